This is an optimization exercise on Yosys and OpenROAD, whose aim is small area, not a production implementation. Function was checked by simulation only, so behaviour that the tests miss may differ from the original. The runs stand in the order in which they began. Some may have run side by side, so a run need not build on the results above it, and the first need not be the original design. Not every run is shown, and edits may drop behaviour that the tests do not exercise. Power and IR drop assume default switching activity.

## flow/design.v

```verilog
module CM_ARB_REQ_PRI
   #(
   parameter REQ_NUM                 = 2,
   parameter PRI_WIDTH               = 1,
   parameter PRI_NUM                 = 1 << PRI_WIDTH
   )
   (
   input                           [REQ_NUM-1:0] req,
   input                 [PRI_WIDTH*REQ_NUM-1:0] pri,
   output                          [REQ_NUM-1:0] req_tmp,
   output reg                    [PRI_WIDTH-1:0] pri_max
   );
reg                                              find_one;
reg                      [PRI_WIDTH*REQ_NUM-1:0] pri_tmp;
reg                                [REQ_NUM-1:0] req_pri[PRI_WIDTH:0];
always@*
begin : REQ_PRI_PROC
  integer ix,iy;
  req_pri[PRI_WIDTH]    = req;
  pri_tmp               = pri;
  pri_max               = {PRI_WIDTH{1'b0}};
  for(ix = PRI_WIDTH-1;ix >= 0;ix = ix-1)
  begin
    find_one = 1'b0;
    for(iy = REQ_NUM-1;iy >= 0;iy = iy-1)
    begin
      find_one          = (pri_tmp[iy*PRI_WIDTH+ix] & req_pri[ix+1][iy]) | find_one;
	    if (find_one == 1'b1)
      begin
        req_pri[ix][iy] = (pri_tmp[iy*PRI_WIDTH+ix] & req_pri[ix+1][iy]);
	      pri_max[ix]     = 1'b1;
      end
	    else
	    begin
	      req_pri[ix]     = req_pri[ix+1];  
      end
	  end
  end
end
assign req_tmp          = req_pri[0];
endmodule
module CM_ARB_DP
  #(
   parameter REQ_NUM                   = 2,
   parameter PRI_WIDTH                 = 1
   )
   (
   input                                         clk,
   input                                         rst_n,
   input                           [REQ_NUM-1:0] req,
   input                 [PRI_WIDTH*REQ_NUM-1:0] pri,
   input                                         ready,
   output                          [REQ_NUM-1:0] gnt,
   output reg                      [REQ_NUM-1:0] last_gnt
   );
reg                                [REQ_NUM-1:0] req_tmp;
reg                                [REQ_NUM-1:0] gnt_c;
CM_ARB_REQ_PRI
   #(
    .REQ_NUM                           (REQ_NUM                                ),
    .PRI_WIDTH                         (PRI_WIDTH                              )
    )
U_CM_ARB_REQ_PRI_0(
    .req                               (req                                    ),
    .pri                               (pri                                    ),
    .req_tmp                           (req_tmp                                ),
    .pri_max                           (                                       )
    );
always@*
begin : GRANT_C_PROC
    integer ix;
    gnt_c               = {REQ_NUM{1'b0}};
  if(rst_n == 1'b0)
    gnt_c               = {REQ_NUM{1'b0}};
  else
  begin
    for(ix = REQ_NUM-1; ix >= 0; ix=ix-1)
    begin
        if(req_tmp[ix] == 1'b1)
          gnt_c         = {{(REQ_NUM-1){1'b0}},1'b1} << ix;
    end
  end
end
always@(posedge clk or negedge rst_n)
begin : LAST_GRANT_PROC
    if(rst_n == 1'b0)
      last_gnt          <= {REQ_NUM{1'b0}};
    else if ((last_gnt != gnt) && (ready == 1'b1))
      last_gnt          <= gnt;
end
assign gnt              = (ready == 1'b0) ? {REQ_NUM{1'b0}} : gnt_c;
endmodule
module decoder(
    input [31:0] HADDR,
    output reg s0_HSEL,
    output reg s1_HSEL,
    output reg s2_HSEL,
    output reg s3_HSEL,
    output reg s4_HSEL,
    output reg s5_HSEL,
    output reg s6_HSEL
);
always @* begin
    s0_HSEL = 1'b0;
    s1_HSEL = 1'b0;
    s2_HSEL = 1'b0;
    s3_HSEL = 1'b0;
    s4_HSEL = 1'b0;
    s5_HSEL = 1'b0;
    s6_HSEL = 1'b0;
    case(HADDR[31:28])
        4'h0: s0_HSEL = 1'b1;
        4'h1: s1_HSEL = 1'b1;
        4'h2: s2_HSEL = 1'b1;
        4'h3: s3_HSEL = 1'b1;
        4'h4: s4_HSEL = 1'b1;
        4'h5: s5_HSEL = 1'b1;
        4'h6: s6_HSEL = 1'b1;
    endcase
end
endmodule
module m2s_mux(    
    input [1:0]       Master_Sel_A,
    input [1:0]       Master_Sel_D,
    input [31:0]      M0_HADDR,
    input [2:0]       M0_HBURST,
    input             M0_HMASTLOCK,
    input [3:0]       M0_HPROT,
    input [2:0]       M0_HSIZE,
    input [1:0]       M0_HTRANS,
    input [31:0]      M0_HWDATA,
    input             M0_HWRITE,
    input [31:0]      M1_HADDR,
    input [2:0]       M1_HBURST,
    input             M1_HMASTLOCK,
    input [3:0]       M1_HPROT,
    input [2:0]       M1_HSIZE,
    input [1:0]       M1_HTRANS,
    input [31:0]      M1_HWDATA,
    input             M1_HWRITE,
    input [31:0]      M2_HADDR,
    input [2:0]       M2_HBURST,
    input             M2_HMASTLOCK,
    input [3:0]       M2_HPROT,
    input [2:0]       M2_HSIZE,
    input [1:0]       M2_HTRANS,
    input [31:0]      M2_HWDATA,
    input             M2_HWRITE,
    input [31:0]      M3_HADDR,
    input [2:0]       M3_HBURST,
    input             M3_HMASTLOCK,
    input [3:0]       M3_HPROT,
    input [2:0]       M3_HSIZE,
    input [1:0]       M3_HTRANS,
    input [31:0]      M3_HWDATA,
    input             M3_HWRITE,
    output reg [31:0] HADDR,
    output reg [2:0]  HBURST,
    output reg        HMASTLOCK,
    output reg [3:0]  HPROT,
    output reg [2:0]  HSIZE,
    output reg [1:0]  HTRANS,
    output reg [31:0] HWDATA,
    output reg        HWRITE
);
always @* begin
    case(Master_Sel_A)
        2'b00:begin
            HADDR     = M0_HADDR;
            HBURST    = M0_HBURST;
            HMASTLOCK = M0_HMASTLOCK;
            HPROT     = M0_HPROT;
            HSIZE     = M0_HSIZE;
            HTRANS    = M0_HTRANS;
            HWRITE    = M0_HWRITE;
        end
        2'b01:begin
            HADDR     = M1_HADDR;
            HBURST    = M1_HBURST;
            HMASTLOCK = M1_HMASTLOCK;
            HPROT     = M1_HPROT;
            HSIZE     = M1_HSIZE;
            HTRANS    = M1_HTRANS;
            HWRITE    = M1_HWRITE;
        end
        2'b10:begin
            HADDR     = M2_HADDR;
            HBURST    = M2_HBURST;
            HMASTLOCK = M2_HMASTLOCK;
            HPROT     = M2_HPROT;
            HSIZE     = M2_HSIZE;
            HTRANS    = M2_HTRANS;
            HWRITE    = M2_HWRITE;
        end
        2'b11:begin
            HADDR     = M3_HADDR;
            HBURST    = M3_HBURST;
            HMASTLOCK = M3_HMASTLOCK;
            HPROT     = M3_HPROT;
            HSIZE     = M3_HSIZE;
            HTRANS    = M3_HTRANS;
            HWRITE    = M3_HWRITE;
        end
        default:begin
            HADDR     = M0_HADDR;
            HBURST    = M0_HBURST;
            HMASTLOCK = M0_HMASTLOCK;
            HPROT     = M0_HPROT;
            HSIZE     = M0_HSIZE;
            HTRANS    = M0_HTRANS;
            HWRITE    = M0_HWRITE;
        end
    endcase
end
always @* begin
    case(Master_Sel_D)
        2'b00:begin
            HWDATA = M0_HWDATA;
        end
        2'b01:begin
            HWDATA = M1_HWDATA;
        end
        2'b10:begin
            HWDATA = M2_HWDATA;
        end
        2'b11:begin
            HWDATA = M3_HWDATA;
        end
        default:begin
            HWDATA = M0_HWDATA;
        end
    endcase
end
endmodule
module s2m_mux(
    input            HCLK,
    input            HRESETn,
    input            s0_HSEL,
    input            s1_HSEL,
    input            s2_HSEL,
    input            s3_HSEL,
    input            s4_HSEL,
    input            s5_HSEL,
    input            s6_HSEL,
    input [31:0]     s0_HRDATA,
    input            s0_HREADYOUT,
    input            s0_HRESP,
    output           s0_HREADY,
    input [31:0]     s1_HRDATA,
    input            s1_HREADYOUT,
    input            s1_HRESP,
    output           s1_HREADY,
    input [31:0]     s2_HRDATA,
    input            s2_HREADYOUT,
    input            s2_HRESP,
    output           s2_HREADY,
    input [31:0]     s3_HRDATA,
    input            s3_HREADYOUT,
    input            s3_HRESP,
    output           s3_HREADY,
    input [31:0]     s4_HRDATA,
    input            s4_HREADYOUT,
    input            s4_HRESP,
    output           s4_HREADY,
    input [31:0]     s5_HRDATA,
    input            s5_HREADYOUT,
    input            s5_HRESP,
    output           s5_HREADY,
    input [31:0]     s6_HRDATA,
    input            s6_HREADYOUT,
    input            s6_HRESP,
    output           s6_HREADY,
    output reg [31:0] HRDATA,
    output reg        HREADY,
    output reg        HRESP
);
reg [2:0] sel;
reg [2:0] nxt_sel;
always @(posedge HCLK or negedge HRESETn) begin
    if(HRESETn == 1'b0)begin
        sel <= 3'b0;
    end
    else if(HREADY == 1'b1)begin
        sel <= nxt_sel;
    end
end
always @* begin
    case({s6_HSEL,s5_HSEL,s4_HSEL,s3_HSEL,s2_HSEL,s1_HSEL,s0_HSEL})
        7'b000_0001: nxt_sel = 3'b001;
        7'b000_0010: nxt_sel = 3'b010;
        7'b000_0100: nxt_sel = 3'b011;
        7'b000_1000: nxt_sel = 3'b100;
        7'b001_0000: nxt_sel = 3'b101;
        7'b010_0000: nxt_sel = 3'b110;
        7'b100_0000: nxt_sel = 3'b111;
        default:     nxt_sel = 3'b000;
    endcase
end
always @* begin
    case(sel)
        3'b000:begin
            HRDATA = 32'b0;
            HREADY = 1'b1;
            HRESP  = 1'b0;
        end
        3'b001:begin
            HRDATA = s0_HRDATA;
            HREADY = s0_HREADYOUT;
            HRESP  = s0_HRESP;
        end
        3'b010:begin
            HRDATA = s1_HRDATA;
            HREADY = s1_HREADYOUT;
            HRESP  = s1_HRESP;
        end
        3'b011:begin
            HRDATA = s2_HRDATA;
            HREADY = s2_HREADYOUT;
            HRESP  = s2_HRESP;
        end
        3'b100:begin
            HRDATA = s3_HRDATA;
            HREADY = s3_HREADYOUT;
            HRESP  = s3_HRESP;
        end
        3'b101:begin
            HRDATA = s4_HRDATA;
            HREADY = s4_HREADYOUT;
            HRESP  = s4_HRESP;
        end
        3'b110:begin
            HRDATA = s5_HRDATA;
            HREADY = s5_HREADYOUT;
            HRESP  = s5_HRESP;
        end
        3'b111:begin
            HRDATA = s6_HRDATA;
            HREADY = s6_HREADYOUT;
            HRESP  = s6_HRESP;
        end
        default:begin
            HRDATA = 32'b0;
            HREADY = 1'b1;
            HRESP  = 1'b0;
        end
    endcase
end
assign s0_HREADY = HREADY & s0_HSEL;
assign s1_HREADY = HREADY & s1_HSEL;
assign s2_HREADY = HREADY & s2_HSEL;
assign s3_HREADY = HREADY & s3_HSEL;
assign s4_HREADY = HREADY & s4_HSEL;
assign s5_HREADY = HREADY & s5_HSEL;
assign s6_HREADY = HREADY & s6_HSEL;
endmodule
module ahb_lite_matrix(
    input             HCLK,
    input             HRESETn,
    input [31:0]      M0_HADDR,
    input [2:0]       M0_HBURST,
    input             M0_HMASTLOCK,
    input [3:0]       M0_HPROT,
    input [2:0]       M0_HSIZE,
    input [1:0]       M0_HTRANS,
    input [31:0]      M0_HWDATA,
    input             M0_HWRITE,
    output            M0_HREADY,
    output reg        M0_HRESP,
    input [1:0]       M0_Pri,
    input [31:0]      M1_HADDR,
    input [2:0]       M1_HBURST,
    input             M1_HMASTLOCK,
    input [3:0]       M1_HPROT,
    input [2:0]       M1_HSIZE,
    input [1:0]       M1_HTRANS,
    input [31:0]      M1_HWDATA,
    input             M1_HWRITE,
    output            M1_HREADY,
    output reg        M1_HRESP,
    input [1:0]       M1_Pri,
    input [31:0]      M2_HADDR,
    input [2:0]       M2_HBURST,
    input             M2_HMASTLOCK,
    input [3:0]       M2_HPROT,
    input [2:0]       M2_HSIZE,
    input [1:0]       M2_HTRANS,
    input [31:0]      M2_HWDATA,
    input             M2_HWRITE,
    output            M2_HREADY,
    output reg        M2_HRESP,
    input [1:0]       M2_Pri,
    input [31:0]      M3_HADDR,
    input [2:0]       M3_HBURST,
    input             M3_HMASTLOCK,
    input [3:0]       M3_HPROT,
    input [2:0]       M3_HSIZE,
    input [1:0]       M3_HTRANS,
    input [31:0]      M3_HWDATA,
    input             M3_HWRITE,
    output            M3_HREADY,
    output reg        M3_HRESP,
    input [1:0]       M3_Pri,
    output  [31:0] HADDR,
    output  [2:0]  HBURST,
    output         HMASTLOCK,
    output  [3:0]  HPROT,
    output  [2:0]  HSIZE,
    output  [1:0]  HTRANS,
    output  [31:0] HWDATA,
    output         HWRITE,
    output           s0_HSEL,
    output           s1_HSEL,
    output           s2_HSEL,
    output           s3_HSEL,
    output           s4_HSEL,
    output           s5_HSEL,
    output           s6_HSEL,
    input [31:0]     s0_HRDATA,
    input            s0_HREADYOUT,
    input            s0_HRESP,
    output           s0_HREADY,
    input [31:0]     s1_HRDATA,
    input            s1_HREADYOUT,
    input            s1_HRESP,
    output           s1_HREADY,
    input [31:0]     s2_HRDATA,
    input            s2_HREADYOUT,
    input            s2_HRESP,
    output           s2_HREADY,
    input [31:0]     s3_HRDATA,
    input            s3_HREADYOUT,
    input            s3_HRESP,
    output           s3_HREADY,
    input [31:0]     s4_HRDATA,
    input            s4_HREADYOUT,
    input            s4_HRESP,
    output           s4_HREADY,
    input [31:0]     s5_HRDATA,
    input            s5_HREADYOUT,
    input            s5_HRESP,
    output           s5_HREADY,
    input [31:0]     s6_HRDATA,
    input            s6_HREADYOUT,
    input            s6_HRESP,
    output           s6_HREADY,
    output [31:0] HRDATA
);
wire HREADY,HRESP;
reg occupied,nxt_occupied;
reg [3:0] control,nxt_control;
wire control_continue;
wire arb_ready;
reg [1:0] Master_Sel_A,Master_Sel_D;
wire [3:0] Mst_req;
wire [3:0] Mst_grant,Mst_last_grant;
wire [7:0] Mst_pri;
wire [3:0] HREADY_MST;
assign Mst_pri = {M3_Pri,M2_Pri,M1_Pri,M0_Pri};
assign Mst_req[0] = |M0_HTRANS;
assign Mst_req[1] = |M1_HTRANS;
assign Mst_req[2] = |M2_HTRANS;
assign Mst_req[3] = |M3_HTRANS;
assign control_continue = |(control & Mst_req);
assign arb_ready = (occupied == 1'b0) | ((occupied == 1'b1) & (control_continue == 1'b0));
always @* begin
    if(arb_ready == 1'b1)begin
        case(Mst_grant)
            4'b0001: Master_Sel_A = 2'b00;
            4'b0010: Master_Sel_A = 2'b01;
            4'b0100: Master_Sel_A = 2'b10;
            4'b1000: Master_Sel_A = 2'b11;
            default: Master_Sel_A = 2'b00;
        endcase
    end
    else begin
        case(control)
            4'b0001: Master_Sel_A = 2'b00;
            4'b0010: Master_Sel_A = 2'b01;
            4'b0100: Master_Sel_A = 2'b10;
            4'b1000: Master_Sel_A = 2'b11;
            default: Master_Sel_A = 2'b00;
        endcase
    end
end
always @(posedge HCLK or negedge HRESETn) begin
    if(HRESETn == 1'b0)begin
        occupied <= 1'b0;
    end
    else begin
        occupied <= nxt_occupied;
    end
end
always @* begin
    if(arb_ready == 1'b1)begin
        if((|Mst_req) == 1'b1)begin
            nxt_occupied = 1'b1;
        end
        else begin
            nxt_occupied = 1'b0;
        end
    end
    else begin
        nxt_occupied = 1'b1;
    end
end
always @(posedge HCLK or negedge HRESETn) begin
    if(HRESETn == 1'b0)begin
        control <= 4'b0000;
    end
    else begin
        control <= nxt_control;
    end
end
always @* begin
    if(arb_ready == 1'b1)begin
        if((|Mst_req) == 1'b1)begin
            nxt_control = Mst_grant;
        end
        else begin
            nxt_control = 4'b0;
        end
    end
    else begin
        nxt_control = 4'b0;
    end
end
always @(posedge HCLK or negedge HRESETn) begin
    if(HRESETn == 1'b0)begin
        Master_Sel_D <= 2'b00;
    end
    else begin
        if(HREADY == 1'b1)
            Master_Sel_D <= Master_Sel_A;
    end
end
always @* begin
    M0_HRESP = 1'b0;
    M1_HRESP = 1'b0;
    M2_HRESP = 1'b0;
    M3_HRESP = 1'b0;
    case(Master_Sel_D)
        2'b00: M0_HRESP = HRESP;
        2'b01: M1_HRESP = HRESP;
        2'b10: M2_HRESP = HRESP;
        2'b11: M3_HRESP = HRESP;
    endcase
end
assign HREADY_MST = HREADY ? (Mst_grant | Mst_last_grant) : 4'b0;
assign M0_HREADY  = HREADY_MST[0];
assign M1_HREADY  = HREADY_MST[1];
assign M2_HREADY  = HREADY_MST[2];
assign M3_HREADY  = HREADY_MST[3];
CM_ARB_DP#(
    .REQ_NUM                   (4),
    .PRI_WIDTH                 (2)
    ) U_arbiter
    (
    .clk        (HCLK),
    .rst_n      (HRESETn),
    .req        (Mst_req),
    .pri        (Mst_pri),
    .ready      (arb_ready),
    .gnt        (Mst_grant),
    .last_gnt   (Mst_last_grant)
    );
decoder U_decoder(
    .*
);
m2s_mux U_m2s_mux(    
    .*
);
s2m_mux U_s2m_mux(
    .*
);
endmodule
```

## flow/run.sh

```bash
#!/bin/bash
# synth_recipe.tcl (not shown) runs the flow's synth.tcl, then flattens the netlist and writes it again
# the make line also repeats each setting of config.mk as NAME=value (left out here)
make -C /OpenROAD-flow-scripts/flow DESIGN_CONFIG=/design/flow/config.mk WORK_HOME=/design/flow/orfs CLKGATE_MAP_FILE= SYNTH_SCRIPT=/design/flow/synth_recipe.tcl finish
```

## flow/config.mk

```make
export PLATFORM = sky130hd
export DESIGN_NAME = ahb_lite_matrix
export DESIGN_NICKNAME = ahb_lite_matrix
export VERILOG_FILES = /design/flow/design.v
export SDC_FILE = /design/flow/constraint.sdc
export NUM_CORES = 4
export LEC_CHECK = 0
export CAP_MARGIN = 20
export CORE_AREA = 5 5 245 245
export DIE_AREA = 0 0 250 250
export SLEW_MARGIN = 20
```

## flow/constraint.sdc

```tcl
create_clock -name core_clock -period 7.0 [get_ports {HCLK}]
set_input_delay 1.4000 -clock core_clock [delete_from_list [all_inputs] [get_ports {HCLK}]]
set_output_delay 1.4000 -clock core_clock [all_outputs]
set_load 0.01 [all_outputs]
```

==> qor.json, run 1 <==
{
  "run_status": {"value": "no timing/DRC/antenna violations"},
  "dr_total_vias": {"value": 8480},
  "cp.required": {"value": 5600, "unit": "ps"},
  "port_buffers": {"value": 691},
  "wl_per_cell": {"value": 24.1, "unit": "µm"},
  "global_route.usage.total": {"value": 14.9, "unit": "%"},
  "whs": {"value": 544, "unit": "ps"},
  "remaining_drcs": {"value": 0},
  "synth_async_sr_flop_share": {"value": 100, "unit": "%"},
  "r2r_start": {"value": "U_s2m_mux.sel[1]$_DFFE_PN0N_"},
  "yosys.area_share.simple": {"value": 23.5, "unit": "%"},
  "finalWorstSetupSlack": {"value": 565, "unit": "ps"},
  "unrepaired_setup_endpoints_after_global_routing": {"value": "no"},
  "layout_min_cycle_time": {"value": 6430, "unit": "ps"},
  "pin_count": {"value": 692},
  "cts_htree_levels": {"value": 1},
  "cts_resized": {"value": 0},
  "clockRootBuffer": {"value": "sky130_fd_sc_hd__clkbuf_16"},
  "startpoint_types": {"value": "input pin"},
  "skew": {"value": 4.64, "unit": "ps"},
  "crit_start": {"value": "M3_HTRANS[0]"},
  "rows": {"value": 88},
  "antenna_violating_nets_post_route": {"value": 0},
  "ir_drop": {"value": 0.138, "unit": "mV"},
  "synth_compound_area_share": {"value": 29.3, "unit": "%"},
  "crit_family": {"value": "compound AO/OA/AOI/OAI gates"},
  "timing_hold_violations_final": {"value": 0},
  "regToRegSetupSlack": {"value": 3880, "unit": "ps"},
  "pre_cts_ws": {"value": 668, "unit": "ps"},
  "pin_count_of_the_biggest_net_entering_global_routing": {"value": 85},
  "crit_type": {"value": "in -> out"},
  "synth_enable_flop_cells": {"value": 0},
  "final-setup-viol-count": {"value": 0},
  "cp_num_cells": {"value": 12},
  "dp.final_hpwl": {"value": 44.5, "unit": "mm"},
  "hold_path_startpoint": {"value": "U_arbiter.last_gnt[1]$_DFFE_PN0P_"},
  "post_cts.repair.setup_buffers": {"value": 0},
  "cts_tree": {"value": "yes"},
  "clock_insertion_delay_worst_skew": {"value": 250, "unit": "ps"},
  "clock_sink_count": {"value": 14},
  "floorplan.initialDensity": {"value": 8.96, "unit": "%"},
  "final_cell_area": {"value": 0.0130, "unit": "mm²"},
  "worstSetupEndpointType": {"value": "primary output"},
  "buf_inv_stages_crit_path": {"value": 2},
  "die_footprint": {"value": 0.0625, "unit": "mm²"},
  "post_cts_clock_slew_at_the_launch_and_capture_registers_of_the_worst_setup_and_hold_paths": {"value": 50, "unit": "ps"},
  "synth_warn": {"value": 7},
  "power_density": {"value": 220, "unit": "mW/mm²"},
  "syn-num-nets": {"value": 1222},
  "critical-path-max-stage-delay": {"value": 640, "unit": "ps"},
  "detail_route.wirelength": {"value": 50.1, "unit": "mm"},
  "areaGrowthSynthToFinish": {"value": 154, "unit": "%"},
  "synth_area_per_cell": {"value": 7.81, "unit": "µm²"},
  "final_period_utilization": {"value": 91.9, "unit": "%"},
  "syn-cell-area": {"value": 0.00514, "unit": "mm²"},
  "most_frequent_cells_in_the_layout": {"value": "sky130_fd_sc_hd__clkdlybuf4s50_1 (691), sky130_fd_sc_hd__nand2_1 (113), sky130_fd_sc_hd__nor2_1 (55), sky130_fd_sc_hd__mux4_2 (50), sky130_fd_sc_hd__a31oi_1 (45)"},
  "placeableCoreArea": {"value": 0.0574, "unit": "mm²"},
  "placed_area": {"value": 0.0129, "unit": "mm²"},
  "antenna_found_initial": {"value": 43},
  "globalplace.congestion": {"value": 0.980},
  "yosysSeqAreaShare": {"value": 6.82, "unit": "%"},
  "number_of_instances_in_the_synthesized_netlist": {"value": 658},
  "cp-endpoint": {"value": "s2_HREADY"},
  "worst_r2r_endpoint": {"value": "U_s2m_mux.sel[2]$_DFFE_PN0N_"},
  "grt_pass1_wl": {"value": 67.9, "unit": "mm"},
  "timing.critical_path.arrival": {"value": 5030, "unit": "ps"},
  "timing.reg2reg.worst_path_depth": {"value": 9},
  "drv_cap": {"value": 0},
  "tightestPinTransition": {"value": 1050, "unit": "ps"},
  "cts_hold_buf": {"value": 0},
  "normalized_max_slew_margin": {"value": 29.6, "unit": "%"},
  "maxClockFrequency": {"value": 155, "unit": "MHz"},
  "numCtsBuffers": {"value": 3},
  "synth_adder_area_share": {"value": 0.974, "unit": "%"},
  "setup_tns": {"value": 0, "unit": "ps"},
  "dominantRegCellSynth": {"value": "sky130_fd_sc_hd__dfrtp_1"},
  "layout-drive-gt1-share": {"value": 10.1, "unit": "%"},
  "drtIter0Drc": {"value": 468},
  "vias_per_cell": {"value": 4.08},
  "power.leakage": {"value": 4.37, "unit": "nW"},
  "worst_path_max_delay_cell": {"value": "sky130_fd_sc_hd__clkdlybuf4s50_1"},
  "holdCritPathClass": {"value": "reg -> reg"},
  "gr-total-overflow": {"value": 0},
  "muxShareOfSynthArea": {"value": 32.2, "unit": "%"},
  "drtPass1Iterations": {"value": 5},
  "layout_commonest_cell": {"value": "sky130_fd_sc_hd__clkdlybuf4s50_1"},
  "layout.filler_cells": {"value": 6263},
  "synth.ff_latch_count": {"value": 14},
  "final_net_count": {"value": 1865},
  "vias_in_the_first_global_route": {"value": 9194},
  "post_synth_num_cell_types": {"value": 59},
  "synth_top_family_by_area": {"value": "multiplexers"},
  "width_of_the_chip": {"value": 250, "unit": "µm"},
  "die_h": {"value": 250, "unit": "µm"},
  "clockBufferDepth": {"value": 2},
  "most_used_cell_cp": {"value": "sky130_fd_sc_hd__clkdlybuf4s50_1"},
  "worstPathMaxFanout": {"value": 10},
  "final_max_slew_viol_count": {"value": 0},
  "synth-xor-area-share": {"value": 0.511, "unit": "%"},
  "cp_cell_sequence": {"value": "clkdlybuf4s50_1 -> o21ai_2 -> o211ai_2 -> and2_4 -> o21a_4 -> o21a_1 -> a21oi_4 -> a21oi_2 -> a32oi_4 -> nand2b_1 -> nor3_1 -> clkdlybuf4s50_1"}
}
## Yosys cell counts, drive strengths merged, types with 3 or more instances
library cell	n	area, µm²
mux2i	18	180
mux4	50	1130
a22o	3	26.3
dfrtp	14	350
nand2	113	424
and2	46	290
a22oi	12	90.1
nor3	11	75.1
nand3	6	30.0
a221o	7	70.1
nor3b	6	60.1
nor2b	7	43.8
a221oi	28	245
a31oi	46	303
mux2	31	349
o22ai	7	43.8
a32oi	3	71.3
a211oi	43	328
nand2b	3	21.3
ha	4	50.1
a21oi	13	83.8
o21ai	29	160
inv	14	52.6
xnor2	3	26.3
buf	29	138
clkbuf	39	146
or2	3	18.8
nor2	56	213
## worst reg2reg max path: stages (launching register included)
cell	delay, ps
sky130_fd_sc_hd__dfrtp_2	700
sky130_fd_sc_hd__clkinv_1	180
sky130_fd_sc_hd__nor2_1	820
sky130_fd_sc_hd__a221oi_1	230
sky130_fd_sc_hd__a21oi_1	260
sky130_fd_sc_hd__a311oi_4	70
sky130_fd_sc_hd__buf_4	270
sky130_fd_sc_hd__inv_1	180
sky130_fd_sc_hd__mux2i_1	240
sky130_fd_sc_hd__a211oi_2	50
## per-stage QoR
stage	util (%)	std cells	power (mW)
after floorplan	-	658	1.39
after global placement	22.5	2061	2.77
after detailed placement	22.5	2061	2.77
after CTS	22.7	2065	2.91
after global routing	22.7	2077	3.06
final	22.7	2079	2.87
## report_power, final
group          total [mW]  internal [mW]  switching, mW
clock               0.122         0.0867         0.0355
sequential          0.157          0.106         0.0512
combinational        2.59           1.37           1.22
## metal layers
layer / GRT usage [%] / up-vias / share of wire, %
li1: - / 3839 / -
met1: 14.7 / 3977 / 34
met2: 28.5 / 550 / 54
met3: 4.88 / 104 / 8.5
met4: 6.14 / 10 / 3.8
met5: 0 / - / 0.14
## how the worst min path moves through the flow
stage                                        endpoint  slack, ps  cells past startpoint
floorplan           U_arbiter.last_gnt[1]$_DFFE_PN0P_        510                      2
global placement    U_arbiter.last_gnt[0]$_DFFE_PN0P_        520                      2
detailed placement  U_arbiter.last_gnt[1]$_DFFE_PN0P_        540                      2
CTS                 U_arbiter.last_gnt[1]$_DFFE_PN0P_        550                      2
global route        U_arbiter.last_gnt[1]$_DFFE_PN0P_        570                      2
finish              U_arbiter.last_gnt[1]$_DFFE_PN0P_        540                      2
## area by class of cell
| cell class | count | area [µm²] | share of cell area, % |
|---|---|---|---|
| diodes | 14 | 35.0 | 0.269 |
| clock buffers | 4 | 88.8 | 0.682 |
| inverters | 15 | 56.3 | 0.432 |
| multi-input cells | 561 | 4470 | 34.3 |
| flip-flops and latches | 14 | 355 | 2.73 |
| well taps | 765 | 957 | 7.35 |
| repair buffers | 706 | 7070 | 54.2 |
## registers in the layout, summed over array words and instances (netlist names)
name                cells
Master_Sel_D            2
U_arbiter.last_gnt      4
U_s2m_mux.sel           3
control                 4
occupied                1
## kinds of logic after synthesis
family	Yosys count
compound gates	199
fa+ha+maj	4
buf+inv	83
xor+xnor	3
flops	14
simple gates	256
mux	99
==> inputs of run 2 (changes only) <==
==> flow/design.v (replaced) <==
module ahb_lite_matrix(
    input             HCLK,
    input             HRESETn,
    input [31:0]      M0_HADDR,
    input [2:0]       M0_HBURST,
    input             M0_HMASTLOCK,
    input [3:0]       M0_HPROT,
    input [2:0]       M0_HSIZE,
    input [1:0]       M0_HTRANS,
    input [31:0]      M0_HWDATA,
    input             M0_HWRITE,
    output            M0_HREADY,
    output reg        M0_HRESP,
    input [1:0]       M0_Pri,
    input [31:0]      M1_HADDR,
    input [2:0]       M1_HBURST,
    input             M1_HMASTLOCK,
    input [3:0]       M1_HPROT,
    input [2:0]       M1_HSIZE,
    input [1:0]       M1_HTRANS,
    input [31:0]      M1_HWDATA,
    input             M1_HWRITE,
    output            M1_HREADY,
    output reg        M1_HRESP,
    input [1:0]       M1_Pri,
    input [31:0]      M2_HADDR,
    input [2:0]       M2_HBURST,
    input             M2_HMASTLOCK,
    input [3:0]       M2_HPROT,
    input [2:0]       M2_HSIZE,
    input [1:0]       M2_HTRANS,
    input [31:0]      M2_HWDATA,
    input             M2_HWRITE,
    output            M2_HREADY,
    output reg        M2_HRESP,
    input [1:0]       M2_Pri,
    input [31:0]      M3_HADDR,
    input [2:0]       M3_HBURST,
    input             M3_HMASTLOCK,
    input [3:0]       M3_HPROT,
    input [2:0]       M3_HSIZE,
    input [1:0]       M3_HTRANS,
    input [31:0]      M3_HWDATA,
    input             M3_HWRITE,
    output            M3_HREADY,
    output reg        M3_HRESP,
    input [1:0]       M3_Pri,
    output  [31:0] HADDR,
    output  [2:0]  HBURST,
    output         HMASTLOCK,
    output  [3:0]  HPROT,
    output  [2:0]  HSIZE,
    output  [1:0]  HTRANS,
    output  [31:0] HWDATA,
    output         HWRITE,
    output           s0_HSEL,
    output           s1_HSEL,
    output           s2_HSEL,
    output           s3_HSEL,
    output           s4_HSEL,
    output           s5_HSEL,
    output           s6_HSEL,
    input [31:0]     s0_HRDATA,
    input            s0_HREADYOUT,
    input            s0_HRESP,
    output           s0_HREADY,
    input [31:0]     s1_HRDATA,
    input            s1_HREADYOUT,
    input            s1_HRESP,
    output           s1_HREADY,
    input [31:0]     s2_HRDATA,
    input            s2_HREADYOUT,
    input            s2_HRESP,
    output           s2_HREADY,
    input [31:0]     s3_HRDATA,
    input            s3_HREADYOUT,
    input            s3_HRESP,
    output           s3_HREADY,
    input [31:0]     s4_HRDATA,
    input            s4_HREADYOUT,
    input            s4_HRESP,
    output           s4_HREADY,
    input [31:0]     s5_HRDATA,
    input            s5_HREADYOUT,
    input            s5_HRESP,
    output           s5_HREADY,
    input [31:0]     s6_HRDATA,
    input            s6_HREADYOUT,
    input            s6_HRESP,
    output           s6_HREADY,
    output [31:0] HRDATA
);
wire [3:0] req = {|M3_HTRANS, |M2_HTRANS, |M1_HTRANS, |M0_HTRANS};
wire [3:0] pri_hi = {M3_Pri[1], M2_Pri[1], M1_Pri[1], M0_Pri[1]};
wire [3:0] pri_lo = {M3_Pri[0], M2_Pri[0], M1_Pri[0], M0_Pri[0]};
function [3:0] pri_step(input [3:0] v, input [3:0] b);
    reg [3:0] vb;
    begin
        vb = v & b;
        pri_step[3] = v[3];
        pri_step[2] = v[2] & (b[2] | ~vb[3]);
        pri_step[1] = v[1] & (b[1] | ~(|vb[3:2]));
        pri_step[0] = v[0] & (b[0] | ~(|vb[3:1]));
    end
endfunction
wire [3:0] req_tmp = pri_step(pri_step(req, pri_hi), pri_lo);
wire [1:0] win = req_tmp[0] ? 2'd0 :
                 req_tmp[1] ? 2'd1 :
                 req_tmp[2] ? 2'd2 :
                 req_tmp[3] ? 2'd3 : 2'd0;
wire any_req = |req;
reg [1:0] gidx;
reg       lg_vld;
reg       occ;
wire hold = occ & req[gidx];           
wire [1:0] Master_Sel_A = hold ? gidx : win;
always @(posedge HCLK) begin
    gidx <= Master_Sel_A;
end
always @(posedge HCLK or negedge HRESETn) begin
    if (!HRESETn) begin
        lg_vld <= 1'b0;
        occ    <= 1'b0;
    end else begin
        lg_vld <= any_req;
        occ    <= ~hold & any_req;
    end
end
wire [3:0] sa = 4'b0001 << Master_Sel_A;
wire [3:0] nsa = ~sa;
wire [45:0] m0_ap = {M0_HADDR, M0_HBURST, M0_HMASTLOCK, M0_HPROT, M0_HSIZE, M0_HTRANS, M0_HWRITE};
wire [45:0] m1_ap = {M1_HADDR, M1_HBURST, M1_HMASTLOCK, M1_HPROT, M1_HSIZE, M1_HTRANS, M1_HWRITE};
wire [45:0] m2_ap = {M2_HADDR, M2_HBURST, M2_HMASTLOCK, M2_HPROT, M2_HSIZE, M2_HTRANS, M2_HWRITE};
wire [45:0] m3_ap = {M3_HADDR, M3_HBURST, M3_HMASTLOCK, M3_HPROT, M3_HSIZE, M3_HTRANS, M3_HWRITE};
assign {HADDR, HBURST, HMASTLOCK, HPROT, HSIZE, HTRANS, HWRITE} =
      (m0_ap | {46{nsa[0]}}) & (m1_ap | {46{nsa[1]}})
    & (m2_ap | {46{nsa[2]}}) & (m3_ap | {46{nsa[3]}});
wire [3:0] a_top = HADDR[31:28];
assign s0_HSEL = (a_top == 4'h0);
assign s1_HSEL = (a_top == 4'h1);
assign s2_HSEL = (a_top == 4'h2);
assign s3_HSEL = (a_top == 4'h3);
assign s4_HSEL = (a_top == 4'h4);
assign s5_HSEL = (a_top == 4'h5);
assign s6_HSEL = (a_top == 4'h6);
wire HREADY, HRESP;
reg [1:0] Master_Sel_D;
reg [2:0] sel_n;
always @(posedge HCLK or negedge HRESETn) begin
    if (!HRESETn) begin
        Master_Sel_D <= 2'b00;
        sel_n        <= 3'b000;
    end else if (HREADY) begin
        Master_Sel_D <= Master_Sel_A;
        sel_n        <= ~a_top[2:0] & {3{~a_top[3]}};
    end
end
wire [6:0] sd = {sel_n == 3'd1, sel_n == 3'd2, sel_n == 3'd3, sel_n == 3'd4,
                 sel_n == 3'd5, sel_n == 3'd6, sel_n == 3'd7};
wire [6:0] nsd = ~sd;
assign HRDATA = ({32{sd[0]}} & s0_HRDATA) | ({32{sd[1]}} & s1_HRDATA)
              | ({32{sd[2]}} & s2_HRDATA) | ({32{sd[3]}} & s3_HRDATA)
              | ({32{sd[4]}} & s4_HRDATA) | ({32{sd[5]}} & s5_HRDATA)
              | ({32{sd[6]}} & s6_HRDATA);
assign HRESP  = |(sd & {s6_HRESP, s5_HRESP, s4_HRESP, s3_HRESP, s2_HRESP, s1_HRESP, s0_HRESP});
assign HREADY = &(nsd | {s6_HREADYOUT, s5_HREADYOUT, s4_HREADYOUT, s3_HREADYOUT,
                         s2_HREADYOUT, s1_HREADYOUT, s0_HREADYOUT});
assign s0_HREADY = HREADY & s0_HSEL;
assign s1_HREADY = HREADY & s1_HSEL;
assign s2_HREADY = HREADY & s2_HSEL;
assign s3_HREADY = HREADY & s3_HSEL;
assign s4_HREADY = HREADY & s4_HSEL;
assign s5_HREADY = HREADY & s5_HSEL;
assign s6_HREADY = HREADY & s6_HSEL;
wire [3:0] nsdm = ~(4'b0001 << Master_Sel_D);
assign HWDATA = (M0_HWDATA | {32{nsdm[0]}}) & (M1_HWDATA | {32{nsdm[1]}})
              & (M2_HWDATA | {32{nsdm[2]}}) & (M3_HWDATA | {32{nsdm[3]}});
always @* begin
    M0_HRESP = HRESP & (Master_Sel_D == 2'd0);
    M1_HRESP = HRESP & (Master_Sel_D == 2'd1);
    M2_HRESP = HRESP & (Master_Sel_D == 2'd2);
    M3_HRESP = HRESP & (Master_Sel_D == 2'd3);
end
wire [3:0] win_oh = req_tmp & ~(req_tmp - 4'd1);
wire [3:0] gnt    = hold ? 4'b0000 : win_oh;
wire [3:0] lgnt   = lg_vld ? (4'b0001 << gidx) : 4'b0000;
wire [3:0] mrdy   = {4{HREADY}} & (gnt | lgnt);
assign M0_HREADY = mrdy[0];
assign M1_HREADY = mrdy[1];
assign M2_HREADY = mrdy[2];
assign M3_HREADY = mrdy[3];
endmodule
==> flow/flow/run.sh (new file) <==
#!/bin/bash
# Standard ORFS layout, with the port buffers made of the smallest buffer
# cell (sky130_fd_sc_hd__buf_1) instead of the resizer's default choice.
set -euo pipefail
bash standard.sh "BUFFER_PORTS_ARGS=-buffer_cell sky130_fd_sc_hd__buf_1" finish > standard_flow.log 2>&1
==> flow/standard.sh (new file) <==
#!/bin/bash
# synth_recipe.tcl (not shown) runs the flow's synth.tcl, then flattens the netlist and writes it again
# the make line also repeats each setting of config.mk as NAME=value (left out here)
make -C /OpenROAD-flow-scripts/flow DESIGN_CONFIG=/design/flow/config.mk WORK_HOME=/design/flow/orfs CLKGATE_MAP_FILE= SYNTH_SCRIPT=/design/flow/synth_recipe.tcl "${@:-finish}"
--- a/flow/config.mk
+++ b/flow/config.mk
@@ -5,6 +5,7 @@
 export SDC_FILE = /design/flow/constraint.sdc
 export NUM_CORES = 4
 export LEC_CHECK = 0
+export ABC_AREA = 1
 export CAP_MARGIN = 20
 export CORE_AREA = 5 5 245 245
 export DIE_AREA = 0 0 250 250
removed: flow/run.sh
==> run 2 against run 1 <==
Effect of this change:
- first-iteration DRC count increased by 46%
- still clean
- register-to-register slack improved by 420 ps
- clock power decreased by 9%
- combinational power decreased by 6%
- sequential cell count decreased by 5
- largest power group unchanged
- synthesized cell count increased by 7.0%
- power decreased by 7.8%
- global-route usage decreased by 1.5 points
- non-clock buffer count decreased by 3
- clock skew increased by 8.9 ps
- sequential power decreased by 35%
- die area unchanged
==> qor.json, run 2 <==
{
  "run_status": {"value": "no timing/DRC/antenna violations", "change": "unchanged"},
  "vias_in_the_first_global_route": {"value": 8177, "change": "was 9194"},
  "grt_pass1_wl": {"value": 60.3, "unit": "mm", "change": "was 67.9 mm"},
  "post-layout-total-power": {"value": 2.64, "unit": "mW", "change": "was 2.87 mW"},
  "worstPathMaxFanout": {"value": 42, "change": "was 10"},
  "cts_tree": {"value": "yes", "change": "unchanged"},
  "placed_area": {"value": 0.00729, "unit": "mm²", "change": "was 0.0129 mm²"},
  "dominantRegCellSynth": {"value": "sky130_fd_sc_hd__dfrtp_1", "change": "unchanged"},
  "synth-xor-area-share": {"value": 0, "unit": "%", "change": "was 0.511%"},
  "yosys.area_share.simple": {"value": 40.9, "unit": "%", "change": "was 23.5%"},
  "synth_warn": {"value": 1, "change": "was 7"},
  "multi_input_area": {"value": 0.00321, "unit": "mm²", "change": "was 0.00447 mm²"},
  "largestRegisters": {"value": "sel_n x3, Master_Sel_D x2, gidx x2", "change": "was U_arbiter.last_gnt x4, control x4, U_s2m_mux.sel x3"},
  "synth_top_family_by_area": {"value": "compound AO/OA/AOI/OAI gates", "change": "was multiplexers"},
  "largest_register_ffs": {"value": 3},
  "final_period_utilization": {"value": 78.2, "unit": "%", "change": "was 91.9%"},
  "crit_type": {"value": "in -> out", "change": "unchanged"},
  "syn-cell-area": {"value": 0.00385, "unit": "mm²", "change": "was 0.00514 mm²"},
  "post_synth_num_cell_types": {"value": 35, "change": "was 59"},
  "global_route.usage.total": {"value": 13.4, "unit": "%", "change": "was 14.9%"},
  "layout.filler_cells": {"value": 6818, "change": "was 6263"},
  "floorplan.initialDensity": {"value": 6.71, "unit": "%", "change": "was 8.96%"},
  "gr-total-overflow": {"value": 0, "change": "unchanged"},
  "met3RoutedLength": {"value": 3.65, "unit": "mm", "change": "was 4.26 mm"},
  "areaGrowthSynthToFinish": {"value": 92.4, "unit": "%", "change": "was 154%"},
  "cts_hold_buf": {"value": 0, "change": "unchanged"},
  "post_cts.repair.setup_buffers": {"value": 0, "change": "unchanged"},
  "synth_async_sr_flop_share": {"value": 77.8, "unit": "%", "change": "was 100%"},
  "clockRootBuffer": {"value": "sky130_fd_sc_hd__clkbuf_16", "change": "unchanged"},
  "met2_length": {"value": 24.8, "unit": "mm", "change": "was 26.8 mm"},
  "timing_hold_violations_final": {"value": 0, "change": "unchanged"},
  "final-seq-area": {"value": 215, "unit": "µm²", "change": "was 355 µm²"},
  "final_net_count": {"value": 1920, "change": "was 1865"},
  "cp.required": {"value": 5600, "unit": "ps", "change": "about the same"},
  "final-setup-viol-count": {"value": 0, "change": "unchanged"},
  "drtPass1Iterations": {"value": 6, "change": "was 5"},
  "port_buffers": {"value": 691, "change": "unchanged"},
  "antenna_found_initial": {"value": 46, "change": "was 43"},
  "clock_sink_count": {"value": 9, "change": "was 14"},
  "cts_htree_levels": {"value": 1, "change": "unchanged"},
  "layout-drive-gt1-share": {"value": 4.56, "unit": "%", "change": "was 10.1%"},
  "placeableCoreArea": {"value": 0.0574, "unit": "mm²", "change": "unchanged"},
  "timing.critical_path.arrival": {"value": 4070, "unit": "ps", "change": "was 5030 ps"},
  "syn-num-nets": {"value": 1264, "change": "was 1222"},
  "synth_compound_area_share": {"value": 41.4, "unit": "%", "change": "was 29.3%"},
  "layout_commonest_cell": {"value": "sky130_fd_sc_hd__buf_1", "change": "was sky130_fd_sc_hd__clkdlybuf4s50_1"},
  "highest-signal-layer": {"value": "met4", "change": "was met5"},
  "die_footprint": {"value": 0.0625, "unit": "mm²", "change": "unchanged"},
  "most_common_cell_in_the_synthesized_netlist": {"value": "sky130_fd_sc_hd__nand2_1", "change": "unchanged"},
  "final_max_slew_viol_count": {"value": 0, "change": "unchanged"},
  "synth.largest_area_cell": {"value": "sky130_fd_sc_hd__o22ai_1", "change": "was sky130_fd_sc_hd__mux4_2"},
  "unrepaired_setup_endpoints_after_global_routing": {"value": "no", "change": "unchanged"},
  "cts_resized": {"value": 0, "change": "unchanged"},
  "antenna_violating_nets_post_route": {"value": 0, "change": "unchanged"},
  "skew": {"value": 13.5, "unit": "ps", "change": "was 4.64 ps"},
  "number_of_instances_in_the_synthesized_netlist": {"value": 704, "change": "was 658"},
  "synth_area_per_cell": {"value": 5.47, "unit": "µm²", "change": "was 7.81 µm²"},
  "holdCritPathClass": {"value": "reg -> reg", "change": "unchanged"},
  "setup_tns": {"value": 0, "unit": "ps", "change": "unchanged"},
  "globalplace.congestion": {"value": 0.978, "change": "was 0.980"},
  "die_h": {"value": 250, "unit": "µm", "change": "unchanged"},
  "dp.final_hpwl": {"value": 41.3, "unit": "mm", "change": "was 44.5 mm"},
  "yosysSeqAreaShare": {"value": 5.59, "unit": "%", "change": "was 6.82%"},
  "dr_total_vias": {"value": 8286, "change": "was 8480"},
  "ir_drop": {"value": 0.404, "unit": "mV", "change": "was 0.138 mV"},
  "drv_cap": {"value": 0, "change": "unchanged"},
  "drtIter0Drc": {"value": 682, "change": "was 468"},
  "yosysTopAreaCellShare": {"value": 24.2, "unit": "%", "change": "was 21.9%"},
  "remaining_drcs": {"value": 0, "change": "unchanged"},
  "normalized_max_slew_margin": {"value": 42.2, "unit": "%", "change": "was 29.6%"},
  "power.leakage": {"value": 2.41, "unit": "nW", "change": "was 4.37 nW"},
  "post_cts_clock_slew_at_the_launch_and_capture_registers_of_the_worst_setup_and_hold_paths": {"value": 50, "unit": "ps", "change": "about the same"},
  "clock_insertion_delay_worst_skew": {"value": 250, "unit": "ps", "change": "about the same"},
  "pin_count": {"value": 692, "change": "unchanged"},
  "numCtsBuffers": {"value": 3, "change": "unchanged"},
  "startpoint_types": {"value": "input pin", "change": "unchanged"},
  "worstSetupEndpointType": {"value": "primary output", "change": "unchanged"},
  "largest-register": {"value": "sel_n"},
  "muxShareOfSynthArea": {"value": 0, "unit": "%", "change": "was 32.2%"},
  "most_frequent_cells_in_the_layout": {"value": "sky130_fd_sc_hd__buf_1 (691), sky130_fd_sc_hd__nand2_1 (154), sky130_fd_sc_hd__o22ai_1 (149), sky130_fd_sc_hd__nor2_1 (101), sky130_fd_sc_hd__inv_1 (51)", "change": "was sky130_fd_sc_hd__clkdlybuf4s50_1 (691), sky130_fd_sc_hd__nand2_1 (113), sky130_fd_sc_hd__nor2_1 (55), sky130_fd_sc_hd__mux4_2 (50), sky130_fd_sc_hd__a31oi_1 (45)"},
  "vias_per_cell": {"value": 3.88, "change": "was 4.08"},
  "synth_enable_flop_cells": {"value": 0, "change": "unchanged"},
  "width_of_the_chip": {"value": 250, "unit": "µm", "change": "unchanged"},
  "final_cell_area": {"value": 0.00741, "unit": "mm²", "change": "was 0.0130 mm²"},
  "tightestPinTransition": {"value": 864, "unit": "ps", "change": "was 1050 ps"},
  "power_density": {"value": 357, "unit": "mW/mm²", "change": "was 220 mW/mm²"},
  "maxClockFrequency": {"value": 183, "unit": "MHz", "change": "was 155 MHz"},
  "layout_min_cycle_time": {"value": 5470, "unit": "ps", "change": "was 6430 ps"},
  "route.layer.met1.wl": {"value": 15.4, "unit": "mm", "change": "was 17.0 mm"},
  "synth.ff_latch_count": {"value": 9, "change": "was 14"},
  "synth_adder_area_share": {"value": 0, "unit": "%", "change": "was 0.974%"},
  "detail_route.wirelength": {"value": 45.8, "unit": "mm", "change": "was 50.1 mm"},
  "utilization": {"value": 12.9, "unit": "%", "change": "was 22.7%"},
  "wl_per_cell": {"value": 21.4, "unit": "µm", "change": "was 24.1 µm"},
  "clockBufferDepth": {"value": 2, "change": "unchanged"},
  "pin_count_of_the_biggest_net_entering_global_routing": {"value": 43, "change": "was 85"},
  "rows": {"value": 88, "change": "unchanged"},
  "synth.top_cells.by_area": {"value": "sky130_fd_sc_hd__o22ai_1 (24%), sky130_fd_sc_hd__nand2_1 (15%), sky130_fd_sc_hd__nor2_1 (9.8%), sky130_fd_sc_hd__a221oi_1 (7.5%), sky130_fd_sc_hd__nand3_1 (5.1%)", "change": "was sky130_fd_sc_hd__mux4_2 (22%), sky130_fd_sc_hd__nand2_1 (8.3%), sky130_fd_sc_hd__dfrtp_1 (6.8%), sky130_fd_sc_hd__mux2_2 (6.8%), sky130_fd_sc_hd__a211oi_1 (6.1%)"},
  "synthTopCellsByCount": {"value": "sky130_fd_sc_hd__nand2_1 (154), sky130_fd_sc_hd__o22ai_1 (149), sky130_fd_sc_hd__nor2_1 (101)", "change": "was sky130_fd_sc_hd__nand2_1 (113), sky130_fd_sc_hd__nor2_1 (55), sky130_fd_sc_hd__mux4_2 (50)"}
}
==> run 2: per-stage QoR <==
stage | hold WS [ps] | instances | worst slack [ps]
2_1_floorplan | 563 | 704 | 2680
4_1_cts | 603 | 2124 | 1460
5_1_grt | 676 | 2136 | 1220
3_5_place_dp | 594 | 2120 | 1470
3_3_place_gp | 595 | 2120 | 1440
6_report | 602 | 2138 | 1530
==> run 2: worst paths after layout <==
path	slack (ps)	depth (start not counted)	to	startpoint
worst max-delay path	1530	16	HTRANS[0]	M3_HTRANS[1]
worst min-delay path	600	2	Master_Sel_D[1]$_DFFE_PN0P_	Master_Sel_D[1]$_DFFE_PN0P_
worst max register to register	4300	11	sel_n[1]$_DFFE_PN0P_	sel_n[2]$_DFFE_PN0P_
worst min register to register	600	2	Master_Sel_D[1]$_DFFE_PN0P_	Master_Sel_D[1]$_DFFE_PN0P_
max in group asynchronous	5360	1	sel_n[2]$_DFFE_PN0P_	HRESETn
min in group asynchronous	1170	1	Master_Sel_D[0]$_DFFE_PN0P_	HRESETn
==> run 2: cell type report <==
| class | count | area share (%) |
|---|---|---|
| Antenna cell | 14 | 0.473 |
| Clock buffer | 3 | 1.01 |
| Clock inverter | 1 | 0.0676 |
| Inverter | 60 | 3.04 |
| Multi-Input combinational cell | 583 | 43.3 |
| Sequential cell | 9 | 2.91 |
| Tap cell | 765 | 12.9 |
| Timing Repair Buffer | 703 | 36.2 |
==> run 2: routing by layer <==
layer | vias up | GRT usage (%)
met5 | - | 0
met4 | 0 | 4.58
met3 | 107 | 2.68
met2 | 617 | 27.0
met1 | 3653 | 13.5
li1 | 3909 | -
==> run 2: cell families after synthesis <==
logic type,count (synthesis)
flops,9
compound gates,233
buf+inv,112
simple gates,350
==> run 2: report_power, final <==
part           leakage [nW]  total, mW  switching, mW  internal, mW
sequential            0.101      0.102         0.0285        0.0730
clock                0.0410      0.111         0.0348        0.0761
combinational          2.27       2.43           1.68         0.746
total                  2.41       2.64           1.75         0.895
==> run 2: worst max-delay path, stage by stage <==
cell                      delay, ps
sky130_fd_sc_hd__buf_1          200
sky130_fd_sc_hd__inv_2           70
sky130_fd_sc_hd__nand2_4        100
sky130_fd_sc_hd__nand3_1         90
sky130_fd_sc_hd__nand3_1         80
sky130_fd_sc_hd__nand2_1         70
sky130_fd_sc_hd__nand2_1         80
sky130_fd_sc_hd__nand2_1         90
sky130_fd_sc_hd__nand2_1         70
sky130_fd_sc_hd__nand3_1         90
sky130_fd_sc_hd__nand2_2        270
sky130_fd_sc_hd__inv_1          180
sky130_fd_sc_hd__nand2_2        650
sky130_fd_sc_hd__o22ai_1        150
sky130_fd_sc_hd__nor2_1         110
sky130_fd_sc_hd__buf_1          310
==> inputs of run 3 (changes only) <==
==> flow/flow/run.sh (replaced) <==
#!/bin/bash
# Standard ORFS layout with two changes:
#  - synthesis is the standard synthesis script, except that Yosys's abc
#    call uses flow/area.abc (area-oriented mapping) instead of ORFS's script;
#    registers are mapped before abc, so they are the same as the standard's;
#  - the port buffers are the smallest buffer cell (sky130_fd_sc_hd__buf_1).
set -euo pipefail
W=$(pwd)
{
  head -n 1 synth_recipe.tcl
  cat <<'EOT'
proc abc {args} {
  set i [lsearch -exact $args -script]
  if {$i >= 0} {
    set args [lreplace $args [expr {$i + 1}] [expr {$i + 1}] $::env(OWN_ABC_SCRIPT)]
  }
  yosys abc {*}$args
}
EOT
  tail -n +2 synth_recipe.tcl
} > own_synth.tcl
export OWN_ABC_SCRIPT="$W/flow/area.abc"
bash standard.sh "SYNTH_SCRIPT=$W/own_synth.tcl" \
  "BUFFER_PORTS_ARGS=-buffer_cell sky130_fd_sc_hd__buf_1" finish > standard_flow.log 2>&1
==> flow/flow/area.abc (new file) <==
strash
&get -n
&st
&dch
&nf -a
&st
&dch
&nf -a
&put
topo
--- a/flow/config.mk
+++ b/flow/config.mk
@@ -8,5 +8,6 @@
 export ABC_AREA = 1
 export CAP_MARGIN = 20
 export CORE_AREA = 5 5 245 245
+export CTS_BUF_LIST = sky130_fd_sc_hd__clkbuf_1 sky130_fd_sc_hd__clkbuf_2
 export DIE_AREA = 0 0 250 250
 export SLEW_MARGIN = 20
==> run 3 against run 2 <==
Effect of this change:
- count of clock-buffer cells in the layout stayed put
- worst setup slack worse by 450 ps
- maximum frequency fell by 7.6%
- via count decreased by 3.2%
- largest cell class unchanged
- sequential power grew 9%
- cell area shrank 7.6%
- synthesized cell count decreased by 32%
- clock power fell by 64%
- highest routed layer is now met5
- power fell by 2.8%
- wire length down 12%
- area after synthesis is 20% lower
- first-iteration DRC count grew 72%
==> qor.json, run 3 <==
{
  "port_buffers": {"value": 691, "change": "unchanged"},
  "dominantRegCellSynth": {"value": "sky130_fd_sc_hd__dfrtp_1", "change": "unchanged"},
  "internal_power": {"value": 906, "unit": "µW", "change": "was 895 µW"},
  "gr-total-overflow": {"value": 0, "change": "unchanged"},
  "die_footprint": {"value": 0.0625, "unit": "mm²", "change": "unchanged"},
  "remaining_drcs": {"value": 0, "change": "unchanged"},
  "met3_usage": {"value": 5.03, "unit": "%", "change": "was 2.68%"},
  "yosysSeqAreaShare": {"value": 7.01, "unit": "%", "change": "was 5.59%"},
  "grt_busiest_layer": {"value": "met2", "change": "unchanged"},
  "setup_tns": {"value": 0, "unit": "ps", "change": "unchanged"},
  "timing_hold_violations_final": {"value": 0, "change": "unchanged"},
  "global_routing_usage_on_met2": {"value": 21.7, "unit": "%", "change": "was 27.0%"},
  "holdCritPathClass": {"value": "reg -> reg", "change": "unchanged"},
  "clock_insertion_delay_worst_skew": {"value": 310, "unit": "ps", "change": "was 250 ps"},
  "placed_area": {"value": 0.00677, "unit": "mm²", "change": "was 0.00729 mm²"},
  "pin_count_of_the_biggest_net_entering_global_routing": {"value": 43, "change": "unchanged"},
  "skew": {"value": 2.57, "unit": "ps", "change": "was 13.5 ps"},
  "final_cell_area": {"value": 0.00684, "unit": "mm²", "change": "was 0.00741 mm²"},
  "grt_pass1_wl": {"value": 52.9, "unit": "mm", "change": "was 60.3 mm"},
  "synth.largest_area_cell": {"value": "sky130_fd_sc_hd__o22ai_1", "change": "unchanged"},
  "power.leakage": {"value": 1.86, "unit": "nW", "change": "was 2.41 nW"},
  "drtPass1Iterations": {"value": 10, "change": "was 6"},
  "crit_type": {"value": "in -> out", "change": "unchanged"},
  "ir_drop": {"value": 0.232, "unit": "mV", "change": "was 0.404 mV"},
  "largest-register": {"value": "sel_n", "change": "unchanged"},
  "vias_per_cell": {"value": 4.06, "change": "was 3.88"},
  "final-instance-count-excl-fill": {"value": 1973, "change": "was 2138"},
  "post_synth_num_cell_types": {"value": 33, "change": "was 35"},
  "detail_route.wirelength": {"value": 40.4, "unit": "mm", "change": "was 45.8 mm"},
  "global_route.usage.total": {"value": 11.6, "unit": "%", "change": "was 13.4%"},
  "power_density": {"value": 375, "unit": "mW/mm²", "change": "was 357 mW/mm²"},
  "placeableCoreArea": {"value": 0.0574, "unit": "mm²", "change": "unchanged"},
  "swShare": {"value": 64.7, "unit": "%", "change": "was 66.1%"},
  "synth_area_per_cell": {"value": 6.45, "unit": "µm²", "change": "was 5.47 µm²"},
  "final_max_slew_viol_count": {"value": 0, "change": "unchanged"},
  "synth_warn": {"value": 1, "change": "unchanged"},
  "drv_cap": {"value": 0, "change": "unchanged"},
  "place_inst": {"value": 1948, "change": "was 2120"},
  "post_cts_clock_slew_at_the_launch_and_capture_registers_of_the_worst_setup_and_hold_paths": {"value": 120, "unit": "ps", "change": "was 50 ps"},
  "power.combinational.fraction": {"value": 94.1, "unit": "%", "change": "was 92.0%"},
  "clock_sink_count": {"value": 9, "change": "unchanged"},
  "clockRootBuffer": {"value": "sky130_fd_sc_hd__clkbuf_2", "change": "was sky130_fd_sc_hd__clkbuf_16"},
  "post_cts.repair.setup_buffers": {"value": 0, "change": "unchanged"},
  "dp.final_hpwl": {"value": 36.2, "unit": "mm", "change": "was 41.3 mm"},
  "grtUsageMet1": {"value": 11.2, "unit": "%", "change": "was 13.5%"},
  "post-layout-total-power": {"value": 2.57, "unit": "mW", "change": "was 2.64 mW"},
  "synth_async_sr_flop_share": {"value": 77.8, "unit": "%", "change": "unchanged"},
  "globalplace.congestion": {"value": 0.960, "change": "was 0.978"},
  "final_net_count": {"value": 1748, "change": "was 1920"},
  "pin_count": {"value": 692, "change": "unchanged"},
  "vias_in_the_first_global_route": {"value": 7622, "change": "was 8177"},
  "largest_register_ffs": {"value": 3, "change": "unchanged"},
  "final-setup-viol-count": {"value": 0, "change": "unchanged"},
  "drtIter0Drc": {"value": 1175, "change": "was 682"},
  "run_status": {"value": "no timing/DRC/antenna violations", "change": "unchanged"},
  "synth.ff_latch_count": {"value": 9, "change": "unchanged"},
  "unrepaired_setup_endpoints_after_global_routing": {"value": "no", "change": "unchanged"},
  "synth.top_cells.by_area": {"value": "sky130_fd_sc_hd__o22ai_1 (30%), sky130_fd_sc_hd__a222oi_1 (15%), sky130_fd_sc_hd__nor2_1 (12%), sky130_fd_sc_hd__a22oi_1 (10%), sky130_fd_sc_hd__dfrtp_1 (5.7%)", "change": "was sky130_fd_sc_hd__o22ai_1 (24%), sky130_fd_sc_hd__nand2_1 (15%), sky130_fd_sc_hd__nor2_1 (9.8%), sky130_fd_sc_hd__a221oi_1 (7.5%), sky130_fd_sc_hd__nand3_1 (5.1%)"},
  "p_switching": {"value": 1.66, "unit": "mW", "change": "was 1.75 mW"},
  "most_frequent_cells_in_the_layout": {"value": "sky130_fd_sc_hd__buf_1 (691), sky130_fd_sc_hd__o22ai_1 (148), sky130_fd_sc_hd__nor2_1 (94), sky130_fd_sc_hd__a222oi_1 (46), sky130_fd_sc_hd__a22oi_1 (42)", "change": "was sky130_fd_sc_hd__buf_1 (691), sky130_fd_sc_hd__nand2_1 (154), sky130_fd_sc_hd__o22ai_1 (149), sky130_fd_sc_hd__nor2_1 (101), sky130_fd_sc_hd__inv_1 (51)"},
  "antenna_violating_nets_post_route": {"value": 0, "change": "unchanged"},
  "rows": {"value": 88, "change": "unchanged"},
  "syn-cell-area": {"value": 0.00307, "unit": "mm²", "change": "was 0.00385 mm²"},
  "antenna_found_initial": {"value": 48, "change": "was 46"},
  "cp.required": {"value": 5600, "unit": "ps", "change": "about the same"},
  "maxClockFrequency": {"value": 169, "unit": "MHz", "change": "was 183 MHz"},
  "tightestPinTransition": {"value": 922, "unit": "ps", "change": "was 864 ps"},
  "clock_power_share": {"value": 1.5, "unit": "%", "change": "was 4.2%"},
  "final_period_utilization": {"value": 84.6, "unit": "%", "change": "was 78.2%"},
  "die_h": {"value": 250, "unit": "µm", "change": "unchanged"},
  "layout-drive-gt1-share": {"value": 2.61, "unit": "%", "change": "was 4.56%"},
  "largestRegisters": {"value": "sel_n x3, Master_Sel_D x2, gidx x2", "change": "unchanged"},
  "cts_htree_levels": {"value": 1, "change": "unchanged"},
  "synth_enable_flop_cells": {"value": 0, "change": "unchanged"},
  "wl_per_cell": {"value": 20.5, "unit": "µm", "change": "was 21.4 µm"},
  "sequential_power_share": {"value": 4.3, "unit": "%", "change": "was 3.8%"},
  "clockBufferDepth": {"value": 2, "change": "unchanged"},
  "startpoint_types": {"value": "input pin", "change": "unchanged"},
  "worstPathMaxFanout": {"value": 42, "change": "unchanged"},
  "cts_tree": {"value": "yes", "change": "unchanged"},
  "normalized_max_slew_margin": {"value": 37.9, "unit": "%", "change": "was 42.2%"},
  "syn-num-nets": {"value": 1036, "change": "was 1264"},
  "number_of_instances_in_the_synthesized_netlist": {"value": 476, "change": "was 704"},
  "synthTopCellsByCount": {"value": "sky130_fd_sc_hd__o22ai_1 (148), sky130_fd_sc_hd__nor2_1 (95), sky130_fd_sc_hd__a222oi_1 (46)", "change": "was sky130_fd_sc_hd__nand2_1 (154), sky130_fd_sc_hd__o22ai_1 (149), sky130_fd_sc_hd__nor2_1 (101)"},
  "worstSetupEndpointType": {"value": "primary output", "change": "unchanged"},
  "cts_resized": {"value": 0, "change": "unchanged"},
  "areaGrowthSynthToFinish": {"value": 123, "unit": "%", "change": "was 92.4%"},
  "numCtsBuffers": {"value": 3, "change": "unchanged"},
  "layout.filler_cells": {"value": 6784, "change": "was 6818"},
  "cts_hold_buf": {"value": 0, "change": "unchanged"},
  "layout_min_cycle_time": {"value": 5920, "unit": "ps", "change": "was 5470 ps"},
  "layout_commonest_cell": {"value": "sky130_fd_sc_hd__buf_1", "change": "unchanged"},
  "timing.critical_path.arrival": {"value": 4520, "unit": "ps", "change": "was 4070 ps"},
  "floorplan.initialDensity": {"value": 5.35, "unit": "%", "change": "was 6.71%"},
  "yosysTopAreaCellShare": {"value": 30.1, "unit": "%", "change": "was 24.2%"},
  "width_of_the_chip": {"value": 250, "unit": "µm", "change": "unchanged"},
  "most_common_cell_in_the_synthesized_netlist": {"value": "sky130_fd_sc_hd__o22ai_1", "change": "was sky130_fd_sc_hd__nand2_1"},
  "dr_total_vias": {"value": 8018, "change": "was 8286"}
}
[run 3: cell count changes after synthesis, sizes merged, moves of 18 or more]
cell,before,now
inv,60,0
buf,28,0
a222oi,0,46
nand2,168,27
a221oi,33,0
clkbuf,24,0
nor2,113,95
[run 3: power by group through the flow]
stage                     clock (mW)  combinational [mW]  sequential [mW]
after floorplan                    0                1.37           0.0964
after global placement             0                2.41            0.113
after detailed placement           0                2.41            0.114
after CTS                     0.0486                2.42            0.112
after global routing          0.0483                2.64            0.117
final                         0.0396                2.42            0.111
[run 3: critical path, stage by stage]
cell	delay, ps
sky130_fd_sc_hd__buf_1	150
sky130_fd_sc_hd__o21ai_0	290
sky130_fd_sc_hd__a21oi_1	140
sky130_fd_sc_hd__o311ai_0	300
sky130_fd_sc_hd__a211o_1	230
sky130_fd_sc_hd__nand2_1	110
sky130_fd_sc_hd__o31ai_2	230
sky130_fd_sc_hd__buf_4	240
sky130_fd_sc_hd__nand2b_2	770
sky130_fd_sc_hd__o22ai_1	310
sky130_fd_sc_hd__nor2_1	170
sky130_fd_sc_hd__buf_1	160
[run 3: cells by family after synthesis]
group,after synthesis,share of synthesized area (%)
AOI/OAI and AO/OA,256,59.3
and+or+nand+nor,199,29.3
DFF,9,7.01
muxes,6,3.67
buffers and inverters,6,0.733
[run 3: final timing paths]
check | startpoint | slack, ps | depth (start not counted) | to
max reg2reg | gidx[1]$_DFF_P_ | 3950 | 9 | sel_n[2]$_DFFE_PN0P_
max in group asynchronous | HRESETn | 5480 | 1 | lg_vld$_DFF_PN0_
max | M2_HTRANS[1] | 1080 | 12 | HADDR[17]
min | Master_Sel_D[1]$_DFFE_PN0P_ | 620 | 1 | Master_Sel_D[1]$_DFFE_PN0P_
min in group asynchronous | HRESETn | 1080 | 1 | sel_n[1]$_DFFE_PN0P_
min reg2reg | Master_Sel_D[1]$_DFFE_PN0P_ | 620 | 1 | Master_Sel_D[1]$_DFFE_PN0P_
[run 3: final cells by class]
| cell class | count | area (µm²) | area share, % |
|---|---|---|---|
| well taps | 765 | 957 | 14.0 |
| multi-input cells | 461 | 2860 | 41.8 |
| repair buffers | 707 | 2710 | 39.7 |
| flip-flops and latches | 9 | 215 | 3.14 |
| clock inverters | 1 | 5.00 | 0.0731 |
| diodes | 21 | 52.6 | 0.768 |
| clock buffers | 3 | 15.0 | 0.219 |
| inverters | 6 | 22.5 | 0.329 |
[run 3: through the flow]
stage	util [%]	hold slack (ps)	setup WS (ps)
2_1_floorplan	-	516	954
6_report	11.9	617	1080
5_1_grt	11.9	680	790
3_3_place_gp	11.8	602	1040
3_5_place_dp	11.8	613	1010
4_1_cts	11.8	644	997
[run 3: routing by layer]
metal	part of all wire [%]	up-vias	routed length, µm
met1	32	3591	12700
li1	-	3562	-
met4	3.3	12	1350
met5	0.19	-	77
met2	52	738	20800
met3	13	115	5410
==> inputs of run 4 (changes only) <==
==> flow/run.sh (new file) <==
#!/bin/bash
# synth_recipe.tcl (not shown) runs the flow's synth.tcl, then flattens the netlist and writes it again
# the make line also repeats each setting of config.mk as NAME=value (left out here)
make -C /OpenROAD-flow-scripts/flow DESIGN_CONFIG=/design/flow/config.mk WORK_HOME=/design/flow/orfs CLKGATE_MAP_FILE= SYNTH_SCRIPT=/design/flow/synth_recipe.tcl finish
--- a/flow/config.mk
+++ b/flow/config.mk
@@ -8,6 +8,6 @@
 export ABC_AREA = 1
 export CAP_MARGIN = 20
 export CORE_AREA = 5 5 245 245
-export CTS_BUF_LIST = sky130_fd_sc_hd__clkbuf_1 sky130_fd_sc_hd__clkbuf_2
+export CTS_BUF_LIST = sky130_fd_sc_hd__clkbuf_2 sky130_fd_sc_hd__clkbuf_4
 export DIE_AREA = 0 0 250 250
 export SLEW_MARGIN = 20
removed: flow/flow/run.sh
removed: flow/flow/area.abc
removed: flow/standard.sh
==> run 4 against run 3 <==
Effect of this change:
- hold slack better by 8.8 ps
- clock skew is 28 ps higher
- sequential cell count stayed put
- worst setup slack worse by 190 ps
- power is 35% higher
- via count is 6.0% higher
- wire length is 28% higher
- clock power is 22% higher
- sequential power is 6% lower
- still clean on timing, DRC and antenna
- maximum frequency is 3.2% lower
- largest power group unchanged
- critical path depth is 4 higher
==> qor.json, run 4 <==
{
  "layout_min_cycle_time": {"value": 6110, "unit": "ps", "change": "was 5920 ps"},
  "cts_resized": {"value": 0, "change": "unchanged"},
  "most_frequent_cells_in_the_layout": {"value": "sky130_fd_sc_hd__clkdlybuf4s50_1 (691), sky130_fd_sc_hd__nand2_1 (153), sky130_fd_sc_hd__o22ai_1 (149), sky130_fd_sc_hd__nor2_1 (101), sky130_fd_sc_hd__inv_1 (51)", "change": "was sky130_fd_sc_hd__buf_1 (691), sky130_fd_sc_hd__o22ai_1 (148), sky130_fd_sc_hd__nor2_1 (94), sky130_fd_sc_hd__a222oi_1 (46), sky130_fd_sc_hd__a22oi_1 (42)"},
  "globalplace.congestion": {"value": 0.995, "change": "was 0.960"},
  "ir_drop": {"value": 0.292, "unit": "mV", "change": "was 0.232 mV"},
  "cts_tree": {"value": "yes", "change": "unchanged"},
  "final-seq-area": {"value": 215, "unit": "µm²", "change": "unchanged"},
  "unrepaired_setup_endpoints_after_global_routing": {"value": "no", "change": "unchanged"},
  "wl_per_cell": {"value": 24.1, "unit": "µm", "change": "was 20.5 µm"},
  "layout.filler_cells": {"value": 6480, "change": "was 6784"},
  "syn-num-nets": {"value": 1264, "change": "was 1036"},
  "port_buffers": {"value": 691, "change": "unchanged"},
  "final_period_utilization": {"value": 87.3, "unit": "%", "change": "was 84.6%"},
  "detail_route.wirelength": {"value": 51.5, "unit": "mm", "change": "was 40.4 mm"},
  "final-instance-count-excl-fill": {"value": 2133, "change": "was 1973"},
  "clock_insertion_delay_worst_skew": {"value": 300, "unit": "ps", "change": "was 310 ps"},
  "drv_cap": {"value": 0, "change": "unchanged"},
  "layout_commonest_cell": {"value": "sky130_fd_sc_hd__clkdlybuf4s50_1", "change": "was sky130_fd_sc_hd__buf_1"},
  "synth.largest_area_cell": {"value": "sky130_fd_sc_hd__o22ai_1", "change": "unchanged"},
  "synth_area_per_cell": {"value": 5.47, "unit": "µm²", "change": "was 6.45 µm²"},
  "final_max_slew_viol_count": {"value": 0, "change": "unchanged"},
  "yosysSeqAreaShare": {"value": 5.59, "unit": "%", "change": "was 7.01%"},
  "regToRegSetupSlack": {"value": 4450, "unit": "ps", "change": "was 3950 ps"},
  "final_net_count": {"value": 1922, "change": "was 1748"},
  "holdCritPathClass": {"value": "reg -> reg", "change": "unchanged"},
  "gr-total-overflow": {"value": 0, "change": "unchanged"},
  "post_synth_num_cell_types": {"value": 35, "change": "was 33"},
  "run_status": {"value": "no timing/DRC/antenna violations", "change": "unchanged"},
  "power_density": {"value": 297, "unit": "mW/mm²", "change": "was 375 mW/mm²"},
  "synth_enable_flop_cells": {"value": 0, "change": "unchanged"},
  "number_of_instances_in_the_synthesized_netlist": {"value": 704, "change": "was 476"},
  "rows": {"value": 88, "change": "unchanged"},
  "placeableCoreArea": {"value": 0.0574, "unit": "mm²", "change": "unchanged"},
  "tightestPinTransition": {"value": 849, "unit": "ps", "change": "was 922 ps"},
  "remaining_drcs": {"value": 0, "change": "unchanged"},
  "crit_type": {"value": "in -> out", "change": "unchanged"},
  "clockBufferDepth": {"value": 2, "change": "unchanged"},
  "vias_in_the_first_global_route": {"value": 8980, "change": "was 7622"},
  "cts_hold_buf": {"value": 0, "change": "unchanged"},
  "dr_total_vias": {"value": 8496, "change": "was 8018"},
  "clockRootBuffer": {"value": "sky130_fd_sc_hd__clkbuf_4", "change": "was sky130_fd_sc_hd__clkbuf_2"},
  "r2r_start": {"value": "sel_n[0]$_DFFE_PN0P_", "change": "was gidx[1]$_DFF_P_"},
  "multi_input_area": {"value": 0.00321, "unit": "mm²", "change": "was 0.00286 mm²"},
  "holdPathStages": {"value": 2, "change": "was 1"},
  "layout-drive-gt1-share": {"value": 4.78, "unit": "%", "change": "was 2.61%"},
  "yosysTopAreaCellShare": {"value": 24.2, "unit": "%", "change": "was 30.1%"},
  "place_inst": {"value": 2122, "change": "was 1948"},
  "startpoint_types": {"value": "input pin", "change": "unchanged"},
  "largest-register": {"value": "sel_n", "change": "unchanged"},
  "pin_count_of_the_biggest_net_entering_global_routing": {"value": 43, "change": "unchanged"},
  "synthTopCellsByCount": {"value": "sky130_fd_sc_hd__nand2_1 (154), sky130_fd_sc_hd__o22ai_1 (149), sky130_fd_sc_hd__nor2_1 (101)", "change": "was sky130_fd_sc_hd__o22ai_1 (148), sky130_fd_sc_hd__nor2_1 (95), sky130_fd_sc_hd__a222oi_1 (46)"},
  "clock_sink_count": {"value": 9, "change": "unchanged"},
  "global_route.usage.total": {"value": 15.2, "unit": "%", "change": "was 11.6%"},
  "pin_count": {"value": 692, "change": "unchanged"},
  "width_of_the_chip": {"value": 250, "unit": "µm", "change": "unchanged"},
  "normalized_max_slew_margin": {"value": 43.2, "unit": "%", "change": "was 37.9%"},
  "cts_htree_levels": {"value": 1, "change": "unchanged"},
  "timing.reg2reg.worst_path_depth": {"value": 10, "change": "was 9"},
  "largest_register_ffs": {"value": 3, "change": "unchanged"},
  "final-setup-viol-count": {"value": 0, "change": "unchanged"},
  "min_to": {"value": "Master_Sel_D[1]$_DFFE_PN0P_", "change": "unchanged"},
  "synth.top_cells.by_area": {"value": "sky130_fd_sc_hd__o22ai_1 (24%), sky130_fd_sc_hd__nand2_1 (15%), sky130_fd_sc_hd__nor2_1 (9.8%), sky130_fd_sc_hd__a221oi_1 (7.5%), sky130_fd_sc_hd__nand3_1 (5.1%)", "change": "was sky130_fd_sc_hd__o22ai_1 (30%), sky130_fd_sc_hd__a222oi_1 (15%), sky130_fd_sc_hd__nor2_1 (12%), sky130_fd_sc_hd__a22oi_1 (10%), sky130_fd_sc_hd__dfrtp_1 (5.7%)"},
  "drtPass1Iterations": {"value": 6, "change": "was 10"},
  "vias_per_cell": {"value": 3.98, "change": "was 4.06"},
  "timing.critical_path.arrival": {"value": 4710, "unit": "ps", "change": "was 4520 ps"},
  "numCtsBuffers": {"value": 3, "change": "unchanged"},
  "maxClockFrequency": {"value": 164, "unit": "MHz", "change": "was 169 MHz"},
  "synth_warn": {"value": 1, "change": "unchanged"},
  "largestRegisters": {"value": "sel_n x3, Master_Sel_D x2, gidx x2", "change": "unchanged"},
  "synth.ff_latch_count": {"value": 9, "change": "unchanged"},
  "floorplan.initialDensity": {"value": 6.71, "unit": "%", "change": "was 5.35%"},
  "hold_path_startpoint": {"value": "Master_Sel_D[1]$_DFFE_PN0P_", "change": "unchanged"},
  "setup_tns": {"value": 0, "unit": "ps", "change": "unchanged"},
  "timing_hold_violations_final": {"value": 0, "change": "unchanged"},
  "worstPathMaxFanout": {"value": 42, "change": "unchanged"},
  "post_cts_clock_slew_at_the_launch_and_capture_registers_of_the_worst_setup_and_hold_paths": {"value": 100, "unit": "ps", "change": "was 120 ps"},
  "dp.final_hpwl": {"value": 45.6, "unit": "mm", "change": "was 36.2 mm"},
  "dominantRegCellSynth": {"value": "sky130_fd_sc_hd__dfrtp_1", "change": "unchanged"},
  "antenna_found_initial": {"value": 27, "change": "was 48"},
  "syn-cell-area": {"value": 0.00385, "unit": "mm²", "change": "was 0.00307 mm²"},
  "worst_r2r_endpoint": {"value": "sel_n[1]$_DFFE_PN0P_", "change": "was sel_n[2]$_DFFE_PN0P_"},
  "synth_async_sr_flop_share": {"value": 77.8, "unit": "%", "change": "unchanged"},
  "most_common_cell_in_the_synthesized_netlist": {"value": "sky130_fd_sc_hd__nand2_1", "change": "was sky130_fd_sc_hd__o22ai_1"},
  "worstSetupEndpointType": {"value": "primary output", "change": "unchanged"},
  "die_h": {"value": 250, "unit": "µm", "change": "unchanged"},
  "antenna_violating_nets_post_route": {"value": 0, "change": "unchanged"},
  "cp.required": {"value": 5600, "unit": "ps", "change": "about the same"},
  "grt_pass1_wl": {"value": 69.0, "unit": "mm", "change": "was 52.9 mm"},
  "post_cts.repair.setup_buffers": {"value": 0, "change": "unchanged"},
  "areaGrowthSynthToFinish": {"value": 203, "unit": "%", "change": "was 123%"},
  "whs": {"value": 625, "unit": "ps", "change": "was 617 ps"},
  "drtIter0Drc": {"value": 568, "change": "was 1175"},
  "skew": {"value": 30.7, "unit": "ps", "change": "was 2.57 ps"},
  "die_footprint": {"value": 0.0625, "unit": "mm²", "change": "unchanged"},
  "power.leakage": {"value": 4.27, "unit": "nW", "change": "was 1.86 nW"}
}
[run 4: cell types whose count changed in the layout (fill, tap and decap cells not counted), sizes merged, moves of 17 or more]
cell,previous run,this run
a221oi,0,33
a222oi,46,0
nor2,95,113
buf,707,14
clkdlybuf4s50,0,691
nand2,27,168
inv,0,60
a22oi,42,25
[run 4: final cells by class]
class	instances	area share (%)
timing repair buffer	705	60.1
multi-input combinational	583	27.5
tap	765	8.20
inverter	60	1.93
sequential	9	1.84
clock buffer	3	0.193
antenna	7	0.150
clock inverter	1	0.0429
[run 4: per-stage QoR]
step           cell area, µm²  utilization [%]  setup slack [ps]  power (mW)
3_3_place_gp            11600             20.3               888        3.45
4_1_cts                 11700             20.3               842        3.54
3_5_place_dp            11600             20.3               848        3.47
5_1_grt                 11700             20.3               517        3.74
2_1_floorplan            3850                -              2680        1.58
6_report                11700             20.4               887        3.47
[run 4: power by group]
part / total (mW) / leakage (nW) / internal (mW) / switching (mW)
sequential: 0.104 / 0.101 / 0.0727 / 0.0314
combinational: 3.32 / 4.15 / 1.58 / 1.74
clock: 0.0482 / 0.0178 / 0.0213 / 0.0269
total: 3.47 / 4.27 / 1.67 / 1.80
[run 4: layer usage]
layer | GRT usage, % | part of all wire [%] | vias up
met5 | 0 | 0.025 | -
met4 | 4.07 | 3.4 | 2
met3 | 4.30 | 8.5 | 82
met2 | 30.1 | 54 | 606
met1 | 15.5 | 34 | 3904
li1 | - | - | 3902
[run 4: worst max path at each step]
stage / startpoint / end / slack, ps / cells past startpoint
finish: M3_HTRANS[1] / HTRANS[0] / 890 / 16
global route: M3_HTRANS[1] / HADDR[11] / 520 / 16
CTS: M3_HTRANS[1] / HTRANS[0] / 840 / 16
detailed placement: M3_HTRANS[1] / HTRANS[0] / 850 / 16
global placement: M3_HTRANS[1] / HTRANS[0] / 890 / 16
floorplan: M1_HTRANS[0] / s5_HREADY / 2680 / 16
[run 4: logic make-up (layout without fill, tap and decap cells)]
kind of cell | after synthesis | after routing | share of synthesized area (%)
other | 0 | 7 | 0
AOI/OAI and AO/OA | 233 | 233 | 41.4
DFF | 9 | 9 | 5.59
buffers and inverters | 112 | 769 | 12.1
and+or+nand+nor | 350 | 350 | 40.9
[run 4: critical path, stage by stage]
cell	delay [ps]
sky130_fd_sc_hd__clkdlybuf4s50_1	500
sky130_fd_sc_hd__inv_2	50
sky130_fd_sc_hd__nand2_4	90
sky130_fd_sc_hd__nand3_1	100
sky130_fd_sc_hd__nand3_1	80
sky130_fd_sc_hd__nand2_1	80
sky130_fd_sc_hd__nand2_1	80
sky130_fd_sc_hd__nand2_1	100
sky130_fd_sc_hd__nand2_1	80
sky130_fd_sc_hd__nand3_1	90
sky130_fd_sc_hd__nand2_2	260
sky130_fd_sc_hd__inv_1	190
sky130_fd_sc_hd__nand2_2	650
sky130_fd_sc_hd__o22ai_1	160
sky130_fd_sc_hd__nor2_1	110
sky130_fd_sc_hd__clkdlybuf4s50_1	650
==> inputs of run 5 (changes only) <==
==> flow/flow/run.sh (new file) <==
#!/bin/bash
# Standard ORFS layout with two changes:
#  - synthesis is the standard synthesis script, except that Yosys's abc
#    call uses flow/area.abc (area-oriented mapping) instead of ORFS's script;
#    registers are mapped before abc, so they are the same as the standard's;
#  - the port buffers are the smallest buffer cell (sky130_fd_sc_hd__buf_1).
set -euo pipefail
W=$(pwd)
{
  head -n 1 synth_recipe.tcl
  cat <<'EOT'
proc abc {args} {
  set i [lsearch -exact $args -script]
  if {$i >= 0} {
    set args [lreplace $args [expr {$i + 1}] [expr {$i + 1}] $::env(OWN_ABC_SCRIPT)]
  }
  yosys abc {*}$args
}
EOT
  tail -n +2 synth_recipe.tcl
} > own_synth.tcl
export OWN_ABC_SCRIPT="$W/flow/area.abc"
bash standard.sh "SYNTH_SCRIPT=$W/own_synth.tcl" \
  "BUFFER_PORTS_ARGS=-buffer_cell sky130_fd_sc_hd__buf_1" RECOVER_POWER=100 finish > standard_flow.log 2>&1
==> flow/flow/area.abc (new file) <==
strash
&get -n
&st
&dch
&nf -a
&st
&dch
&nf -a
&put
topo
==> flow/standard.sh (new file) <==
#!/bin/bash
# synth_recipe.tcl (not shown) runs the flow's synth.tcl, then flattens the netlist and writes it again
# the make line also repeats each setting of config.mk as NAME=value (left out here)
make -C /OpenROAD-flow-scripts/flow DESIGN_CONFIG=/design/flow/config.mk WORK_HOME=/design/flow/orfs CLKGATE_MAP_FILE= SYNTH_SCRIPT=/design/flow/synth_recipe.tcl "${@:-finish}"
--- a/flow/config.mk
+++ b/flow/config.mk
@@ -7,7 +7,8 @@
 export LEC_CHECK = 0
 export ABC_AREA = 1
 export CAP_MARGIN = 20
+export CELL_PAD_IN_SITES_DETAIL_PLACEMENT = 1
 export CORE_AREA = 5 5 245 245
-export CTS_BUF_LIST = sky130_fd_sc_hd__clkbuf_2 sky130_fd_sc_hd__clkbuf_4
+export CTS_BUF_LIST = sky130_fd_sc_hd__clkbuf_4
 export DIE_AREA = 0 0 250 250
 export SLEW_MARGIN = 20
removed: flow/run.sh
==> run 5 against run 4 <==
Effect of this change:
- the layout now fails its checks (capacitance limit, slew limit)
- first-iteration DRC count increased by 80%
- power decreased by 25%
- sequential cell count unchanged
- wire length decreased by 16%
- register-to-register slack got worse by 560 ps
- area after synthesis decreased by 20%
- cell area decreased by 42%
- global-route usage decreased by 2.9 points
- sequential share of layout area increased by 1.3 points
- non-clock buffer count increased by 2
- core utilization decreased by 8.5 points
- largest power group unchanged
==> qor.json, run 5 <==
{
  "run_status": {"value": "failed layout checks", "change": "was no timing/DRC/antenna violations"},
  "layout.failed_checks": {"value": "capacitance limit, slew limit"},
  "layout_commonest_cell": {"value": "sky130_fd_sc_hd__buf_1", "change": "was sky130_fd_sc_hd__clkdlybuf4s50_1"},
  "vias_per_cell": {"value": 4.14, "change": "was 3.98"},
  "r2r_start": {"value": "gidx[1]$_DFF_P_", "change": "was sel_n[0]$_DFFE_PN0P_"},
  "vias_in_the_first_global_route": {"value": 8117, "change": "was 8980"},
  "grt_pass1_wl": {"value": 57.0, "unit": "mm", "change": "was 69.0 mm"},
  "layout.filler_cells": {"value": 7300, "change": "was 6480"},
  "ir_drop": {"value": 0.240, "unit": "mV", "change": "was 0.292 mV"},
  "post_cts_clock_slew_at_the_launch_and_capture_registers_of_the_worst_setup_and_hold_paths": {"value": 80, "unit": "ps", "change": "was 100 ps"},
  "crit_family": {"value": "compound AO/OA/AOI/OAI gates", "change": "was simple AND/OR/NAND/NOR gates"},
  "width_of_the_chip": {"value": 250, "unit": "µm", "change": "unchanged"},
  "drtPass1Iterations": {"value": 10, "change": "was 6"},
  "layout-drive-gt1-share": {"value": 2.36, "unit": "%", "change": "was 4.78%"},
  "worst_r2r_endpoint": {"value": "sel_n[2]$_DFFE_PN0P_", "change": "was sel_n[1]$_DFFE_PN0P_"},
  "most_common_cell_in_the_synthesized_netlist": {"value": "sky130_fd_sc_hd__o22ai_1", "change": "was sky130_fd_sc_hd__nand2_1"},
  "synth-xor-area-share": {"value": 0, "unit": "%", "change": "unchanged"},
  "die_footprint": {"value": 0.0625, "unit": "mm²", "change": "unchanged"},
  "largestRegisters": {"value": "sel_n x3, Master_Sel_D x2, gidx x2", "change": "unchanged"},
  "synth.largest_area_cell": {"value": "sky130_fd_sc_hd__o22ai_1", "change": "unchanged"},
  "buf_inv_stages_crit_path": {"value": 3, "change": "was 4"},
  "pin_count": {"value": 692, "change": "unchanged"},
  "post_cts.repair.setup_buffers": {"value": 0, "change": "unchanged"},
  "worstSetupEndpointType": {"value": "primary output", "change": "unchanged"},
  "clock_insertion_delay_worst_skew": {"value": 300, "unit": "ps", "change": "about the same"},
  "critical-path-max-stage-delay": {"value": 770, "unit": "ps", "change": "was 650 ps"},
  "synth_area_per_cell": {"value": 6.45, "unit": "µm²", "change": "was 5.47 µm²"},
  "regToRegSetupSlack": {"value": 3890, "unit": "ps", "change": "was 4450 ps"},
  "synth_compound_area_share": {"value": 59.3, "unit": "%", "change": "was 41.4%"},
  "cts_resized": {"value": 0, "change": "unchanged"},
  "cp.required": {"value": 5600, "unit": "ps", "change": "about the same"},
  "cp_num_cells": {"value": 12, "change": "was 16"},
  "cts_htree_levels": {"value": 1, "change": "unchanged"},
  "globalplace.congestion": {"value": 0.960, "change": "was 0.995"},
  "muxShareOfSynthArea": {"value": 3.67, "unit": "%", "change": "was 0%"},
  "gr-total-overflow": {"value": 0, "change": "unchanged"},
  "dp.final_hpwl": {"value": 38.6, "unit": "mm", "change": "was 45.6 mm"},
  "route.layer.met1.wl": {"value": 13.5, "unit": "mm", "change": "was 17.6 mm"},
  "final_max_slew_viol_count": {"value": 35, "change": "was 0"},
  "crit_type": {"value": "in -> out", "change": "unchanged"},
  "port_buffers": {"value": 691, "change": "unchanged"},
  "clockBufferDepth": {"value": 2, "change": "unchanged"},
  "die_h": {"value": 250, "unit": "µm", "change": "unchanged"},
  "normalized_max_slew_margin": {"value": -12.5, "unit": "%", "change": "was 43.2%"},
  "worst_path_max_delay_cell": {"value": "sky130_fd_sc_hd__nand2b_2", "change": "was sky130_fd_sc_hd__nand2_2"},
  "setup_tns": {"value": 0, "unit": "ps", "change": "unchanged"},
  "most_frequent_cells_in_the_layout": {"value": "sky130_fd_sc_hd__buf_1 (683), sky130_fd_sc_hd__o22ai_1 (148), sky130_fd_sc_hd__nor2_1 (94), sky130_fd_sc_hd__a222oi_1 (46), sky130_fd_sc_hd__a22oi_1 (42)", "change": "was sky130_fd_sc_hd__clkdlybuf4s50_1 (691), sky130_fd_sc_hd__nand2_1 (153), sky130_fd_sc_hd__o22ai_1 (149), sky130_fd_sc_hd__nor2_1 (101), sky130_fd_sc_hd__inv_1 (51)"},
  "synth_async_sr_flop_share": {"value": 77.8, "unit": "%", "change": "unchanged"},
  "synthTopCellsByCount": {"value": "sky130_fd_sc_hd__o22ai_1 (148), sky130_fd_sc_hd__nor2_1 (95), sky130_fd_sc_hd__a222oi_1 (46)", "change": "was sky130_fd_sc_hd__nand2_1 (154), sky130_fd_sc_hd__o22ai_1 (149), sky130_fd_sc_hd__nor2_1 (101)"},
  "highest-signal-layer": {"value": "met5", "change": "unchanged"},
  "holdCritPathClass": {"value": "reg -> reg", "change": "unchanged"},
  "global_route.usage.total": {"value": 12.3, "unit": "%", "change": "was 15.2%"},
  "syn-cell-area": {"value": 0.00307, "unit": "mm²", "change": "was 0.00385 mm²"},
  "syn-num-nets": {"value": 1036, "change": "was 1264"},
  "largest_register_ffs": {"value": 3, "change": "unchanged"},
  "worstPathMaxFanout": {"value": 42, "change": "unchanged"},
  "detail_route.wirelength": {"value": 43.0, "unit": "mm", "change": "was 51.5 mm"},
  "wl_per_cell": {"value": 21.8, "unit": "µm", "change": "was 24.1 µm"},
  "cts_tree": {"value": "yes", "change": "unchanged"},
  "maxClockFrequency": {"value": 166, "unit": "MHz", "change": "was 164 MHz"},
  "power.leakage": {"value": 1.85, "unit": "nW", "change": "was 4.27 nW"},
  "most_used_cell_cp": {"value": "sky130_fd_sc_hd__buf_1", "change": "was sky130_fd_sc_hd__nand2_1"},
  "pre_cts_ws": {"value": 925, "unit": "ps", "change": "was 848 ps"},
  "final_net_count": {"value": 1748, "change": "was 1922"},
  "synth_top_family_by_area": {"value": "compound AO/OA/AOI/OAI gates", "change": "unchanged"},
  "antenna_violating_nets_post_route": {"value": 0, "change": "unchanged"},
  "largest-register": {"value": "sel_n", "change": "unchanged"},
  "synth.top_cells.by_area": {"value": "sky130_fd_sc_hd__o22ai_1 (30%), sky130_fd_sc_hd__a222oi_1 (15%), sky130_fd_sc_hd__nor2_1 (12%), sky130_fd_sc_hd__a22oi_1 (10%), sky130_fd_sc_hd__dfrtp_1 (5.7%)", "change": "was sky130_fd_sc_hd__o22ai_1 (24%), sky130_fd_sc_hd__nand2_1 (15%), sky130_fd_sc_hd__nor2_1 (9.8%), sky130_fd_sc_hd__a221oi_1 (7.5%), sky130_fd_sc_hd__nand3_1 (5.1%)"},
  "number_of_instances_in_the_synthesized_netlist": {"value": 476, "change": "was 704"},
  "tightestPinTransition": {"value": 1690, "unit": "ps", "change": "was 849 ps"},
  "yosys.area_share.simple": {"value": 29.3, "unit": "%", "change": "was 40.9%"},
  "placeableCoreArea": {"value": 0.0574, "unit": "mm²", "change": "unchanged"},
  "dr_total_vias": {"value": 8162, "change": "was 8496"},
  "yosysSeqAreaShare": {"value": 7.01, "unit": "%", "change": "was 5.59%"},
  "unrepaired_setup_endpoints_after_global_routing": {"value": "no", "change": "unchanged"},
  "met3RoutedLength": {"value": 5.48, "unit": "mm", "change": "was 4.40 mm"},
  "crit_start": {"value": "M3_HTRANS[0]", "change": "was M3_HTRANS[1]"},
  "clockRootBuffer": {"value": "sky130_fd_sc_hd__clkbuf_4", "change": "unchanged"},
  "finalWorstSetupSlack": {"value": 974, "unit": "ps", "change": "was 887 ps"},
  "synth_enable_flop_cells": {"value": 0, "change": "unchanged"},
  "antenna_found_initial": {"value": 44, "change": "was 27"},
  "dominantRegCellSynth": {"value": "sky130_fd_sc_hd__dfrtp_1", "change": "unchanged"},
  "final_period_utilization": {"value": 86.1, "unit": "%", "change": "was 87.3%"},
  "drv_cap": {"value": 1, "change": "was 0"},
  "skew": {"value": 1.64, "unit": "ps", "change": "was 30.7 ps"},
  "synth_warn": {"value": 1, "change": "unchanged"},
  "cp_cell_sequence": {"value": "buf_1 -> o21ai_0 -> a21oi_1 -> o311ai_0 -> a211o_1 -> nand2_1 -> o31ai_1 -> buf_4 -> nand2b_2 -> o22ai_1 -> nor2_1 -> buf_1", "change": "was clkdlybuf4s50_1 -> inv_2 -> nand2_4 -> nand3_1 -> nand3_1 -> nand2_1 -> nand2_1 -> nand2_1 -> nand2_1 -> nand3_1 -> nand2_2 -> inv_1 -> nand2_2 -> o22ai_1 -> nor2_1 -> clkdlybuf4s50_1"},
  "rows": {"value": 88, "change": "unchanged"},
  "timing_hold_violations_final": {"value": 0, "change": "unchanged"},
  "remaining_drcs": {"value": 0, "change": "unchanged"},
  "post_synth_num_cell_types": {"value": 33, "change": "was 35"},
  "areaGrowthSynthToFinish": {"value": 122, "unit": "%", "change": "was 203%"},
  "yosysTopAreaCellShare": {"value": 30.1, "unit": "%", "change": "was 24.2%"},
  "cts_hold_buf": {"value": 0, "change": "unchanged"},
  "power_density": {"value": 383, "unit": "mW/mm²", "change": "was 297 mW/mm²"},
  "layout_min_cycle_time": {"value": 6030, "unit": "ps", "change": "was 6110 ps"},
  "clock_sink_count": {"value": 9, "change": "unchanged"},
  "pin_count_of_the_biggest_net_entering_global_routing": {"value": 43, "change": "unchanged"},
  "floorplan.initialDensity": {"value": 5.35, "unit": "%", "change": "was 6.71%"},
  "timing.reg2reg.worst_path_depth": {"value": 9, "change": "was 10"},
  "drtIter0Drc": {"value": 1023, "change": "was 568"},
  "timing.critical_path.arrival": {"value": 4630, "unit": "ps", "change": "was 4710 ps"},
  "startpoint_types": {"value": "input pin", "change": "unchanged"},
  "met2_length": {"value": 22.8, "unit": "mm", "change": "was 27.8 mm"},
  "numCtsBuffers": {"value": 3, "change": "unchanged"},
  "synth.ff_latch_count": {"value": 9, "change": "unchanged"},
  "cp-endpoint": {"value": "HADDR[17]", "change": "was HTRANS[0]"},
  "synth_adder_area_share": {"value": 0, "unit": "%", "change": "unchanged"},
  "final-setup-viol-count": {"value": 0, "change": "unchanged"}
}
## run 5: cell types whose count changed after synthesis, moves of 24 or more
cell / delta
sky130_fd_sc_hd__a221oi_1: -33
sky130_fd_sc_hd__inv_1: -51
sky130_fd_sc_hd__clkbuf_1: -24
sky130_fd_sc_hd__nand2_1: -127
sky130_fd_sc_hd__a222oi_1: +46
## run 5: layout make-up
class | instances | area (µm²) | share of cell area (%)
antenna | 18 | 45.0 | 0.660
timing repair buffer | 707 | 2710 | 39.7
inverter | 6 | 22.5 | 0.330
multi-input combinational | 461 | 2850 | 41.8
clock buffer | 3 | 22.5 | 0.330
sequential | 9 | 215 | 3.15
tap | 765 | 957 | 14.0
clock inverter | 1 | 5.00 | 0.0733
## run 5: cells by family after synthesis
logic type,Yosys count
AO/OA/AOI/OAI,256
buffers and inverters,6
flip-flops,9
multiplexers,6
AND/OR/NAND/NOR,199
## run 5: power by group
| part | internal (mW) | switching, mW | total [mW] |
|---|---|---|---|
| Sequential | 0.0744 | 0.0361 | 0.111 |
| Combinational | 0.817 | 1.64 | 2.45 |
| Clock | 0.0214 | 0.0284 | 0.0498 |
| Total | 0.913 | 1.70 | 2.61 |
## run 5: through the flow
step,total power [mW],cell area (µm²),utilization [%],hold WS [ps],instances
2_1_floorplan,1.47,3070,-,516,476
3_3_place_gp,2.52,6770,11.8,602,1948
3_5_place_dp,2.57,6770,11.8,616,1948
4_1_cts,2.64,6800,11.9,636,1952
5_1_grt,2.84,6790,11.8,673,1956
6_report,2.61,6830,11.9,608,1970
## run 5: worst min path at each step
stage | start | to | depth (start not counted)
6_report | Master_Sel_D[0]$_DFFE_PN0P_ | Master_Sel_D[0]$_DFFE_PN0P_ | 1
2_1_floorplan | Master_Sel_D[1]$_DFFE_PN0P_ | Master_Sel_D[1]$_DFFE_PN0P_ | 1
3_5_place_dp | Master_Sel_D[1]$_DFFE_PN0P_ | Master_Sel_D[1]$_DFFE_PN0P_ | 1
3_3_place_gp | Master_Sel_D[1]$_DFFE_PN0P_ | Master_Sel_D[1]$_DFFE_PN0P_ | 1
4_1_cts | Master_Sel_D[1]$_DFFE_PN0P_ | Master_Sel_D[1]$_DFFE_PN0P_ | 1
5_1_grt | Master_Sel_D[1]$_DFFE_PN0P_ | Master_Sel_D[1]$_DFFE_PN0P_ | 1
## run 5: worst reg2reg max path, cell delays in order (launching register included)
cell and delay (ps):
sky130_fd_sc_hd__dfxtp_1 470, sky130_fd_sc_hd__nor2b_1 110, sky130_fd_sc_hd__nand2_1 80, sky130_fd_sc_hd__nand2_1 60
sky130_fd_sc_hd__or4_1 500, sky130_fd_sc_hd__o211ai_1 230, sky130_fd_sc_hd__buf_4 270, sky130_fd_sc_hd__mux4_2 570
sky130_fd_sc_hd__or2_0 440, sky130_fd_sc_hd__o21ai_0 290
## run 5: per-layer routing
layer	up-vias	GRT usage, %
li1	3560	-
met3	113	4.94
met1	3776	12.2
met2	697	24.2
met5	-	0
met4	16	2.64
==> inputs of run 6 (changes only) <==
--- a/flow/flow/run.sh
+++ b/flow/flow/run.sh
@@ -21,4 +21,4 @@
 } > own_synth.tcl
 export OWN_ABC_SCRIPT="$W/flow/area.abc"
 bash standard.sh "SYNTH_SCRIPT=$W/own_synth.tcl" \
-  "BUFFER_PORTS_ARGS=-buffer_cell sky130_fd_sc_hd__buf_1" RECOVER_POWER=100 finish > standard_flow.log 2>&1
+  "BUFFER_PORTS_ARGS=-buffer_cell sky130_fd_sc_hd__buf_1" finish > standard_flow.log 2>&1
==> flow/flow/area.abc (replaced) <==
strash
&get -n
&st
&dc2
&dch
&nf -a -p -C 32 -F 8 -A 8
&st
&dch
&nf -a -p -C 32 -F 8 -A 8
&put
topo
--- a/flow/config.mk
+++ b/flow/config.mk
@@ -7,8 +7,8 @@
 export LEC_CHECK = 0
 export ABC_AREA = 1
 export CAP_MARGIN = 20
-export CELL_PAD_IN_SITES_DETAIL_PLACEMENT = 1
 export CORE_AREA = 5 5 245 245
 export CTS_BUF_LIST = sky130_fd_sc_hd__clkbuf_4
 export DIE_AREA = 0 0 250 250
+export PLACE_DENSITY = 0.95
 export SLEW_MARGIN = 20
==> run 6 against run 5 <==
Effect of this change:
- the run now finishes clean
- core utilization about the same
- worst setup slack worse by 350 ps
- die area unchanged
- sequential cell count stayed put
- via count is 0.60% lower
- synthesized cell count decreased by 1.3%
- clock power shrank 4.8%
- first-iteration DRC count increased by 0.98%
- sequential power about the same
- clock skew up 0.65 ps
- global-route usage down 0.73 points
- power decreased by 3.0%
- critical path type unchanged
- critical endpoint is now s3_HREADY
- largest cell class unchanged
==> qor.json, run 6 <==
{
  "run_status": {"value": "no timing/DRC/antenna violations", "change": "was failed layout checks"},
  "pre_cts_ws": {"value": 617, "unit": "ps", "change": "was 925 ps"},
  "internal_power": {"value": 902, "unit": "µW", "change": "was 913 µW"},
  "grt_pass1_wl": {"value": 53.6, "unit": "mm", "change": "was 57.0 mm"},
  "placeableCoreArea": {"value": 0.0574, "unit": "mm²", "change": "unchanged"},
  "synth_enable_flop_cells": {"value": 0, "change": "unchanged"},
  "finalWorstSetupSlack": {"value": 625, "unit": "ps", "change": "was 974 ps"},
  "syn-cell-area": {"value": 0.00305, "unit": "mm²", "change": "was 0.00307 mm²"},
  "worst_path_max_delay_cell": {"value": "sky130_fd_sc_hd__mux4_2", "change": "was sky130_fd_sc_hd__nand2b_2"},
  "post_cts.repair.setup_buffers": {"value": 0, "change": "unchanged"},
  "most_frequent_cells_in_the_layout": {"value": "sky130_fd_sc_hd__buf_1 (691), sky130_fd_sc_hd__o22ai_1 (148), sky130_fd_sc_hd__nor2_1 (96), sky130_fd_sc_hd__a22oi_1 (54), sky130_fd_sc_hd__a222oi_1 (41)", "change": "was sky130_fd_sc_hd__buf_1 (683), sky130_fd_sc_hd__o22ai_1 (148), sky130_fd_sc_hd__nor2_1 (94), sky130_fd_sc_hd__a222oi_1 (46), sky130_fd_sc_hd__a22oi_1 (42)"},
  "timing.critical_path.arrival": {"value": 4980, "unit": "ps", "change": "was 4630 ps"},
  "numCtsBuffers": {"value": 3, "change": "unchanged"},
  "p_switching": {"value": 1.63, "unit": "mW", "change": "was 1.70 mW"},
  "largestRegisters": {"value": "sel_n x3, Master_Sel_D x2, gidx x2", "change": "unchanged"},
  "largest-register": {"value": "sel_n", "change": "unchanged"},
  "die_footprint": {"value": 0.0625, "unit": "mm²", "change": "unchanged"},
  "areaGrowthSynthToFinish": {"value": 124, "unit": "%", "change": "was 122%"},
  "port_buffers": {"value": 691, "change": "unchanged"},
  "synth_async_sr_flop_share": {"value": 77.8, "unit": "%", "change": "unchanged"},
  "vias_in_the_first_global_route": {"value": 7699, "change": "was 8117"},
  "pin_count": {"value": 692, "change": "unchanged"},
  "placed_area": {"value": 0.00675, "unit": "mm²", "change": "was 0.00677 mm²"},
  "crit_family": {"value": "compound AO/OA/AOI/OAI gates", "change": "unchanged"},
  "post_synth_num_cell_types": {"value": 31, "change": "was 33"},
  "met3RoutedLength": {"value": 7.11, "unit": "mm", "change": "was 5.48 mm"},
  "sequential_power_share": {"value": 4.5, "unit": "%", "change": "was 4.2%"},
  "clock_sink_count": {"value": 9, "change": "unchanged"},
  "most_common_cell_in_the_synthesized_netlist": {"value": "sky130_fd_sc_hd__o22ai_1", "change": "unchanged"},
  "synth.ff_latch_count": {"value": 9, "change": "unchanged"},
  "globalplace.congestion": {"value": 0.922, "change": "was 0.960"},
  "holdCritPathClass": {"value": "reg -> reg", "change": "unchanged"},
  "crit_type": {"value": "in -> out", "change": "unchanged"},
  "unrepaired_setup_endpoints_after_global_routing": {"value": "no", "change": "unchanged"},
  "power.combinational.fraction": {"value": 93.6, "unit": "%", "change": "was 93.9%"},
  "setup_tns": {"value": 0, "unit": "ps", "change": "unchanged"},
  "clockBufferDepth": {"value": 2, "change": "unchanged"},
  "synth.top_cells.by_area": {"value": "sky130_fd_sc_hd__o22ai_1 (30%), sky130_fd_sc_hd__a222oi_1 (13%), sky130_fd_sc_hd__a22oi_1 (13%), sky130_fd_sc_hd__nor2_1 (12%), sky130_fd_sc_hd__dfrtp_1 (5.7%)", "change": "was sky130_fd_sc_hd__o22ai_1 (30%), sky130_fd_sc_hd__a222oi_1 (15%), sky130_fd_sc_hd__nor2_1 (12%), sky130_fd_sc_hd__a22oi_1 (10%), sky130_fd_sc_hd__dfrtp_1 (5.7%)"},
  "layout_min_cycle_time": {"value": 6380, "unit": "ps", "change": "was 6030 ps"},
  "buf_inv_stages_crit_path": {"value": 3, "change": "unchanged"},
  "final_cell_area": {"value": 0.00682, "unit": "mm²", "change": "was 0.00683 mm²"},
  "clock_insertion_delay_worst_skew": {"value": 280, "unit": "ps", "change": "was 300 ps"},
  "dominantRegCellSynth": {"value": "sky130_fd_sc_hd__dfrtp_1", "change": "unchanged"},
  "skew": {"value": 2.30, "unit": "ps", "change": "was 1.64 ps"},
  "rows": {"value": 88, "change": "unchanged"},
  "timing_hold_violations_final": {"value": 0, "change": "unchanged"},
  "tightestPinTransition": {"value": 691, "unit": "ps", "change": "was 1690 ps"},
  "drtPass1Iterations": {"value": 10, "change": "unchanged"},
  "startpoint_types": {"value": "input pin", "change": "unchanged"},
  "remaining_drcs": {"value": 0, "change": "unchanged"},
  "holdPathStages": {"value": 1, "change": "unchanged"},
  "synth_area_per_cell": {"value": 6.49, "unit": "µm²", "change": "was 6.45 µm²"},
  "clockRootBuffer": {"value": "sky130_fd_sc_hd__clkbuf_4", "change": "unchanged"},
  "cp_cell_sequence": {"value": "buf_1 -> o21ai_0 -> a21oi_1 -> o311a_1 -> o21ai_0 -> a32oi_1 -> nand2_1 -> buf_4 -> mux4_2 -> or2_0 -> nor3_1 -> buf_1", "change": "was buf_1 -> o21ai_0 -> a21oi_1 -> o311ai_0 -> a211o_1 -> nand2_1 -> o31ai_1 -> buf_4 -> nand2b_2 -> o22ai_1 -> nor2_1 -> buf_1"},
  "dr_total_vias": {"value": 8113, "change": "was 8162"},
  "wl_per_cell": {"value": 20.7, "unit": "µm", "change": "was 21.8 µm"},
  "die_h": {"value": 250, "unit": "µm", "change": "unchanged"},
  "synth_warn": {"value": 1, "change": "unchanged"},
  "regToRegSetupSlack": {"value": 3600, "unit": "ps", "change": "was 3890 ps"},
  "synth.largest_area_cell": {"value": "sky130_fd_sc_hd__o22ai_1", "change": "unchanged"},
  "highest-signal-layer": {"value": "met5", "change": "unchanged"},
  "final-setup-viol-count": {"value": 0, "change": "unchanged"},
  "largest_register_ffs": {"value": 3, "change": "unchanged"},
  "gr-total-overflow": {"value": 0, "change": "unchanged"},
  "global_route.usage.total": {"value": 11.6, "unit": "%", "change": "was 12.3%"},
  "worstPathMaxFanout": {"value": 9, "change": "was 42"},
  "layout_commonest_cell": {"value": "sky130_fd_sc_hd__buf_1", "change": "unchanged"},
  "cts_tree": {"value": "yes", "change": "unchanged"},
  "critical-path-max-stage-delay": {"value": 530, "unit": "ps", "change": "was 770 ps"},
  "drtIter0Drc": {"value": 1033, "change": "was 1023"},
  "clock_power_share": {"value": 1.9, "unit": "%", "change": "about the same"},
  "maxClockFrequency": {"value": 157, "unit": "MHz", "change": "was 166 MHz"},
  "antenna_violating_nets_post_route": {"value": 0, "change": "unchanged"},
  "route.layer.met1.wl": {"value": 13.1, "unit": "mm", "change": "was 13.5 mm"},
  "swShare": {"value": 64.4, "unit": "%", "change": "was 65.1%"},
  "cts_hold_buf": {"value": 0, "change": "unchanged"},
  "power_density": {"value": 372, "unit": "mW/mm²", "change": "was 383 mW/mm²"},
  "final-instance-count-excl-fill": {"value": 1962, "change": "was 1970"},
  "met2_length": {"value": 18.9, "unit": "mm", "change": "was 22.8 mm"},
  "timing.reg2reg.worst_path_depth": {"value": 10, "change": "was 9"},
  "cp.required": {"value": 5600, "unit": "ps", "change": "about the same"},
  "syn-num-nets": {"value": 1030, "change": "was 1036"},
  "detail_route.wirelength": {"value": 40.5, "unit": "mm", "change": "was 43.0 mm"},
  "yosysTopAreaCellShare": {"value": 30.4, "unit": "%", "change": "was 30.1%"},
  "drv_cap": {"value": 0, "change": "was 1"},
  "dp.final_hpwl": {"value": 36.3, "unit": "mm", "change": "was 38.6 mm"},
  "final_max_slew_viol_count": {"value": 0, "change": "was 35"},
  "layout-drive-gt1-share": {"value": 2.80, "unit": "%", "change": "was 2.36%"},
  "final_net_count": {"value": 1741, "change": "was 1748"},
  "cp_num_cells": {"value": 12, "change": "unchanged"},
  "antenna_found_initial": {"value": 50, "change": "was 44"},
  "ir_drop": {"value": 0.342, "unit": "mV", "change": "was 0.240 mV"},
  "place_inst": {"value": 1941, "change": "was 1948"},
  "cts_resized": {"value": 0, "change": "unchanged"},
  "floorplan.initialDensity": {"value": 5.32, "unit": "%", "change": "was 5.35%"},
  "normalized_max_slew_margin": {"value": 53.9, "unit": "%", "change": "was -12.5%"},
  "worstSetupEndpointType": {"value": "primary output", "change": "unchanged"},
  "pin_count_of_the_biggest_net_entering_global_routing": {"value": 43, "change": "unchanged"},
  "power.leakage": {"value": 1.84, "unit": "nW", "change": "was 1.85 nW"},
  "yosysSeqAreaShare": {"value": 7.05, "unit": "%", "change": "was 7.01%"},
  "post_cts_clock_slew_at_the_launch_and_capture_registers_of_the_worst_setup_and_hold_paths": {"value": 80, "unit": "ps", "change": "about the same"},
  "width_of_the_chip": {"value": 250, "unit": "µm", "change": "unchanged"},
  "final_period_utilization": {"value": 91.1, "unit": "%", "change": "was 86.1%"},
  "cts_htree_levels": {"value": 1, "change": "unchanged"},
  "vias_per_cell": {"value": 4.14, "change": "about the same"},
  "number_of_instances_in_the_synthesized_netlist": {"value": 470, "change": "was 476"},
  "synthTopCellsByCount": {"value": "sky130_fd_sc_hd__o22ai_1 (148), sky130_fd_sc_hd__nor2_1 (98), sky130_fd_sc_hd__a22oi_1 (54)", "change": "was sky130_fd_sc_hd__o22ai_1 (148), sky130_fd_sc_hd__nor2_1 (95), sky130_fd_sc_hd__a222oi_1 (46)"}
}
run 6: cell types whose count changed in the layout (fill, tap and decap cells not counted), moves of 2 or more:
cell                       before  now
sky130_fd_sc_hd__a31oi_1        3    1
sky130_fd_sc_hd__clkbuf_1       9    0
sky130_fd_sc_hd__nand2_1       27   16
sky130_fd_sc_hd__or2_0          4    2
sky130_fd_sc_hd__nor2_1        94   96
sky130_fd_sc_hd__o311a_1        0    2
sky130_fd_sc_hd__a222oi_1      46   41
sky130_fd_sc_hd__a21oi_1        4    6
sky130_fd_sc_hd__buf_1        683  691
sky130_fd_sc_hd__a22oi_1       42   54
run 6: worst paths after layout:
check                                            startpoint                           to
worst max-delay path                           M3_HTRANS[0]                    s3_HREADY
worst min-delay path            Master_Sel_D[1]$_DFFE_PN0P_  Master_Sel_D[1]$_DFFE_PN0P_
worst max register to register              gidx[1]$_DFF_P_         sel_n[2]$_DFFE_PN0P_
worst min register to register  Master_Sel_D[1]$_DFFE_PN0P_  Master_Sel_D[1]$_DFFE_PN0P_
max in group asynchronous                           HRESETn  Master_Sel_D[1]$_DFFE_PN0P_
min in group asynchronous                           HRESETn         sel_n[1]$_DFFE_PN0P_
run 6: power by group through the flow:
stage	combinational, mW	clock, mW	sequential, mW
2_1_floorplan	1.37	0	0.0956
3_3_place_gp	2.30	0	0.116
3_5_place_dp	2.35	0	0.118
4_1_cts	2.36	0.0554	0.116
5_1_grt	2.58	0.0551	0.123
6_report	2.38	0.0474	0.114
run 6: through the flow:
stage	hold slack [ps]	total power [mW]	utilization, %
final	680	2.54	11.9
after global routing	738	2.76	11.8
after CTS	699	2.53	11.8
after detailed placement	678	2.47	11.8
after global placement	651	2.41	11.8
after floorplan	516	1.46	-
run 6: routing by layer:
| metal | GRT usage (%) | vias up |
|---|---|---|
| met5 | 0 | - |
| li1 | - | 3547 |
| met3 | 7.69 | 124 |
| met2 | 20.0 | 766 |
| met1 | 11.8 | 3642 |
| met4 | 2.70 | 34 |
run 6: cell type report:
| class | count | area [µm²] |
|---|---|---|
| Fill cell | 6659 | 50500 |
| Multi-Input combinational cell | 455 | 2850 |
| Timing Repair Buffer | 706 | 2710 |
| Tap cell | 765 | 957 |
| Sequential cell | 9 | 215 |
| Antenna cell | 17 | 42.5 |
| Clock buffer | 3 | 22.5 |
| Inverter | 6 | 22.5 |
| Clock inverter | 1 | 5.00 |
run 6: kinds of logic after synthesis:
kind of cell | count (synthesis) | synth area share [%]
mux | 6 | 3.69
compound gates | 267 | 62.1
simple gates | 182 | 26.4
flops | 9 | 7.06
buf+inv | 6 | 0.738

-- afterwards: timing with drivers on the ports --
No port has a modelled driver above. Below, the same layouts with a new extraction and two added sets of constraints.
Step 1, drivers: a clkbuf_16 drives HCLK and a buf_2 each remaining input, both assumed.
Step 2, shift: input delay + t, output delay - t, t = (earliest + latest rising clock arrival at the registers) / 2. This alone moves slack from input paths to output paths.
Three values: ideal ports, drivers, drivers and shift; two values: the first two.
run | shift t [ns] | slack for setup (ns) | hold slack, ns | worst setup path at the end | cell pins on the clock port's net
run 1 | 0.292 | 0.565 / 0.536 / 0.536 | 0.544 / 0.544 / 0.544 | input to output | 1
run 2 | 0.289 | 1.527 / 1.457 / 1.457 | 0.602 / 0.602 / 0.602 | input to output | 1
run 3 | 0.345 | 1.080 / 1.057 / 1.057 | 0.617 / 0.617 / 0.617 | input to output | 1
run 4 | 0.325 | 0.887 / 0.747 / 0.747 | 0.625 / 0.625 / 0.625 | input to output | 1
run 5 | 0.346 | 0.974 / 0.950 / 0.950 | 0.608 / 0.608 / 0.608 | input to output | 1
run 6 | 0.318 | 0.625 / 0.593 / 0.593 | 0.680 / 0.680 / 0.680 | input to output | 1
For run 4, which loses most, drivers alone change the setup slack by -0.140 ns; drivers and shift together by -0.140 ns.
